What follows belongs to an exercise in optimizing a design on an open flow for small area; a production flow would make more cautious choices.
At most, simulation tests tie the RTL to the original design; equivalence was not proved.
Order is by start time. A run may have started before the one above it ended, and the first run may already hold edits.
Some runs may be left out. An edit can pass the tests and still lose a function that they never use.
No functional check of the RTL was part of run 1.
Power is estimated from default activity; no workload was simulated.

**flow/run.sh**
```bash
#!/bin/bash
# synth_recipe.tcl (not shown) runs the flow's synth.tcl, then flattens the netlist and writes it again
# the make line also repeats each setting of config.mk as NAME=value (left out here)
make -C /OpenROAD-flow-scripts/flow DESIGN_CONFIG=/design/flow/config.mk WORK_HOME=/design/flow/orfs CLKGATE_MAP_FILE= SYNTH_SCRIPT=/design/flow/synth_recipe.tcl finish
```
**flow/config.mk**
```make
export PLATFORM = sky130hd
export DESIGN_NAME = ACTIVEPRO
export DESIGN_NICKNAME = ACTIVEPRO
export VERILOG_FILES = /design/flow/design.v
export SDC_FILE = /design/flow/constraint.sdc
export NUM_CORES = 4
export LEC_CHECK = 0
export CAP_MARGIN = 20
export CORE_MARGIN = 2
export CORE_UTILIZATION = 50
export PLACE_DENSITY = 0.6
export SLEW_MARGIN = 20
```
**flow/constraint.sdc**
```tcl
create_clock -name core_clock -period 10.0 [get_ports {SYS_CLOCK}]
set_input_delay 2.0000 -clock core_clock [delete_from_list [all_inputs] [get_ports {SYS_CLOCK}]]
set_output_delay 2.0000 -clock core_clock [all_outputs]
set_load 0.01 [all_outputs]
```
**flow/design.v**
```verilog
module ACTIVEPRO (
    input       RESET,
    input       SYS_CLOCK,                
    output reg  ACTIVE_DATA ,             
    output reg  ACTIVE_CLOCK,             
    input [511:0] ACTIVE_MESSAGE,         
    input [5:0] ACTIVE_CHANNEL,           
    input  ACTIVE_WR                      
    );
    reg [63:0][7:0] ACTIVE_MESSAGE_LATCHED; 
    reg [7:0] MESSAGE_LENGTH;
    reg [14:0] state;
    wire clockstate;
    wire [2:0] bitcount;
    wire [7:0] bytecount;
    assign clockstate = state[0];
    assign bitcount[2:0] = state[3:1];
    assign bytecount[7:0] = state[11:4];
    wire [7:0] FIRST_BYTE;
    assign FIRST_BYTE = 8'h7F;
    wire [7:0] SECOND_BYTE;
    assign SECOND_BYTE = (ACTIVE_CHANNEL & 8'h3F) | 8'h40;
    reg [7:0] clock_divider;
    reg [7:0] NEW_LENGTH;
    always @*
    begin
        NEW_LENGTH = 8'd66;
        for (int x = 63; x >= 1; x--)
            if (ACTIVE_MESSAGE[8*x +: 8] == 8'h0)
                NEW_LENGTH = x + 2;         
    end
    always @ (posedge SYS_CLOCK)
    begin
        if (RESET)
        begin
            state <= 0;
            ACTIVE_CLOCK <= 0;
            ACTIVE_DATA <= 0;
        end
        else
        begin
            if (state)
            begin
                state <= state + 1;
                if (clockstate == 1)    
                begin
                    ACTIVE_CLOCK <= 0;
                    if (bytecount == 0)
                        ACTIVE_DATA <= FIRST_BYTE[7-bitcount];
                    else if (bytecount == 1)
                        ACTIVE_DATA <= SECOND_BYTE[7-bitcount];
                    else
                        ACTIVE_DATA <= ACTIVE_MESSAGE_LATCHED[MESSAGE_LENGTH - bytecount - 1][7-bitcount];
                end
                else if (clockstate == 0)  ACTIVE_CLOCK <= 1;
                if (bytecount >= MESSAGE_LENGTH) state <= 0;
            end
            else         
            begin
                if (ACTIVE_WR) 
                begin
                    state <= 1;      
                    ACTIVE_MESSAGE_LATCHED <= ACTIVE_MESSAGE;
                    MESSAGE_LENGTH <= NEW_LENGTH;
                end
            end
        end
    end
endmodule 
```
==> results.txt, run 1 <==
switching portion of total power between 20% and 30%; simple-gate share of the synthesized area between 8 and 9%; final max-slew violation count 0; worst endpoint required time 10330 ps; Yosys top cell area share between 60 and 70%; Iter 0 DRT Violations 1511; most numerous cell in the Yosys netlist edfxtp_1; initial core utilization between 50% and 60%; Comb pwr share between 10% and 20%; Vias ~15000; mapped cell area approximately 23000 um^2; outcome timing/DRC/antenna clean; vias in the first global route around 16000; Critical Path Start ACTIVE_MESSAGE[441]; Least-Margin Pin Slew 1124 ps; Top-Level Pins roughly 520; worst vdd ir approximately 120 uV; setup TNS 0 ps; xor/xnor share of the synthesized area 0.7349%; Post-synth top cells edfxtp_1, mux4_2, nor4_1; ys flop type edfxtp_1; number of clock sinks 536; Num CTS Buffers 55; R2R Path End ACTIVE_DATA; # setup viols final 0; routed vias/inst approximately 6; Detailed Route WL 68.33 mm; Total Routing Usage GR 29.06%; top cells by area, synth edfxtp_1, mux4_2, nor4_1; largest net degree at the start of global routing 196; core area 44410 um^2; Seq pwr share about 50%; Setup crit end MESSAGE_LENGTH[2]; post-synthesis sequential area ratio 70.33%; area leader, netlist edfxtp_1; RSZ-0062 raised after global routing false; critical path launch point type input port; Mapped Nets 1833; Tcrit/Tclk final between 40% and 50%; DRC 0; Max clock buf depth 3; Fmax achieved 0.2220 GHz; Fin Clk Skew 15.27 ps; type of the worst setup path in2reg; Post-CTS Hold Fix Bufs 0; Post-Synth Adder-Cell Area less than 1%; synth unique cells 61; GR Overflow Total 0; FF-to-FF Start state[1]; fin crit period 4505 ps; Power Density 172.4 nW/um^2; Die X 216.8 um; synth-to-layout area growth 33.83%; initial antenna violation count 14; r2r setup slk 5520 ps; R2R cell count 10; # H-tree levels 2; Final Hold Fails 0; relative max-transition margin 25.05%; first-pass GRT wire length 98.63 mm; combinational family with the most area after synthesis multiplexers; crit path max fanout 4; Site Rows 77; worst skew pair latency 610 ps; CTS Root Cell clkbuf_16; dpl hpwl 51.63 mm; WL/cell 27.38 um; Clk pwr share a little under two fifths; CTS tree built; CTS clock-pin slew for the worst setup and hold paths 60 ps; Yosys Warn Count 1; layout cells sized above 1 12.57%; Vert. Die Dim 216.8 um; IO Port Bufs 522; Final Hold Slack 498.1 ps; Pint 4.079 mW; Net Sw Power about 1.1 mW; Async S/R FF share, synth 0%; setup slack at placement 4987 ps; antenna viol nets, final 0; mean post-synth cell area 17.41 um^2; type of the worst min-delay path reg2reg; die area 47010 um^2; leak pwr 9.773 nW; EDFF count, synth just over 500; mux share of post-synthesis cell area 13.02%; Critical Path AT between 4000 and 5000 ps; Placer Congestion 0.8815; Synth Register Bits 536; crit end category register; final net count around 2400; drt pass-1 iters 6; hold-critical path depth 2; Post-CTS Setup Bufs 0; post-CTS resize count 0; synthesized instance count 1301; Final WS setup 5495 ps; Max-Cap Viols 0; Synth Area in Compound Gates 5.382%
## metal layers
metal | GRT usage, % | part of all wire [%] | vias up
li1 | - | - | 6629
met4 | 7.420 | 2.1 | 8
met5 | 0 | 0.085 | -
met3 | 7.897 | 9.8 | 105
met2 | 49.10 | 50 | 747
met1 | 37.54 | 38 | 7534
## cells in the final DEF, fill, tap and decap left out, drive strengths merged, types with 3 or more instances in the layout
master and instances:
a211oi 3, a21o 6, a21oi 24, a221oi 13, a22o 22, a22oi 30
a31oi 10, and2 5, buf 16, bufinv 5, clkbuf 63, clkdlybuf4s50 522
clkinv 32, dfxtp 17, diode 11, edfxtp 519, ha 10, inv 20
mux4 130, nand2 99, nand3 25, nand4 12, nor2 51, nor2b 5
nor3 18, nor4 113, o2111ai 5, o211ai 5, o21ai 26, o31ai 4
or4 23, xnor2 12, xor2 7
## layout make-up
| class | instances | area, um^2 |
|---|---|---|
| Clock buffer | 63 | 1428 |
| Multi-Input combinational cell | 697 | 6409 |
| Inverter | 19 | 71.32 |
| Timing Repair Buffer | 538 | 5370 |
| Tap cell | 592 | 740.7 |
| Fill cell | 3055 | 14110 |
| Sequential cell | 536 | 15930 |
| Antenna cell | 11 | 27.53 |
| Clock inverter | 40 | 325.3 |
## power groups by stage
stage	Sequential [mW]	Combinational, mW	Clock [mW]
final	2.66	0.570	1.99
after global routing	2.67	0.607	2.11
after CTS	2.66	0.570	2.02
after detailed placement	2.71	0.567	0
after global placement	2.70	0.562	0
after floorplan	2.75	0.236	0
## registers in the layout, indices dropped and copies added, names as in the netlist
signal                  count
ACTIVE_MESSAGE_LATCHED    512
ACTIVE_CLOCK                1
state                      15
MESSAGE_LENGTH              7
ACTIVE_DATA                 1
## through the flow
stage	std cells	total power, mW	utilization [%]	instance area [um^2]
2_1_floorplan	1301	2.989	-	22660
3_3_place_gp	2382	3.261	64.22	28520
3_5_place_dp	2382	3.274	64.22	28520
4_1_cts	2485	5.250	68.17	30280
5_1_grt	2494	5.384	68.22	30300
6_report	2496	5.223	68.23	30300
## cells by family after synthesis
kind of cell               Yosys count
muxes                              132
adders and majority gates           11
xor gates and xnor gates            19
DFF                                536
and+or+nand+nor                    364
AOI/OAI and AO/OA                  171
buffers and inverters               68
## worst min path at each step
stage,startpoint,to,slack [ps]
global route,state[9],state[11],530
detailed placement,state[9],state[11],480
floorplan,state[12],state[12],450
CTS,state[9],state[11],490
global placement,state[8],state[8],470
finish,state[9],state[11],500
## critical path, stage by stage
cell and delay, ps:
clkdlybuf4s50_1 440, nor4_1 910, nand2_1 250, and4_1 240, a21oi_1 150, o2111ai_1 120, a211oi_1 320, o31ai_1 100
a211oi_1 180, o21ai_0 110
==> inputs of run 2 (changes only) <==
==> flow/design.v (replaced) <==
module ACTIVEPRO (
    input       RESET,
    input       SYS_CLOCK,                
    output reg  ACTIVE_DATA ,             
    output reg  ACTIVE_CLOCK,             
    input [511:0] ACTIVE_MESSAGE,         
    input [5:0] ACTIVE_CHANNEL,           
    input  ACTIVE_WR                      
    );
    localparam L = 513;
    reg          busy;                    
    reg          idle;                    
    reg [10:0]   cnt;                     
    reg [5:0]    X;                       
    reg [L-1:0]  ring;
    wire [L-1:0] mp;
    genvar g;
    generate
        for (g = 0; g < 512; g = g + 1) begin : perm
            assign mp[(2*g) % L] = ACTIVE_MESSAGE[g];
        end
    endgenerate
    assign mp[511] = 1'b0;
    always @ (posedge SYS_CLOCK)
        ring <= ~(({ring[L-2:0], ring[L-1]} | {L{idle}}) & (mp | {L{busy}}));
    wire [63:0] tap;
    generate
        for (g = 0; g < 64; g = g + 1) begin : taps
            assign tap[g] = ring[(16*g + 46) % L];
        end
    endgenerate
    reg [5:0] NEW_X;
    always @*
    begin
        NEW_X = 6'd63;
        for (int x = 63; x >= 1; x--)
            if (ACTIVE_MESSAGE[8*x +: 8] == 8'h0)
                NEW_X = x - 1;
    end
    wire [6:0] B = cnt[10:4];             
    wire [2:0] bitn = cnt[3:1];
    wire       last = (B == {1'b0, X});
    wire [7:0] SECOND_BYTE = {2'b01, ACTIVE_CHANNEL};
    reg        dbit;
    always @*
    begin
        if (B[6] && B[1:0] == 2'b01)       dbit = (bitn != 3'd0);
        else if (B[6] && B[1:0] == 2'b10)  dbit = SECOND_BYTE[7-bitn];
        else                               dbit = ~tap[X];
    end
    always @ (posedge SYS_CLOCK)
    begin
        cnt <= busy ? cnt + 11'd1 : {7'd125, 4'd1};
        if (!busy) X <= NEW_X;
    end
    always @ (posedge SYS_CLOCK)
    begin
        if (RESET)
        begin
            busy <= 1'b0;
            idle <= 1'b1;
            ACTIVE_CLOCK <= 1'b0;
            ACTIVE_DATA <= 1'b0;
        end
        else
        begin
            busy <= busy ? !last : ACTIVE_WR;
            idle <= idle ? !ACTIVE_WR : last;
            if (busy)
            begin
                ACTIVE_CLOCK <= !cnt[0];
                if (cnt[0]) ACTIVE_DATA <= dbit;
            end
        end
    end
endmodule
==> results.txt, run 2 <==
Post-Synth Adder-Cell Area 0.07266% (-0.57 points); Post-synth top cells dfxtp_1, o22ai_1, clkbuf_1; die area 35940 um^2 (-24%); antenna viol nets, final 0 (unchanged); Yosys top cell area share 61.39% (-7.4 points); Detailed Route WL 59.23 mm (-13%); combinational family with the most area after synthesis compound AO/OA/AOI/OAI gates; # setup viols final 0 (unchanged); xor/xnor share of the synthesized area 0.7630% (+0.028 points); most frequent cells in the layout dfxtp_1, clkdlybuf4s50_1, o22ai_1, nor4_1, nand2_1; post-synthesis sequential area ratio 62.43% (-7.9 points); Async S/R FF share, synth 0% (unchanged); Fmax achieved 0.2464 GHz (+11%); Die X 189.6 um (-13%); Max clock buf depth 3 (unchanged); Top-Level Pins 523 (unchanged); most common cell after layout, fill and taps aside dfxtp_1; drt pass-1 iters 5 (-1); R2R Path End ACTIVE_DATA; worst skew pair latency 560 ps (-50 ps); Critical Path AT 4450 ps (-380 ps); relative max-transition margin 24.72% (-0.33 points); worst endpoint required time 10400 ps (+70 ps); Synth Register Bits 534 (-0.37%); critical hold path startpoint ring[15]; crit end category register; core area 33700 um^2 (-24%); number of clock sinks 534 (-0.37%); type of the worst setup path in2reg; R2R cell count 8 (-2); post-CTS resize count 0 (unchanged); GR Overflow Total 0 (unchanged); final max-slew violation count 0 (unchanged); synth-to-layout area growth 41.86%; Total Routing Usage GR 31.17% (+2.1 points); # H-tree levels 2 (unchanged); mux share of post-synthesis cell area 2.442% (-11 points); Vert. Die Dim 189.6 um (-13%); largest net degree at the start of global routing 265 (+35%); IO Port Bufs 522 (unchanged); critical path launch point type input port; Non-Filler Instances 2564 (+2.7%); Tcrit/Tclk final 40.58% (-4.5 points); synth unique cells 52 (-15%); DRC 0 (unchanged); Synth Area in Compound Gates 21.66% (+16 points); CTS Root Cell clkbuf_16; Worst Hold End ring[16]; most numerous cell in the Yosys netlist dfxtp_1; fillers 2558 (-16%); RSZ-0062 raised after global routing false; Site Rows 67 (-13%); DP Cell Count 2463 (+3.4%); first-pass GRT wire length 86.51 mm (-12%); WL/cell 23.10 um (-16%); Iter 0 DRT Violations 1115 (-26%); Yosys Warn Count 1 (unchanged); critical path's largest stage delay 570 ps (-340 ps); most flop-heavy register ring; slowest cell on the critical path or4_1; layout cells sized above 1 5.026% (-7.5 points); outcome timing/DRC/antenna clean; type of the worst min-delay path reg2reg; Mapped Nets 2131 (+16%); fin crit period 4058 ps (-447.1 ps); crit path max fanout 2 (-2); FF-to-FF Start X[1]; CTS clock-pin slew for the worst setup and hold paths 60 ps (about the same); Fin Clk Skew 14.65 ps (-0.6286 ps); simple-gate share of the synthesized area 9.635% (+1.3 points); worst vdd ir 138.4 uV (+14%); initial antenna violation count 8 (-6); final net count 2592 (+9.0%); hold-critical path depth 1 (-1); Power Density 206.3 nW/um^2 (+20%); Final Hold Fails 0 (unchanged); final design utilization 72.48% (+4.3 points); dpl hpwl 44.11 mm (-15%); Post-CTS Setup Bufs 0 (unchanged); setup TNS 0 ps (unchanged); routed vias/inst 6.035 (+0.28%); Least-Margin Pin Slew 1129 ps (+4.914 ps); Pwr Total 5.039 mW (-3.5%); WP depth 8 (-2); r2r setup slk 6620 ps (+1100 ps); Regs by FF count ring: 513 flops, cnt: 11 flops, X: 6 flops; ys flop type dfxtp_1; Num CTS Buffers 52 (-5.5%); Post-CTS Hold Fix Bufs 0 (unchanged); EDFF count, synth 6 (-99%); synthesized instance count 1609 (+24%); Max-Cap Viols 0 (unchanged); Vias 15475 (+3.0%); vias in the first global route 15325 (-1.5%); mapped cell area 17220 um^2 (-24%); mean post-synth cell area 10.70 um^2 (-39%); max reg flops 513 (+0.20%); worst-path cell chain clkdlybuf4s50_1 -> or4_1 -> o211a_1 -> o21ai_0 -> a21boi_0 -> o2111ai_1 -> o2111ai_1 -> a211oi_1; top cells by area, synth dfxtp_1, o22ai_1, nor4_1; Placer Congestion 0.9370 (+6.3%); CP top delay family compound AO/OA/AOI/OAI gates; CTS tree built; most frequent CP cell o2111ai_1; area leader, netlist dfxtp_1; initial core utilization 51.10% (+0.11 points); leak pwr 9.230 nW (-5.6%); Buffers & Inverters on Critical Path 1 (unchanged)
[run 2: where the power goes]
group | leakage, nW | internal (mW) | switching, mW
combinational | 3.85 | 0.321 | 0.242
clock | 0.881 | 1.20 | 0.806
sequential | 4.50 | 2.37 | 0.105
[run 2: routing by layer]
layer | share of wire (%) | vias up | track usage (%)
li1 | - | 7263 | -
met1 | 40 | 7411 | 38.29
met2 | 49 | 696 | 54.09
met3 | 8.7 | 103 | 7.452
met4 | 2.8 | 2 | 9.988
met5 | 0.022 | - | 0
[run 2: kinds of logic after synthesis]
| kind of cell | count (synthesis) |
|---|---|
| compound gates | 591 |
| xor+xnor | 15 |
| fa+ha+maj | 1 |
| buf+inv | 132 |
| flops | 534 |
| mux | 23 |
| simple gates | 313 |
[run 2: worst max-delay path by stage]
stage                     endpoint  slack (ps)                 from
after floorplan               X[0]        6360  ACTIVE_MESSAGE[499]
after global routing          X[2]        5850  ACTIVE_MESSAGE[431]
after global placement        X[2]        5380  ACTIVE_MESSAGE[431]
final                         X[0]        5940  ACTIVE_MESSAGE[503]
after CTS                     X[0]        5940  ACTIVE_MESSAGE[503]
after detailed placement      X[0]        5370  ACTIVE_MESSAGE[503]
[run 2: metrics by stage]
stage	hold WS (ps)	area [um^2]	setup slack, ps
after floorplan	388.1	17220	6363
after global placement	392.4	22610	5378
after detailed placement	399.4	22610	5373
after CTS	408.1	24380	5942
after global routing	412.4	24420	5846
final	409.3	24430	5942
[run 2: cell type report]
type                       instances  area [um^2]  area share, %
clock buffer                      76         1584          6.485
timing repair buffer             530         5330          21.82
clock inverter                    17        190.2         0.7786
antenna                            7        17.52        0.07171
sequential                       534        10760          44.04
inverter                           9        33.78         0.1383
multi-input combinational        943         5953          24.37
tap                              448        560.5          2.295
==> inputs of run 3 (changes only) <==
--- a/flow/config.mk
+++ b/flow/config.mk
@@ -10,2 +10,4 @@
 export CORE_UTILIZATION = 50
+export CTS_BUF_LIST = sky130_fd_sc_hd__clkbuf_4 sky130_fd_sc_hd__clkbuf_8
+export CTS_CLUSTER_SIZE = 30
 export PLACE_DENSITY = 0.6
==> results.txt, run 3 <==
Yosys Warn Count 1 (unchanged); ys flop type dfxtp_1; Setup crit end X[2]; Max-Cap Viols 0 (unchanged); fillers 2581 (+0.90%); most numerous cell in the Yosys netlist dfxtp_1; vias in the first global route 15574 (+1.6%); Site Rows 67 (unchanged); CTS tree built; outcome timing/DRC/antenna clean; worst vdd ir 110.6 uV (-20%); worst skew pair latency 620 ps (+60 ps); post-synthesis sequential area ratio 62.43% (unchanged); largest net degree at the start of global routing 265 (unchanged); final design utilization 72.48% (about the same); Detailed Route WL 59.42 mm (+0.31%); Post-CTS Setup Bufs 0 (unchanged); fin crit period 3997 ps (-61.19 ps); RSZ-0062 raised after global routing false; antenna viol nets, final 0 (unchanged); post-CTS resize count 0 (unchanged); critical hold path startpoint ring[380]; Vert. Die Dim 189.6 um (unchanged); CTS Root Cell clkbuf_8; Total Routing Usage GR 31.50% (+0.33 points); DRC 0 (unchanged); top cells by area, synth dfxtp_1, o22ai_1, nor4_1; CTS clock-pin slew for the worst setup and hold paths 70 ps (about the same); synth unique cells 52 (unchanged); slowest cell on the critical path nor4_1; FF-to-FF Start X[1]; initial core utilization 51.10% (unchanged); EDFF count, synth 6 (unchanged); Placer Congestion 0.9370 (unchanged); Yosys top cell area share 61.39% (unchanged); Reg area 10760 um^2 (unchanged); Num CTS Buffers 81 (+56%); routed vias/inst 5.938 (-1.6%); Regs by FF count ring: 513 flops, cnt: 11 flops, X: 6 flops; multi-input combinational cell area 5953 um^2 (unchanged); Fin Clk Skew 27.31 ps (+12.66 ps); crit end category register; relative max-transition margin 19.24% (-5.5 points); Top-Level Pins 523 (unchanged); Least-Margin Pin Slew 1211 ps (+82.23 ps); crit path max fanout 4 (+2); most flop-heavy register ring; IO Port Bufs 522 (unchanged); layout cells sized above 1 7.678% (+2.7 points); type of the worst setup path in2reg; GR Overflow Total 0 (unchanged); leak pwr 9.300 nW (+0.75%); mapped cell area 17220 um^2 (unchanged); most common cell after layout, fill and taps aside dfxtp_1; first-pass GRT wire length 87.19 mm (+0.79%); type of the worst min-delay path reg2reg; die area 35940 um^2 (unchanged); final max-slew violation count 0 (unchanged); critical path's largest stage delay 890 ps (+320 ps); dpl hpwl 44.11 mm (unchanged); Power Density 203.6 nW/um^2 (-1.3%); initial antenna violation count 13 (+5); mean post-synth cell area 10.70 um^2 (unchanged); R2R Path End ACTIVE_DATA; Post-synth top cells dfxtp_1, o22ai_1, clkbuf_1; Mapped Nets 2131 (unchanged); area leader, netlist dfxtp_1; Iter 0 DRT Violations 1143 (+2.5%); core area 33700 um^2 (unchanged); Tcrit/Tclk final 39.97% (-0.61 points); Critical Path Start ACTIVE_MESSAGE[431]; most frequent cells in the layout dfxtp_1, clkdlybuf4s50_1, o22ai_1, nor4_1, clkbuf_8; # setup viols final 0 (unchanged); Critical Path AT 4500 ps (+50 ps); r2r setup slk 6630 ps (about the same); synthesized instance count 1609 (unchanged); worst-path cell chain clkdlybuf4s50_1 -> nor4_1 -> nand2_1 -> and4_1 -> a211oi_1 -> o31ai_1 -> a21oi_1 -> a221o_1; synth-to-layout area growth 41.85% (about the same); max reg flops 513 (unchanged); # H-tree levels 3 (+1); final net count 2620 (+1.1%); WL/cell 22.68 um (-1.8%); R2R cell count 8 (unchanged); Synth Register Bits 534 (unchanged); Async S/R FF share, synth 0% (unchanged); Max clock buf depth 3 (unchanged); Final Hold Fails 0 (unchanged); critical path launch point type input port; Vias 15557 (+0.53%); Die X 189.6 um (unchanged); Fmax achieved 0.2502 GHz (+1.5%); Post-CTS Hold Fix Bufs 0 (unchanged); setup TNS 0 ps (unchanged); number of clock sinks 534 (unchanged); worst endpoint required time 10500 ps (+100 ps); drt pass-1 iters 5 (unchanged)
run 3: cell counts after synthesis:
Identical to the previous run, type by type.
run 3: through the flow:
stage          hold slack, ps  total power, mW  worst slack [ps]  instances  cell area [um^2]
2_1_floorplan           388.1            2.726              6363       1609             17220
3_3_place_gp            392.4            3.048              5378       2463             22610
3_5_place_dp            399.4            3.064              5373       2463             22610
4_1_cts                 406.2            4.982              6017       2610             24400
5_1_grt                 409.6            5.152              5919       2619             24420
6_report                397.6            4.972              6003       2620             24430
run 3: where the power goes:
group	leakage, nW	internal, mW	switching [mW]
sequential	4.50	2.37	0.105
clock	0.963	1.10	0.839
combinational	3.84	0.320	0.240
run 3: worst max-delay path: cells and delay by family:
kind	cells	cell delay (ps)
compound gates	4	610
buf+inv	1	430
simple gates	3	1430
run 3: area by class of cell:
cell class | count | share of cell area, %
clock inverters | 22 | 0.7684
clock buffers | 125 | 6.557
repair buffers | 529 | 21.72
flip-flops and latches | 534 | 44.04
inverters | 9 | 0.1383
multi-input cells | 943 | 24.37
diodes | 10 | 0.1024
well taps | 448 | 2.295
run 3: how the worst min path moves through the flow:
| stage | to | slack [ps] | depth (start not counted) |
|---|---|---|---|
| 2_1_floorplan | ring[16] | 390 | 1 |
| 3_3_place_gp | ring[20] | 390 | 1 |
| 3_5_place_dp | ring[24] | 400 | 1 |
| 4_1_cts | ring[24] | 410 | 1 |
| 5_1_grt | ring[24] | 410 | 1 |
| 6_report | ring[381] | 400 | 1 |
run 3: metal layers:
metal  routed length (um)  vias to the layer above  global-route usage (%)
met3                 5047                      103                   8.578
li1                     -                     7344                       -
met4                 1614                        4                   12.61
met1                24050                     7446                   38.24
met5                   27                        -                       0
met2                28680                      660                   53.20
run 3: logic make-up (layout without fill, tap and decap cells):
kind of cell | Yosys count | after routing | synth area share [%]
DFF | 534 | 534 | 62.43
and+or+nand+nor | 313 | 313 | 9.635
adders and majority gates | 1 | 1 | 0.07265
buffers and inverters | 132 | 685 | 2.994
xor gates and xnor gates | 15 | 15 | 0.7629
AOI/OAI and AO/OA | 591 | 591 | 21.66
muxes | 23 | 23 | 2.442
other | 0 | 10 | 0
==> inputs of run 4 (changes only) <==
--- a/flow/config.mk
+++ b/flow/config.mk
@@ -9,6 +9,6 @@
 export CORE_MARGIN = 2
-export CORE_UTILIZATION = 50
-export CTS_BUF_LIST = sky130_fd_sc_hd__clkbuf_4 sky130_fd_sc_hd__clkbuf_8
-export CTS_CLUSTER_SIZE = 30
-export PLACE_DENSITY = 0.6
+export CORE_UTILIZATION = 75
+export CTS_BUF_LIST = sky130_fd_sc_hd__clkbuf_4
+export CTS_CLUSTER_SIZE = 20
+export PLACE_DENSITY = 0.85
 export SLEW_MARGIN = 20
==> results.txt, run 4 <==
area leader, netlist dfxtp_1; EDFF count, synth 6 (unchanged); post-synthesis sequential area ratio 62.43% (unchanged); outcome did not finish; Post-synth top cells dfxtp_1, o22ai_1, clkbuf_1; Mapped Nets 2131 (unchanged); top cells by area, synth dfxtp_1, o22ai_1, nor4_1; Site Rows 55 (-18%); Vert. Die Dim 155.5 um (-18%); Die X 155.5 um (-18%); Err [ERROR GPL-0301] Utilization 104.841 % exceeds 100%.; synthesized instance count 1609 (unchanged); Top-Level Pins 523 (unchanged); ys flop type dfxtp_1; initial core utilization 76.29% (+25 points); Async S/R FF share, synth 0% (unchanged); IO Port Bufs 522 (unchanged); mean post-synth cell area 10.70 um^2 (unchanged); mapped cell area 17220 um^2 (unchanged); synth unique cells 52 (unchanged); Synth Register Bits 534 (unchanged); Yosys top cell area share 61.39% (unchanged); Fail Step global placement (3_3_place_gp); Yosys Warn Count 1 (unchanged); most numerous cell in the Yosys netlist dfxtp_1
==> run 4: logic make-up after synthesis <==
kind of cell	after synthesis	share of synthesized area, %
and+or+nand+nor	313	9.635
muxes	23	2.442
adders and majority gates	1	0.07265
xor gates and xnor gates	15	0.7629
AOI/OAI and AO/OA	591	21.66
buffers and inverters	132	2.994
DFF	534	62.43
==> inputs of run 5 (changes only) <==
==> flow/flow/run.sh (new file) <==
#!/bin/bash
# Standard layout, with the port buffers made from the smallest buffer cell.
set -euo pipefail
export BUFFER_PORTS_ARGS="-buffer_cell sky130_fd_sc_hd__buf_1"
bash standard.sh finish > standard_flow.log 2>&1
==> flow/standard.sh (new file) <==
#!/bin/bash
# synth_recipe.tcl (not shown) runs the flow's synth.tcl, then flattens the netlist and writes it again
# the make line also repeats each setting of config.mk as NAME=value (left out here)
make -C /OpenROAD-flow-scripts/flow DESIGN_CONFIG=/design/flow/config.mk WORK_HOME=/design/flow/orfs CLKGATE_MAP_FILE= SYNTH_SCRIPT=/design/flow/synth_recipe.tcl "${@:-finish}"
--- a/flow/config.mk
+++ b/flow/config.mk
@@ -9,6 +9,4 @@
 export CORE_MARGIN = 2
-export CORE_UTILIZATION = 75
-export CTS_BUF_LIST = sky130_fd_sc_hd__clkbuf_4
-export CTS_CLUSTER_SIZE = 20
-export PLACE_DENSITY = 0.85
+export CORE_UTILIZATION = 50
+export PLACE_DENSITY = 0.6
 export SLEW_MARGIN = 20
removed: flow/run.sh
==> results.txt, run 5 <==
IO Port Bufs 522 (unchanged); Final WS setup just over 6000 ps; Tcrit/Tclk final 38.30%; largest net degree at the start of global routing ~250; die area 35940 um^2; most flop-heavy register ring; Async S/R FF share, synth 0% (unchanged); final net count 2590; first-pass GRT wire length between 80 and 90 mm; initial antenna violation count 7; synth unique cells 52 (unchanged); # setup viols final 0; drt pass-1 iters 5; Power Density 231.3 nW/um^2; worst endpoint required time between 10000 and 15000 ps; area leader, netlist dfxtp_1; max reg flops approximately 500; Fin Clk Skew 15.07 ps; ys flop type dfxtp_1; final design utilization 62.62%; Final Hold Slack about 400 ps; top cells by area, synth dfxtp_1, o22ai_1, nor4_1; routed vias/inst 5.956; fillers 2923; core area between 30000 and 40000 um^2; CTS Root Cell clkbuf_16; leak pwr between 7 and 8 nW; Critical Path AT 4270 ps; Post-synth top cells dfxtp_1, o22ai_1, clkbuf_1; worst vdd ir 150.9 uV; Fmax achieved about 0.26 GHz; Yosys top cell area share 61.39% (unchanged); setup TNS 0 ps; synth-to-layout area growth 22.55%; Yosys Warn Count 1 (unchanged); synthesized instance count 1609 (unchanged); initial core utilization 51.10% (-25 points); Detailed Route WL 56.76 mm; Die X 189.6 um (+22%); most frequent cells in the layout dfxtp_1, buf_1, o22ai_1, nor4_1, nand2_1; worst skew pair latency around 580 ps; outcome timing/DRC/antenna clean; mapped cell area 17220 um^2 (unchanged); Vert. Die Dim 189.6 um (+22%); DRC 0; Post-CTS Hold Fix Bufs 0; Least-Margin Pin Slew 1216 ps; crit end category register; antenna viol nets, final 0; post-CTS resize count 0; crit path max fanout 4; Pwr Total 4.880 mW; Regs by FF count ring: 513 flops, cnt: 11 flops, X: 6 flops; mean post-synth cell area 10.70 um^2 (unchanged); relative max-transition margin 18.96%; RSZ-0062 raised after global routing false; # H-tree levels 2; layout cells sized above 1 4.836%; type of the worst setup path in2reg; Max-Cap Viols 0; Placer Congestion 0.9209; Max clock buf depth 3; Post-CTS Setup Bufs 0; Total Routing Usage GR between 30% and 40%; dpl hpwl 42.03 mm; Vias 15260; Site Rows 67 (+22%); most numerous cell in the Yosys netlist dfxtp_1; CTS tree built; CTS clock-pin slew for the worst setup and hold paths around 60 ps; post-synthesis sequential area ratio 62.43% (unchanged); Mapped Nets 2131 (unchanged); GR Overflow Total 0; critical path launch point type input port; setup slack at placement 5683 ps; Num CTS Buffers between 50 and 60; Iter 0 DRT Violations 1092; type of the worst min-delay path reg2reg; fin crit period 3830 ps; vias in the first global route 14756; EDFF count, synth 6 (unchanged); Synth Register Bits 534 (unchanged); Final Hold Fails 0; final max-slew violation count 0; number of clock sinks roughly 530; Top-Level Pins 523 (unchanged); WL/cell 22.15 um; most common cell after layout, fill and taps aside dfxtp_1
run 5: cell counts after synthesis:
No cell type changed its count.
run 5: path summary, 6_finish.rpt:
check / endpoint / cells past startpoint / slack (ps) / from
max: X[2] / 8 / 6170 / ACTIVE_MESSAGE[431]
min: ring[173] / 1 / 400 / ring[172]
max reg2reg: ACTIVE_DATA / 8 / 6750 / X[1]
min reg2reg: ring[173] / 1 / 400 / ring[172]
run 5: worst max-delay path, cell delays in order:
cell and delay, ps:
buf_1 100, nor4_1 990, nand2_1 260, and4_1 290, a211oi_1 230, o31ai_1 110
a21oi_1 150, a221o_1 150
run 5: final cells by class:
| type | count | area, um^2 | share of cell area, % |
|---|---|---|---|
| sequential | 534 | 10760 | 50.98 |
| clock inverter | 18 | 196.4 | 0.9309 |
| antenna | 5 | 12.51 | 0.05929 |
| tap | 448 | 560.5 | 2.656 |
| timing repair buffer | 528 | 2042 | 9.676 |
| clock buffer | 77 | 1546 | 7.328 |
| inverter | 9 | 33.78 | 0.1601 |
| multi-input combinational | 943 | 5953 | 28.21 |
run 5: report_power, final:
part           switching [mW]  internal [mW]  total, mW
sequential              0.104           2.37       2.47
combinational           0.239          0.186      0.424
clock                   0.814           1.17       1.98
total                    1.16           3.72       4.88
run 5: cells by family after synthesis:
logic type,count (synthesis),synth area share [%]
xor gates and xnor gates,15,0.7629
muxes,23,2.442
and+or+nand+nor,313,9.635
buffers and inverters,132,2.994
adders and majority gates,1,0.07265
DFF,534,62.43
AOI/OAI and AO/OA,591,21.66
run 5: metrics by stage:
stage | area, um^2 | instances
after floorplan | 17220 | 1609
after global placement | 19350 | 2462
after detailed placement | 19350 | 2462
after CTS | 21090 | 2557
after global routing | 21100 | 2561
final | 21100 | 2562
run 5: metal layers:
metal	up-vias	routed length [um]	track usage [%]
met2	656	27190	50.52
met4	4	1448	9.481
met1	7254	23530	38.66
met5	-	23	0
li1	7250	-	-
met3	96	4564	6.788
==> inputs of run 6 (changes only) <==
--- a/flow/design.v
+++ b/flow/design.v
@@ -31,12 +31,22 @@
     endgenerate
-    reg [5:0] NEW_X;
-    always @*
-    begin
-        NEW_X = 6'd63;
-        for (int x = 63; x >= 1; x--)
-            if (ACTIVE_MESSAGE[8*x +: 8] == 8'h0)
-                NEW_X = x - 1;
-    end
     wire [6:0] B = cnt[10:4];             
     wire [2:0] bitn = cnt[3:1];
+    wire [31:0] det;
+    generate
+        for (g = 0; g < 32; g = g + 1) begin : dets
+            localparam integer Q = (16*(2*g+2) + 2*(g % 8)) % L;
+            assign det[g] = &{ring[(Q+14) % L], ring[(Q+12) % L], ring[(Q+10) % L], ring[(Q+8) % L],
+                              ring[(Q+6) % L],  ring[(Q+4) % L],  ring[(Q+2) % L],  ring[Q]};
+        end
+    endgenerate
+    wire       search = B[6] & (B[1] ^ B[0]) & cnt[0];    
+    wire [3:0] hit;
+    generate
+        for (g = 0; g < 4; g = g + 1) begin : hits
+            assign hit[g] = det[8*g + bitn];
+        end
+    endgenerate
+    wire [1:0] a = hit[0] ? 2'd0 : hit[1] ? 2'd1 : hit[2] ? 2'd2 : 2'd3;
+    wire [5:0] cand = {a, bitn, ~B[1]};
+    wire       take = search & (|hit) & (cand < X);
     wire       last = (B == {1'b0, X});
@@ -53,3 +63,4 @@
         cnt <= busy ? cnt + 11'd1 : {7'd125, 4'd1};
-        if (!busy) X <= NEW_X;
+        if (!busy)     X <= 6'd63;
+        else if (take) X <= cand;
     end
==> results.txt, run 6 <==
RSZ-0062 raised after global routing false; xor/xnor share of the synthesized area 0.6979% (-0.065 points); final instance area 20210 um^2 (-4.2%); FF-to-FF Start cnt[3]; worst-path cell chain clkinv_2 -> nor4_1 -> nor4_1 -> o311ai_1 -> nor2_1 -> ha_1 -> nor3_1 -> o211ai_1 -> a21oi_1 -> a31oi_1; most frequent CP cell nor4_1; final net count 2417 (-6.7%); Yosys top cell area share 65.53% (+4.1 points); CTS Root Cell clkbuf_16; synth unique cells 46 (-12%); post-synthesis sequential area ratio 65.53% (+3.1 points); Mapped Nets 1960 (-8.0%); synthesized instance count 1430 (-11%); area leader, netlist dfxtp_1; final max-slew violation count 0 (unchanged); outcome timing/DRC/antenna clean; most frequent cells in the layout dfxtp_1, buf_1, o22ai_1, nand4_1, clkbuf_16; number of clock sinks 534 (unchanged); simple-gate share of the synthesized area 5.530% (-4.1 points); type of the worst setup path reg2reg; critical path launch point type register; Post-CTS Hold Fix Bufs 0 (unchanged); critical path's largest stage delay 840 ps (-150 ps); leak pwr 7.288 nW (-6.3%); Post-synth top cells dfxtp_1, o22ai_1, clkbuf_1; vias in the first global route 13075 (-11%); Regs by FF count ring: 513 flops, cnt: 11 flops, X: 6 flops; slowest cell on the critical path dfxtp_1; CP top delay family simple AND/OR/NAND/NOR gates; mux share of post-synthesis cell area 2.684% (+0.24 points); Top-Level Pins 523 (unchanged); Max-Cap Viols 0 (unchanged); mean post-synth cell area 11.41 um^2 (+6.6%); routed vias/inst 5.671 (-4.8%); CTS clock-pin slew for the worst setup and hold paths 60 ps (about the same); Final Hold Fails 0 (unchanged); Die X 184.6 um (-2.6%); crit end category register; Post-DP Area 18410 um^2 (-4.9%); top cells by area, synth dfxtp_1, o22ai_1, mux4_2; Iter 0 DRT Violations 903 (-17%); core area 32370 um^2 (-3.9%); initial antenna violation count 9 (+2); Power Density 242.7 nW/um^2 (+5.0%); first-pass GRT wire length 73.66 mm (-12%); ys flop type dfxtp_1; Tcrit/Tclk final 34.95% (-3.3 points); worst skew pair latency 570 ps (about the same); setup TNS 0 ps (unchanged); die area 34090 um^2 (-5.1%); Yosys Warn Count 1 (unchanged); Async S/R FF share, synth 0% (unchanged); IO Port Bufs 522 (unchanged); Fmax achieved 0.2861 GHz (+9.6%); Site Rows 66 (-1.5%); synth-to-layout area growth 23.86%; EDFF count, synth 0 (-6); Pwr Total 4.905 mW (+0.50%); drt pass-1 iters 5 (unchanged); Post-CTS Setup Bufs 0 (unchanged); fin crit period 3495 ps (-334.6 ps); dpl hpwl 35.32 mm (-16%); WL/cell 21.21 um (-4.3%); combinational family with the most area after synthesis compound AO/OA/AOI/OAI gates; layout cells sized above 1 6.376% (+1.5 points); DRC 0 (unchanged); most common cell after layout, fill and taps aside dfxtp_1; Fin Clk Skew 18.21 ps (+3.142 ps); GR Overflow Total 0 (unchanged); Synth Area in Compound Gates 21.44% (-0.22 points); antenna viol nets, final 0 (unchanged); max reg flops 513 (unchanged); Detailed Route WL 50.54 mm (-11%); Buffers & Inverters on Critical Path 1 (unchanged); # setup viols final 0 (unchanged); Vias 13513 (-11%); Critical Path Start cnt[3]; Placer Congestion 0.8287 (-10%); Num CTS Buffers 52 (unchanged); Vert. Die Dim 184.6 um (-2.6%); initial core utilization 50.40% (-0.70 points); # H-tree levels 2 (unchanged); worst vdd ir 183.8 uV (+22%); worst endpoint required time 10380 ps (-60 ps); most numerous cell in the Yosys netlist dfxtp_1; CTS tree built; Post-Synth Adder-Cell Area 0.6902% (+0.62 points); Max clock buf depth 3 (unchanged); relative max-transition margin 21.20% (+2.2 points); post-CTS resize count 0 (unchanged); Critical Path AT 3880 ps (-390 ps); most flop-heavy register ring; crit path max fanout 17 (+13); Total Routing Usage GR 28.02% (-2.1 points); type of the worst min-delay path reg2reg; Least-Margin Pin Slew 1182 ps (-33.64 ps); largest net degree at the start of global routing 242 (-1.6%); critical hold path startpoint ring[118]; mapped cell area 16310 um^2 (-5.3%); Synth Register Bits 534 (unchanged)
[run 6: metrics by stage]
step	std cells	hold WS [ps]	utilization [%]	setup slack [ps]
after global routing	2378	414.3	62.38	6245
after global placement	2275	399.2	56.86	6033
after floorplan	1430	398.9	-	6791
after CTS	2371	410.5	62.33	6178
final	2383	408.4	62.42	6505
after detailed placement	2275	405.0	56.86	6036
[run 6: cell type report]
class / instances / area [um^2]
fillers: 2850 / 12160
inverters: 12 / 46.29
flip-flops and latches: 534 / 10700
clock buffers: 73 / 1491
multi-input cells: 757 / 5065
well taps: 442 / 553.0
diodes: 12 / 30.03
repair buffers: 530 / 2044
clock inverters: 23 / 276.5
[run 6: worst paths after layout]
| kind | cells after the start | end | slack [ps] |
|---|---|---|---|
| min reg2reg | 1 | ring[119] | 410 |
| min | 1 | ring[119] | 410 |
| max | 10 | X[0] | 6510 |
| max reg2reg | 10 | X[0] | 6510 |
[run 6: logic make-up (layout without fill, tap and decap cells)]
| group | after synthesis | in the layout |
|---|---|---|
| compound gates | 553 | 553 |
| flops | 534 | 534 |
| simple gates | 162 | 162 |
| buf+inv | 139 | 638 |
| mux | 20 | 20 |
| xor+xnor | 13 | 13 |
| fa+ha+maj | 9 | 9 |
| other cells | 0 | 12 |
[run 6: metal layers]
metal | track usage, % | vias up | wire, um | share of wire, %
met2 | 47.94 | 500 | 24920 | 49
met4 | 11.17 | 0 | 1500 | 3.0
met3 | 7.370 | 99 | 3808 | 7.5
li1 | - | 6545 | - | -
met1 | 33.61 | 6369 | 20310 | 40
met5 | 0 | - | 0 | 0
[run 6: power by group]
group / internal, mW / total [mW] / switching (mW)
Clock: 1.20 / 2.01 / 0.811
Sequential: 2.37 / 2.50 / 0.138
Combinational: 0.189 / 0.396 / 0.207
Total: 3.75 / 4.90 / 1.15
==> inputs of run 7 (changes only) <==
--- a/flow/config.mk
+++ b/flow/config.mk
@@ -10,2 +10,5 @@
 export CORE_UTILIZATION = 50
+export CTS_BUF_LIST = sky130_fd_sc_hd__clkbuf_16
+export CTS_CLUSTER_DIAMETER = 80
+export CTS_CLUSTER_SIZE = 30
 export PLACE_DENSITY = 0.6
==> results.txt, run 7 <==
outcome timing/DRC/antenna clean; CTS tree built; Power Density 207.7 nW/um^2 (-14%); Max clock buf depth 3 (unchanged); R2R cell count 10 (unchanged); FF-to-FF Start cnt[3]; Async S/R FF share, synth 0% (unchanged); most frequent cells in the layout dfxtp_1, buf_1, o22ai_1, nand4_1, nor3_1; top cells by area, synth dfxtp_1, o22ai_1, mux4_2; mapped cell area 16310 um^2 (unchanged); Total Routing Usage GR 27.06% (-0.96 points); max reg flops 513 (unchanged); Tcrit/Tclk final 34.90% (-0.045 points); RSZ-0062 raised after global routing false; Yosys Warn Count 1 (unchanged); Least-Margin Pin Slew 1127 ps (-54.57 ps); setup slack at placement 6036 ps (unchanged); most common cell after layout, fill and taps aside dfxtp_1; synth unique cells 46 (unchanged); Placer Congestion 0.8287 (unchanged); relative max-transition margin 24.84% (+3.6 points); Yosys top cell area share 65.53% (unchanged); Synth Register Bits 534 (unchanged); R2R Path End X[0]; Critical Path AT 3870 ps (about the same); DP Cell Count 2275 (unchanged); Non-Filler Instances 2315 (-2.9%); most frequent CP cell nor4_1; critical path launch point type register; first-pass GRT wire length 71.10 mm (-3.5%); routed vias/inst 5.701 (+0.54%); mean post-synth cell area 11.41 um^2 (unchanged); setup TNS 0 ps (unchanged); crit path max fanout 17 (unchanged); post-synthesis sequential area ratio 65.53% (unchanged); # H-tree levels 1 (-1); Final Hold Fails 0 (unchanged); Site Rows 66 (unchanged); r2r setup slk 6510 ps (about the same); Fin Clk Skew 19.77 ps (+1.567 ps); area leader, netlist dfxtp_1; most numerous cell in the Yosys netlist dfxtp_1; Post-CTS Setup Bufs 0 (unchanged); type of the worst min-delay path reg2reg; Regs by FF count ring: 513 flops, cnt: 11 flops, X: 6 flops; Mapped Nets 1960 (unchanged); WL/cell 21.29 um (+0.40%); Post-CTS Hold Fix Bufs 0 (unchanged); Vert. Die Dim 184.6 um (unchanged); EDFF count, synth 0 (unchanged); number of clock sinks 534 (unchanged); worst vdd ir 163.6 uV (-11%); Iter 0 DRT Violations 842 (-6.8%); largest net degree at the start of global routing 242 (unchanged); post-CTS resize count 0 (unchanged); worst endpoint required time 10380 ps (about the same); hold-critical path depth 1 (unchanged); Post-synth top cells dfxtp_1, o22ai_1, clkbuf_1; Worst Hold End ring[307]; Top-Level Pins 523 (unchanged); type of the worst setup path reg2reg; crit end category register; most flop-heavy register ring; DRC 0 (unchanged); # setup viols final 0 (unchanged); final design utilization 58.97% (-3.5 points); Num CTS Buffers 22 (-58%); slowest cell on the critical path dfxtp_1; worst-path cell chain clkinv_2 -> nor4_1 -> nor4_1 -> o311ai_1 -> nor2_1 -> ha_1 -> nor3_1 -> o211ai_1 -> a21oi_1 -> a31oi_1; final max-slew violation count 0 (unchanged); worst skew pair latency 550 ps (-20 ps); IO Port Bufs 522 (unchanged); antenna viol nets, final 0 (unchanged); synthesized instance count 1430 (unchanged); drt pass-1 iters 6 (+1); core area 32370 um^2 (unchanged); Vias 13198 (-2.3%); initial antenna violation count 9 (unchanged); GR Overflow Total 0 (unchanged); Final WS setup 6510 ps (+4.510 ps); fin crit period 3490 ps (-4.510 ps); Detailed Route WL 49.29 mm (-2.5%); dpl hpwl 35.32 mm (unchanged); final net count 2388 (-1.2%); Fmax achieved 0.2865 GHz (+0.13%); critical path's largest stage delay 850 ps (about the same); critical hold path startpoint ring[306]; CTS Root Cell clkbuf_16; layout cells sized above 1 3.545% (-2.8 points); synth-to-layout area growth 17.01%; Max-Cap Viols 0 (unchanged); CTS clock-pin slew for the worst setup and hold paths 110 ps (+50 ps); leak pwr 6.724 nW (-7.7%); ys flop type dfxtp_1; vias in the first global route 12525 (-4.2%); die area 34090 um^2 (unchanged); initial core utilization 50.40% (unchanged); Die X 184.6 um (unchanged)
## run 7: cell counts after synthesis
Identical to the previous run, type by type.
## run 7: how the worst max path moves through the flow
stage                                  from          end  slack (ps)  cells past startpoint
after floorplan           ACTIVE_CHANNEL[0]  ACTIVE_DATA        6790                      5
after global placement    ACTIVE_CHANNEL[1]  ACTIVE_DATA        6030                      6
after detailed placement  ACTIVE_CHANNEL[1]  ACTIVE_DATA        6040                      6
after CTS                            cnt[1]         X[0]        6210                     10
after global routing                 cnt[3]         X[0]        6250                     10
final                                cnt[3]         X[0]        6510                     10
## run 7: layer usage
layer,vias to the layer above,part of all wire [%],global-route usage [%]
met5,-,0,0
met4,0,3.2,10.10
met3,73,7.6,7.014
met2,421,49,46.11
met1,6257,40,32.97
li1,6447,-,-
## run 7: through the flow
| step | power (mW) | hold WS (ps) | instance area [um^2] |
|---|---|---|---|
| detailed placement | 2.935 | 405.0 | 18410 |
| floorplan | 2.756 | 398.9 | 16310 |
| CTS | 3.981 | 421.9 | 19030 |
| global placement | 2.921 | 399.2 | 18410 |
| finish | 3.965 | 417.9 | 19090 |
| global route | 4.126 | 427.0 | 19080 |
## run 7: layout make-up
class | instances | area, um^2
Antenna cell | 11 | 27.53
Clock buffer | 23 | 575.6
Clock inverter | 5 | 50.05
Fill cell | 2962 | 13280
Inverter | 12 | 46.29
Multi-Input combinational cell | 757 | 5065
Sequential cell | 534 | 10700
Tap cell | 442 | 553.0
Timing Repair Buffer | 531 | 2072
## run 7: logic make-up after synthesis
logic type,synth area share (%)
AOI/OAI and AO/OA,21.44
xor gates and xnor gates,0.6979
adders and majority gates,0.6902
buffers and inverters,3.428
DFF,65.53
muxes,2.684
and+or+nand+nor,5.530
## run 7: report_power, final
| group | internal (mW) | total, mW | switching [mW] |
|---|---|---|---|
| registers | 2.36 | 2.50 | 0.137 |
| logic | 0.190 | 0.396 | 0.206 |
| clock network | 0.425 | 1.07 | 0.644 |
| total | 2.98 | 3.96 | 0.986 |
## run 7: critical path: cells and delay by family, from the launching register on
kind / cells / cell delay [ps]
DFF: 1 / 850
and+or+nand+nor: 4 / 940
adders and majority gates: 1 / 220
AOI/OAI and AO/OA: 4 / 940
buffers and inverters: 1 / 380
==> inputs of run 8 (changes only) <==
--- a/flow/config.mk
+++ b/flow/config.mk
@@ -11,4 +11,4 @@
 export CTS_BUF_LIST = sky130_fd_sc_hd__clkbuf_16
-export CTS_CLUSTER_DIAMETER = 80
-export CTS_CLUSTER_SIZE = 30
+export CTS_CLUSTER_DIAMETER = 60
+export CTS_CLUSTER_SIZE = 36
 export PLACE_DENSITY = 0.6
==> results.txt, run 8 <==
antenna viol nets, final 0 (unchanged); Vert. Die Dim 184.6 um (unchanged); Site Rows 66 (unchanged); EDFF count, synth 0 (unchanged); fillers 2898 (-2.2%); setup slack at placement 6036 ps (unchanged); final design utilization 60.81% (+1.8 points); Fmax achieved 0.2892 GHz (+0.93%); Reg area 10700 um^2 (unchanged); CTS Root Cell clkbuf_16; Critical Path AT 3800 ps (-70 ps); Tcrit/Tclk final 34.58% (-0.32 points); Detailed Route WL 49.64 mm (+0.70%); type of the worst min-delay path reg2reg; Comb pwr share 8.9% (-1.1 points); Placer Congestion 0.8287 (unchanged); Critical Path Start cnt[3]; Die X 184.6 um (unchanged); Post-CTS Setup Bufs 0 (unchanged); initial core utilization 50.40% (unchanged); Max clock buf depth 3 (unchanged); worst skew pair latency 540 ps (about the same); drt pass-1 iters 7 (+1); Least-Margin Pin Slew 1191 ps (+63.55 ps); Net Sw Power 1.142 mW (+16%); Final Hold Slack 410.3 ps (-7.645 ps); Post-Synth Adder-Cell Area 0.6902% (unchanged); synth unique cells 46 (unchanged); Final WS setup 6542 ps (+32.23 ps); final max-slew violation count 0 (unchanged); Pint 3.301 mW (+11%); initial antenna violation count 9 (unchanged); crit end category register; Yosys top cell area share 65.53% (unchanged); xor/xnor share of the synthesized area 0.6979% (unchanged); critical path launch point type register; final net count 2400 (+0.50%); most frequent cells in the layout dfxtp_1, buf_1, o22ai_1, nand4_1, clkbuf_16; Total Routing Usage GR 27.47% (+0.41 points); core area 32370 um^2 (unchanged); ys flop type dfxtp_1; Post-CTS Hold Fix Bufs 0 (unchanged); combinational family with the most area after synthesis compound AO/OA/AOI/OAI gates; vias in the first global route 12786 (+2.1%); switching portion of total power 25.71% (+0.83 points); mux share of post-synthesis cell area 2.684% (unchanged); FF-to-FF Start cnt[3]; mapped cell area 16310 um^2 (unchanged); CTS clock-pin slew for the worst setup and hold paths 90 ps (-20 ps); relative max-transition margin 20.61% (-4.2 points); mean post-synth cell area 11.41 um^2 (unchanged); largest net degree at the start of global routing 242 (unchanged); post-CTS resize count 0 (unchanged); top cells by area, synth dfxtp_1, o22ai_1, mux4_2; worst vdd ir 146.9 uV (-10%); Post-synth top cells dfxtp_1, o22ai_1, clkbuf_1; first-pass GRT wire length 71.96 mm (+1.2%); worst endpoint required time 10340 ps (-40 ps); # setup viols final 0 (unchanged); GRT met2 Usage 46.39% (+0.29 points); most common cell after layout, fill and taps aside dfxtp_1; routed vias/inst 5.705 (about the same); setup TNS 0 ps (unchanged); RSZ-0062 raised after global routing false; layout cells sized above 1 5.119% (+1.6 points); GRT Max-Usage Layer met2; most flop-heavy register ring; max reg flops 513 (unchanged); IO Port Bufs 522 (unchanged); met3 Usage GRT 7.390% (+0.38 points); critical hold path startpoint ring[386]; # H-tree levels 2 (+1); Final Hold Fails 0 (unchanged); CTS tree built; area leader, netlist dfxtp_1; Seq pwr share 56.3% (-6.7 points); Yosys Warn Count 1 (unchanged); GR Overflow Total 0 (unchanged); Iter 0 DRT Violations 888 (+5.5%); crit path max fanout 17 (unchanged); Clk pwr share 34.8% (+7.8 points); synth-to-layout area growth 20.66%; leak pwr 7.013 nW (+4.3%); Synth Area in Compound Gates 21.44% (unchanged); met1 Use GR 33.03% (+0.068 points); Num CTS Buffers 34 (+55%); dpl hpwl 35.32 mm (unchanged); simple-gate share of the synthesized area 5.530% (unchanged); number of clock sinks 534 (unchanged); outcome timing/DRC/antenna clean; post-synthesis sequential area ratio 65.53% (unchanged); Power Density 225.7 nW/um^2 (+8.7%); WL/cell 21.12 um (-0.80%); synthesized instance count 1430 (unchanged); Top-Level Pins 523 (unchanged); type of the worst setup path reg2reg; fin crit period 3458 ps (-32.23 ps); Max-Cap Viols 0 (unchanged); Async S/R FF share, synth 0% (unchanged); Synth Register Bits 534 (unchanged); Regs by FF count ring: 513 flops, cnt: 11 flops, X: 6 flops; multi-input combinational cell area 5065 um^2 (unchanged); most numerous cell in the Yosys netlist dfxtp_1; Fin Clk Skew 27.48 ps (+7.705 ps); die area 34090 um^2 (unchanged); Mapped Nets 1960 (unchanged); Vias 13407 (+1.6%); DRC 0 (unchanged)
-- run 8: changes by cell type in the layout (fill, tap and decap cells not counted), sizes merged --
cell / delta
bufinv: +1
clkbuf: +14
diode: +2
clkinv: +6
inv: +12
-- run 8: power by group through the flow --
| stage | Clock [mW] | Combinational, mW | Sequential (mW) |
|---|---|---|---|
| 3_5_place_dp | 0 | 0.391 | 2.54 |
| 6_report | 1.55 | 0.397 | 2.50 |
| 3_3_place_gp | 0 | 0.381 | 2.54 |
| 4_1_cts | 1.58 | 0.393 | 2.50 |
| 2_1_floorplan | 0 | 0.275 | 2.48 |
| 5_1_grt | 1.66 | 0.437 | 2.52 |
-- run 8: cell families after synthesis --
logic type,count (synthesis)
AND/OR/NAND/NOR,162
flip-flops,534
adder cells (fa/ha/maj),9
buffers and inverters,139
AO/OA/AOI/OAI,553
XOR/XNOR,13
multiplexers,20
-- run 8: final cells by class --
class,count,share of cell area (%)
Antenna cell,13,0.1653
Clock buffer,37,4.703
Clock inverter,24,1.475
Inverter,12,0.2352
Multi-Input combinational cell,757,25.73
Sequential cell,534,54.36
Tap cell,442,2.809
Timing Repair Buffer,531,10.53
-- run 8: path summary, 6_finish.rpt --
kind,endpoint,slack [ps],cells after the start
max,X[0],6540,10
max reg2reg,X[0],6540,10
min reg2reg,ring[387],410,1
min,ring[387],410,1
-- run 8: critical path: stages (launching register included) --
cell      delay (ps)
dfxtp_1          850
clkinv_2         380
nor4_1           440
nor4_1            90
o311ai_1         170
nor2_1           150
ha_1             210
nor3_1           240
o211ai_1         180
a21oi_1          390
a31oi_1          170
-- run 8: stage by stage --
step | power, mW | std cells | cell area (um^2)
detailed placement | 2.935 | 2275 | 18410
global placement | 2.921 | 2275 | 18410
global route | 4.622 | 2343 | 19670
finish | 4.443 | 2350 | 19690
CTS | 4.468 | 2336 | 19620
floorplan | 2.756 | 1430 | 16310
-- run 8: routing by layer --
layer | share of wire (%) | wire length [um]
met5 | 0 | 0
met2 | 49 | 24160
met1 | 40 | 19760
met4 | 3.4 | 1669
met3 | 8.1 | 4043
==> inputs of run 9 (changes only) <==
--- a/flow/config.mk
+++ b/flow/config.mk
@@ -7,3 +7,3 @@
 export LEC_CHECK = 0
-export CAP_MARGIN = 20
+export CAP_MARGIN = 0
 export CORE_MARGIN = 2
@@ -11,5 +11,5 @@
 export CTS_BUF_LIST = sky130_fd_sc_hd__clkbuf_16
-export CTS_CLUSTER_DIAMETER = 60
-export CTS_CLUSTER_SIZE = 36
+export CTS_CLUSTER_DIAMETER = 80
+export CTS_CLUSTER_SIZE = 30
 export PLACE_DENSITY = 0.6
-export SLEW_MARGIN = 20
+export SLEW_MARGIN = 0
==> results.txt, run 9 <==
outcome timing/DRC/antenna clean; Clk pwr share 27.0% (-7.8 points); vias in the first global route 12525 (-2.0%); Post-CTS Hold Fix Bufs 0 (unchanged); worst skew pair latency 550 ps (about the same); Detailed Route WL 49.22 mm (-0.84%); Fin Clk Skew 20.65 ps (-6.829 ps); Final Hold Fails 0 (unchanged); most frequent cells in the layout dfxtp_1, buf_1, o22ai_1, nand4_1, nor3_1; Fmax achieved 0.2615 GHz (-9.6%); Least-Margin Pin Slew 1201 ps (+10.50 ps); die area 34090 um^2 (unchanged); switching portion of total power 24.85% (-0.86 points); leak pwr 6.710 nW (-4.3%); final instance area 19060 um^2 (-3.2%); final design utilization 58.88% (-1.9 points); core area 32370 um^2 (unchanged); Num CTS Buffers 22 (-35%); Vert. Die Dim 184.6 um (unchanged); Total Routing Usage GR 27.06% (-0.41 points); area leader, netlist dfxtp_1; final max-slew violation count 0 (unchanged); DRC 0 (unchanged); first-pass GRT wire length 71.10 mm (-1.2%); Site Rows 66 (unchanged); final net count 2387 (-0.54%); antenna viol nets, final 0 (unchanged); FF-to-FF Start cnt[1]; Top-Level Pins 523 (unchanged); Synth Register Bits 534 (unchanged); # setup viols final 0 (unchanged); CTS clock-pin slew for the worst setup and hold paths 110 ps (+20 ps); # H-tree levels 1 (-1); Yosys top cell area share 65.53% (unchanged); mean post-synth cell area 11.41 um^2 (unchanged); CTS tree built; Iter 0 DRT Violations 857 (-3.5%); Power Density 207.8 nW/um^2 (-7.9%); top cells by area, synth dfxtp_1, o22ai_1, mux4_2; Post-synth top cells dfxtp_1, o22ai_1, clkbuf_1; Async S/R FF share, synth 0% (unchanged); fillers 2965 (+2.3%); Non-Filler Instances 2314 (-1.5%); Post-DP Area 18410 um^2 (unchanged); RSZ-0062 raised after global routing false; worst vdd ir 163.9 uV (+12%); Final Hold Slack 419.6 ps (+9.304 ps); most flop-heavy register ring; Regs by FF count ring: 513 flops, cnt: 11 flops, X: 6 flops; WL/cell 21.27 um (+0.70%); mapped cell area 16310 um^2 (unchanged); initial core utilization 50.40% (unchanged); ys flop type dfxtp_1; Yosys Warn Count 1 (unchanged); Final WS setup 6176 ps (-366.1 ps); Seq pwr share 63.1% (+6.8 points); EDFF count, synth 0 (unchanged); most common cell after layout, fill and taps aside dfxtp_1; relative max-transition margin 19.91% (-0.70 points); fin crit period 3824 ps (+366.1 ps); Max clock buf depth 3 (unchanged); worst endpoint required time 10370 ps (+30 ps); post-synthesis sequential area ratio 65.53% (unchanged); dpl hpwl 35.32 mm (unchanged); Critical Path Start cnt[1]; largest net degree at the start of global routing 242 (unchanged); initial antenna violation count 9 (unchanged); synthesized instance count 1430 (unchanged); type of the worst min-delay path reg2reg; setup slack at placement 6036 ps (unchanged); Vias 13217 (-1.4%); crit path max fanout 21 (+4); CTS Root Cell clkbuf_16; Critical Path AT 4190 ps (+390 ps); Tcrit/Tclk final 38.24% (+3.7 points); Placer Congestion 0.8287 (unchanged); max reg flops 513 (unchanged); Mapped Nets 1960 (unchanged); most numerous cell in the Yosys netlist dfxtp_1; Die X 184.6 um (unchanged); drt pass-1 iters 5 (-2); Reg area 10700 um^2 (about the same); DP Cell Count 2275 (unchanged); Pwr Total 3.961 mW (-11%); Comb pwr share 9.9% (+1.0 points); IO Port Bufs 522 (unchanged); critical hold path startpoint ring[452]; multi-input combinational cell area 5065 um^2 (unchanged); critical path launch point type register; synth-to-layout area growth 16.83%; number of clock sinks 534 (unchanged); synth unique cells 46 (unchanged); Net Sw Power 984.2 uW (-14%); setup TNS 0 ps (unchanged); GR Overflow Total 0 (unchanged); Pint 2.977 mW (-9.8%); layout cells sized above 1 3.439% (-1.7 points); type of the worst setup path reg2reg; Max-Cap Viols 0 (unchanged); routed vias/inst 5.712 (+0.12%); Post-CTS Setup Bufs 0 (unchanged); crit end category register; post-CTS resize count 0 (unchanged)
-- run 9: cell counts after synthesis --
No cell type changed its count.
-- run 9: cell type report --
cell class | count | share of cell area, %
sequential | 534 | 56.13
tap | 442 | 2.901
inverter | 12 | 0.2429
multi-input combinational | 757 | 26.57
clock buffer | 23 | 3.020
clock inverter | 5 | 0.2626
timing repair buffer | 530 | 10.73
antenna | 11 | 0.1444
-- run 9: worst max-delay path, stage by stage (launching register included) --
cell and delay [ps]:
dfxtp_1 1090, inv_1 410, nor3_1 270, nor2_1 70, o311ai_1 460, nor2_1 150, ha_1 210, nor3_1 240
o211ai_1 180, a21oi_1 400, a31oi_1 170
-- run 9: final timing paths --
path                                   to  slack (ps)  cells after the start
worst min-delay path            ring[453]         420                      1
worst min register to register  ring[453]         420                      1
worst max-delay path                 X[0]        6180                     10
worst max register to register       X[0]        6180                     10
-- run 9: routing by layer --
metal,vias to the layer above,track usage (%),routed length [um]
met3,73,7.014,3739
met4,0,10.10,1597
met2,450,46.11,24130
met5,-,0,0
li1,6450,-,-
met1,6244,32.97,19750
-- run 9: kinds of logic after synthesis --
family | synth area share [%]
and+or+nand+nor | 5.530
buffers and inverters | 3.428
adders and majority gates | 0.6902
DFF | 65.53
AOI/OAI and AO/OA | 21.44
xor gates and xnor gates | 0.6979
muxes | 2.684
-- run 9: power groups by stage --
stage	Clock (mW)	Sequential, mW	Combinational (mW)
after detailed placement	0	2.54	0.391
final	1.07	2.50	0.394
after global routing	1.17	2.52	0.435
after global placement	0	2.54	0.381
after floorplan	0	2.48	0.275
after CTS	1.09	2.50	0.393
==> inputs of run 10 (changes only) <==
--- a/flow/config.mk
+++ b/flow/config.mk
@@ -12,3 +12,3 @@
 export CTS_CLUSTER_DIAMETER = 80
-export CTS_CLUSTER_SIZE = 30
+export CTS_CLUSTER_SIZE = 32
 export PLACE_DENSITY = 0.6
==> results.txt, run 10 <==
crit path max fanout 21 (unchanged); R2R cell count 10 (unchanged); hold-critical path depth 1 (unchanged); Die X 184.6 um (unchanged); RSZ-0062 raised after global routing false; worst skew pair latency 550 ps (about the same); GRT Max-Usage Layer met2; DRC 0 (unchanged); initial core utilization 50.40% (unchanged); dpl hpwl 35.32 mm (unchanged); Post-CTS Hold Fix Bufs 0 (unchanged); Top-Level Pins 523 (unchanged); GR Overflow Total 0 (unchanged); crit end category register; relative max-transition margin 21.87% (+2.0 points); Post-CTS Setup Bufs 0 (unchanged); Mapped Nets 1960 (unchanged); type of the worst min-delay path reg2reg; Vert. Die Dim 184.6 um (unchanged); Critical Path AT 4310 ps (+120 ps); FF-to-FF Start cnt[1]; Yosys Warn Count 1 (unchanged); Max clock buf depth 3 (unchanged); max reg flops 513 (unchanged); Least-Margin Pin Slew 1170 ps (-30.99 ps); post-CTS resize count 0 (unchanged); top cells by area, synth dfxtp_1, o22ai_1, mux4_2; IO Port Bufs 522 (unchanged); CTS tree built; antenna viol nets, final 0 (unchanged); type of the worst setup path reg2reg; # H-tree levels 1 (unchanged); layout cells sized above 1 3.281% (-0.16 points); Fin Clk Skew 25.26 ps (+4.613 ps); ys flop type dfxtp_1; Synth Register Bits 534 (unchanged); final net count 2386 (-0.042%); Power Density 207.0 nW/um^2 (-0.38%); WL/cell 21.36 um (+0.43%); area leader, netlist dfxtp_1; most common cell after layout, fill and taps aside dfxtp_1; Tcrit/Tclk final 39.22% (+0.98 points); leak pwr 6.691 nW (-0.28%); Regs by FF count ring: 513 flops, cnt: 11 flops, X: 6 flops; worst endpoint required time 10390 ps (+20 ps); # setup viols final 0 (unchanged); Num CTS Buffers 21 (-4.5%); post-synthesis sequential area ratio 65.53% (unchanged); fin crit period 3922 ps (+98.01 ps); Vias 13218 (+0.0076%); Final Hold Fails 0 (unchanged); first-pass GRT wire length 71.26 mm (+0.22%); mapped cell area 16310 um^2 (unchanged); Yosys top cell area share 65.53% (unchanged); setup TNS 0 ps (unchanged); met3 Usage GRT 6.837% (-0.18 points); largest net degree at the start of global routing 242 (unchanged); Iter 0 DRT Violations 956 (+12%); drt pass-1 iters 5 (unchanged); Worst Hold End ring[5]; critical path launch point type register; final max-slew violation count 0 (unchanged); Placer Congestion 0.8287 (unchanged); Async S/R FF share, synth 0% (unchanged); CTS Root Cell clkbuf_16; Max-Cap Viols 0 (unchanged); number of clock sinks 534 (unchanged); initial antenna violation count 9 (unchanged); met1 Use GR 33.15% (+0.19 points); Site Rows 66 (unchanged); Final Hold Slack 415.9 ps (-3.721 ps); most frequent cells in the layout dfxtp_1, buf_1, o22ai_1, nand4_1, nor3_1; Total Routing Usage GR 27.11% (+0.054 points); most flop-heavy register ring; Detailed Route WL 49.37 mm (+0.30%); Fmax achieved 0.2550 GHz (-2.5%); outcome timing/DRC/antenna clean; mean post-synth cell area 11.41 um^2 (unchanged); core area 32370 um^2 (unchanged); final design utilization 58.74% (-0.15 points); worst vdd ir 147.5 uV (-10%); most numerous cell in the Yosys netlist dfxtp_1; synth unique cells 46 (unchanged); die area 34090 um^2 (unchanged); Post-synth top cells dfxtp_1, o22ai_1, clkbuf_1; GRT met2 Usage 46.69% (+0.59 points); EDFF count, synth 0 (unchanged); CTS clock-pin slew for the worst setup and hold paths 120 ps (about the same); vias in the first global route 12481 (-0.35%); synthesized instance count 1430 (unchanged); r2r setup slk 6080 ps (-100 ps); routed vias/inst 5.720 (+0.14%); synth-to-layout area growth 16.54%; R2R Path End X[0]; critical hold path startpoint ring[4]
==> run 10: area by class of cell <==
class	instances	area [um^2]
clock buffer	21	525.5
tap	442	553.0
multi-input combinational	757	5065
timing repair buffer	530	2044
inverter	12	46.29
sequential	534	10700
clock inverter	5	55.05
antenna	10	25.02
fill	2973	13360
==> run 10: metrics by stage <==
stage | std cells | power (mW) | area [um^2] | setup WS (ps)
4_1_cts | 2301 | 3.953 | 18990 | 6186
3_3_place_gp | 2275 | 2.921 | 18410 | 6033
2_1_floorplan | 1430 | 2.756 | 16310 | 6791
3_5_place_dp | 2275 | 2.935 | 18410 | 6036
6_report | 2311 | 3.936 | 19010 | 6078
5_1_grt | 2307 | 4.099 | 19000 | 5859
==> run 10: how the worst max path moves through the flow <==
stage / from / to / depth (start not counted)
2_1_floorplan: ACTIVE_CHANNEL[0] / ACTIVE_DATA / 5
3_3_place_gp: ACTIVE_CHANNEL[1] / ACTIVE_DATA / 6
3_5_place_dp: ACTIVE_CHANNEL[1] / ACTIVE_DATA / 6
4_1_cts: cnt[1] / X[0] / 10
5_1_grt: cnt[1] / X[0] / 10
6_report: cnt[1] / X[0] / 10
==> run 10: power by group <==
part           internal [mW]  switching, mW
clock                  0.395          0.647
sequential              2.36          0.137
combinational          0.189          0.205
==> run 10: critical path: stages (launching register included) <==
cell and delay (ps):
dfxtp_1 1110, inv_1 440, nor3_1 280, nor2_1 80, o311ai_1 470, nor2_1 150, ha_1 220, nor3_1 240
o211ai_1 180, a21oi_1 410, a31oi_1 170
==> run 10: cells by family (layout without fill, tap and decap cells) <==
logic type	Yosys count	after routing	synth area share, %
AOI/OAI and AO/OA	553	553	21.44
xor gates and xnor gates	13	13	0.6979
adders and majority gates	9	9	0.6902
buffers and inverters	139	568	3.428
DFF	534	534	65.53
muxes	20	20	2.684
other	0	10	0
and+or+nand+nor	162	162	5.530
==> run 10: routing by layer <==
| layer | routed length (um) | vias up |
|---|---|---|
| met2 | 24340 | 451 |
| met5 | 0 | - |
| li1 | - | 6434 |
| met4 | 1275 | 0 |
| met1 | 19780 | 6271 |
| met3 | 3970 | 62 |
==> inputs of run 11 (changes only) <==
--- a/flow/config.mk
+++ b/flow/config.mk
@@ -9,7 +9,7 @@
 export CORE_MARGIN = 2
-export CORE_UTILIZATION = 50
+export CORE_UTILIZATION = 60
 export CTS_BUF_LIST = sky130_fd_sc_hd__clkbuf_16
-export CTS_CLUSTER_DIAMETER = 80
+export CTS_CLUSTER_DIAMETER = 70
 export CTS_CLUSTER_SIZE = 32
-export PLACE_DENSITY = 0.6
+export PLACE_DENSITY = 0.75
 export SLEW_MARGIN = 0
==> results.txt, run 11 <==
IO Port Bufs 522 (unchanged); worst vdd ir 204.7 uV (+39%); Least-Margin Pin Slew 1104 ps (-66.74 ps); Num CTS Buffers 26 (+24%); max reg flops 513 (unchanged); type of the worst min-delay path reg2reg; Fmax achieved 0.2761 GHz (+8.3%); Fin Clk Skew 34.69 ps (+9.428 ps); setup TNS 0 ps (unchanged); Seq pwr share 59.5% (-4.0 points); Detailed Route WL 48.81 mm (-1.1%); Max-Cap Viols 0 (unchanged); Critical Path AT 4020 ps (-290 ps); Max clock buf depth 3 (unchanged); Final Hold Slack 412.1 ps (-3.753 ps); Total Routing Usage GR 32.35% (+5.2 points); most flop-heavy register ring; Comb pwr share 9.3% (-0.7 points); Non-Filler Instances 2228 (-3.6%); core area 26800 um^2 (-17%); largest net degree at the start of global routing 245 (+1.2%); leak pwr 6.842 nW (+2.2%); RSZ-0062 raised after global routing false; Die X 168.9 um (-8.5%); DRC 0 (unchanged); Vias 13555 (+2.5%); drt pass-1 iters 5 (unchanged); area leader, netlist dfxtp_1; post-CTS resize count 0 (unchanged); relative max-transition margin 26.42% (+4.6 points); CTS clock-pin slew for the worst setup and hold paths 110 ps (about the same); critical path launch point type register; Net Sw Power 1.112 mW (+12%); Site Rows 60 (-9.1%); # H-tree levels 1 (unchanged); CTS tree built; first-pass GRT wire length 71.82 mm (+0.77%); ys flop type dfxtp_1; Async S/R FF share, synth 0% (unchanged); Post-CTS Hold Fix Bufs 0 (unchanged); antenna viol nets, final 0 (unchanged); # setup viols final 0 (unchanged); synth-to-layout area growth 17.85%; worst skew pair latency 590 ps (+40 ps); Post-synth top cells dfxtp_1, o22ai_1, clkbuf_1; Final Hold Fails 0 (unchanged); top cells by area, synth dfxtp_1, o22ai_1, mux4_2; final net count 2390 (+0.17%); most numerous cell in the Yosys netlist dfxtp_1; Clk pwr share 31.1% (+4.6 points); Regs by FF count ring: 513 flops, cnt: 11 flops, X: 6 flops; Vert. Die Dim 168.9 um (-8.5%); final max-slew violation count 0 (unchanged); die area 28530 um^2 (-16%); Tcrit/Tclk final 36.22% (-3.0 points); Mapped Nets 1960 (unchanged); synthesized instance count 1430 (unchanged); Iter 0 DRT Violations 1069 (+12%); CTS Root Cell clkbuf_16; Placer Congestion 0.8897 (+7.4%); worst endpoint required time 10400 ps (about the same); number of clock sinks 534 (unchanged); Synth Register Bits 534 (unchanged); switching portion of total power 26.42% (+1.3 points); Pint 3.097 mW (+5.1%); most common cell after layout, fill and taps aside dfxtp_1; layout cells sized above 1 4.213% (+0.93 points); routed vias/inst 6.084 (+6.4%); fin crit period 3622 ps (-300.6 ps); DP Cell Count 2173 (-4.5%); initial core utilization 60.87% (+10 points); synth unique cells 46 (unchanged); dpl hpwl 35.12 mm (-0.58%); GR Overflow Total 0 (unchanged); r2r setup slk 6380 ps (+300 ps); crit end category register; Top-Level Pins 523 (unchanged); vias in the first global route 13174 (+5.6%); Yosys Warn Count 1 (unchanged); post-synthesis sequential area ratio 65.53% (unchanged); WL/cell 21.91 um (+2.5%); most frequent cells in the layout dfxtp_1, buf_1, o22ai_1, nand4_1, nor3_1; mean post-synth cell area 11.41 um^2 (unchanged); mapped cell area 16310 um^2 (unchanged); type of the worst setup path reg2reg; outcome timing/DRC/antenna clean; crit path max fanout 23 (+9.5%); Pwr Total 4.208 mW (+6.9%); initial antenna violation count 3 (-6); Post-CTS Setup Bufs 0 (unchanged); EDFF count, synth 0 (unchanged); Yosys top cell area share 65.53% (unchanged); Power Density 218.9 nW/um^2 (+5.7%)
run 11: cell counts after synthesis:
No cell type changed its count.
run 11: routing by layer:
metal / part of all wire, % / GRT usage [%] / wire [um]
met3: 7.9 / 7.646 / 3865
met1: 39 / 39.08 / 18890
met5: 0 / 0 / 0
met4: 4.6 / 16.15 / 2264
met2: 49 / 54.37 / 23780
run 11: metrics by stage:
stage	util [%]	cell area, um^2	setup slack (ps)
final	71.74	19230	6378
after global placement	68.18	18270	6625
after detailed placement	68.18	18270	6518
after CTS	71.63	19200	6463
after global routing	71.66	19200	6111
after floorplan	-	16310	6791
run 11: final cells by class:
cell class                 instances  area [um^2]
sequential                       534        10700
timing repair buffer             529         2037
multi-input combinational        757         5065
fill                            2041         7574
inverter                          12        46.29
antenna                           12        30.03
clock inverter                    16        247.7
tap                              341        426.7
clock buffer                      27        675.6
run 11: final timing paths:
kind / startpoint / end / cells past startpoint
worst max register to register: cnt[2] / X[0] / 10
worst max-delay path: cnt[2] / X[0] / 10
worst min-delay path: ring[87] / ring[88] / 1
worst min register to register: ring[87] / ring[88] / 1
run 11: critical path, cell delays in order (launching register included):
cell	delay, ps
dfxtp_1	970
inv_2	270
nor3_1	250
nor4_1	80
nor4_1	580
a21oi_1	220
ha_1	320
nand2_1	90
o211ai_1	140
a21oi_1	360
a31oi_1	150
run 11: logic make-up after synthesis:
logic type	count (synthesis)	share of synthesized area [%]
AO/OA/AOI/OAI	553	21.44
flip-flops	534	65.53
AND/OR/NAND/NOR	162	5.530
buffers and inverters	139	3.428
multiplexers	20	2.684
XOR/XNOR	13	0.6979
adder cells (fa/ha/maj)	9	0.6902
run 11: power groups by stage:
| stage | sequential, mW | clock, mW | combinational, mW |
|---|---|---|---|
| detailed placement | 2.55 | 0 | 0.386 |
| CTS | 2.50 | 1.31 | 0.389 |
| finish | 2.51 | 1.31 | 0.393 |
| floorplan | 2.48 | 0 | 0.275 |
| global route | 2.53 | 1.39 | 0.431 |
| global placement | 2.54 | 0 | 0.371 |
==> inputs of run 12 (changes only) <==
--- a/flow/config.mk
+++ b/flow/config.mk
@@ -9,7 +9,7 @@
 export CORE_MARGIN = 2
-export CORE_UTILIZATION = 60
-export CTS_BUF_LIST = sky130_fd_sc_hd__clkbuf_16
-export CTS_CLUSTER_DIAMETER = 70
-export CTS_CLUSTER_SIZE = 32
-export PLACE_DENSITY = 0.75
+export CORE_UTILIZATION = 50
+export CTS_BUF_LIST = sky130_fd_sc_hd__clkbuf_8 sky130_fd_sc_hd__clkbuf_16
+export CTS_CLUSTER_DIAMETER = 80
+export CTS_CLUSTER_SIZE = 20
+export PLACE_DENSITY = 0.6
 export SLEW_MARGIN = 0
==> results.txt, run 12 <==
# setup viols final 0 (unchanged); CTS Root Cell clkbuf_16; # H-tree levels 1 (unchanged); Post-CTS Setup Bufs 0 (unchanged); R2R cell count 10 (unchanged); antenna viol nets, final 0 (unchanged); Total Routing Usage GR 27.25% (-5.1 points); Yosys Warn Count 1 (unchanged); Final Hold Slack 411.7 ps (-0.4130 ps); setup slack at placement 6036 ps (-481.3 ps); GR Overflow Total 0 (unchanged); worst-path cell chain inv_1 -> nor3_1 -> nor2_1 -> o311ai_1 -> nor2_1 -> ha_1 -> nor3_1 -> o211ai_1 -> a21oi_1 -> a31oi_1; Buffers & Inverters on Critical Path 1 (unchanged); Tcrit/Tclk final 38.87% (+2.7 points); relative max-transition margin 22.93% (-3.5 points); Final Hold Fails 0 (unchanged); Fmax achieved 0.2573 GHz (-6.8%); crit path max fanout 21 (-8.7%); CTS tree built; most frequent cells in the layout dfxtp_1, buf_1, o22ai_1, nand4_1; Setup crit end X[0]; Max-Cap Viols 0 (unchanged); EDFF count, synth 0 (unchanged); leak pwr 6.812 nW (-0.44%); Die X 184.6 um (+9.3%); synthesized instance count 1430 (unchanged); fin crit period 3887 ps (+265.1 ps); Vert. Die Dim 184.6 um (+9.3%); Yosys top cell area share 65.53% (unchanged); layout cells sized above 1 3.749% (-0.46 points); critical path's largest stage delay 1090 ps (+120 ps); Max clock buf depth 3 (unchanged); Mapped Nets 1960 (unchanged); core area 32370 um^2 (+21%); mapped cell area 16310 um^2 (unchanged); post-synthesis sequential area ratio 65.53% (unchanged); Critical Path AT 4290 ps (+270 ps); IO Port Bufs 522 (unchanged); setup TNS 0 ps (unchanged); R2R Path End X[0]; area leader, netlist dfxtp_1; routed vias/inst 5.709 (-6.2%); Post-synth top cells dfxtp_1, o22ai_1, clkbuf_1; Vias 13257 (-2.2%); WL/cell 21.40 um (-2.3%); FF-to-FF Start cnt[1]; type of the worst min-delay path reg2reg; number of clock sinks 534 (unchanged); Top-Level Pins 523 (unchanged); Least-Margin Pin Slew 1155 ps (+50.85 ps); Iter 0 DRT Violations 973 (-9.0%); final net count 2395 (+0.21%); Post-CTS Hold Fix Bufs 0 (unchanged); mean post-synth cell area 11.41 um^2 (unchanged); Placer Congestion 0.8287 (-6.9%); synth unique cells 46 (unchanged); most common cell after layout, fill and taps aside dfxtp_1; ys flop type dfxtp_1; initial core utilization 50.40% (-10 points); most numerous cell in the Yosys netlist dfxtp_1; dpl hpwl 35.32 mm (+0.58%); RSZ-0062 raised after global routing false; crit end category register; WP depth 10 (unchanged); initial antenna violation count 10 (+7); drt pass-1 iters 5 (unchanged); worst vdd ir 155.8 uV (-24%); Async S/R FF share, synth 0% (unchanged); post-CTS resize count 0 (unchanged); hold-critical path depth 1 (unchanged); Power Density 214.6 nW/um^2 (-2.0%); critical path launch point type register; top cells by area, synth dfxtp_1, o22ai_1, mux4_2; worst skew pair latency 580 ps (about the same); CTS clock-pin slew for the worst setup and hold paths 90 ps (-20 ps); final max-slew violation count 0 (unchanged); max reg flops 513 (unchanged); type of the worst setup path reg2reg; Fin Clk Skew 13.47 ps (-21.22 ps); DRC 0 (unchanged); first-pass GRT wire length 71.55 mm (-0.37%); slowest cell on the critical path dfxtp_1; Site Rows 66 (+10%); synth-to-layout area growth 18.08%; worst endpoint required time 10400 ps (about the same); Detailed Route WL 49.69 mm (+1.8%); Regs by FF count ring: 513 flops, cnt: 11 flops, X: 6 flops; Critical Path Start cnt[1]; CP top delay family compound AO/OA/AOI/OAI gates; r2r setup slk 6110 ps (-270 ps); most flop-heavy register ring; Final WS setup 6113 ps (-265.1 ps); Synth Register Bits 534 (unchanged); outcome timing/DRC/antenna clean; largest net degree at the start of global routing 242 (-1.2%); vias in the first global route 12646 (-4.0%); Num CTS Buffers 30 (+15%); die area 34090 um^2 (+20%)
==> run 12: worst min-delay path by stage <==
stage	endpoint	slack, ps	startpoint
2_1_floorplan	ring[0]	400	ring[512]
3_3_place_gp	ring[312]	400	ring[311]
3_5_place_dp	ring[82]	400	ring[81]
4_1_cts	ring[150]	410	ring[149]
5_1_grt	ring[263]	420	ring[262]
6_report	ring[64]	410	ring[63]
==> run 12: metal layers <==
metal / vias to the layer above / track usage (%) / share of wire, %
met1: 6244 / 33.10 / 40
met4: 0 / 11.08 / 3.6
met2: 463 / 46.30 / 49
met5: - / 0 / 0
met3: 86 / 6.817 / 7.9
li1: 6464 / - / -
==> run 12: worst register-to-register path, cell delays in order (launching register included) <==
cell	delay [ps]
dfxtp_1	1090
inv_1	430
nor3_1	270
nor2_1	70
o311ai_1	460
nor2_1	160
ha_1	220
nor3_1	240
o211ai_1	190
a21oi_1	410
a31oi_1	170
==> run 12: area by class of cell <==
cell class | instances | area [um^2]
fill | 2941 | 13110
sequential | 534 | 10700
multi-input combinational | 757 | 5065
timing repair buffer | 530 | 2044
clock buffer | 32 | 789.5
tap | 442 | 553.0
inverter | 12 | 46.29
clock inverter | 2 | 33.78
antenna | 13 | 32.53
==> run 12: cell families after synthesis <==
group,count (synthesis),share of synthesized area (%)
AO/OA/AOI/OAI,553,21.44
XOR/XNOR,13,0.6979
adder cells (fa/ha/maj),9,0.6902
buffers and inverters,139,3.428
flip-flops,534,65.53
multiplexers,20,2.684
AND/OR/NAND/NOR,162,5.530
==> run 12: metrics by stage <==
step	power, mW	util, %	instance area (um^2)	cells
6_report	4.133	59.51	19260	2322
5_1_grt	4.300	59.46	19250	2316
4_1_cts	4.152	59.41	19230	2309
3_5_place_dp	2.935	56.86	18410	2275
3_3_place_gp	2.921	56.86	18410	2275
2_1_floorplan	2.756	-	16310	1430
==> run 12: power by group <==
part	leakage (nW)	internal [mW]	switching (mW)
registers	4.50	2.36	0.137
clock network	0.409	0.582	0.657
logic	1.91	0.189	0.206
==> inputs of run 13 (changes only) <==
--- a/flow/config.mk
+++ b/flow/config.mk
@@ -10,5 +10,5 @@
 export CORE_UTILIZATION = 50
-export CTS_BUF_LIST = sky130_fd_sc_hd__clkbuf_8 sky130_fd_sc_hd__clkbuf_16
-export CTS_CLUSTER_DIAMETER = 80
-export CTS_CLUSTER_SIZE = 20
+export CTS_BUF_LIST = sky130_fd_sc_hd__clkbuf_8
+export CTS_CLUSTER_DIAMETER = 70
+export CTS_CLUSTER_SIZE = 18
 export PLACE_DENSITY = 0.6
==> results.txt, run 13 <==
Async S/R FF share, synth 0% (unchanged); DRC 0 (unchanged); max reg flops 513 (unchanged); ys flop type dfxtp_1; Post-synth top cells dfxtp_1, o22ai_1, clkbuf_1; mapped cell area 16310 um^2 (unchanged); synthesized instance count 1430 (unchanged); GR Overflow Total 0 (unchanged); relative max-transition margin 23.08% (+0.15 points); core area 32370 um^2 (unchanged); Max-Cap Viols 0 (unchanged); Critical Path AT 4290 ps (about the same); crit path max fanout 21 (unchanged); CTS clock-pin slew for the worst setup and hold paths 110 ps (+20 ps); RSZ-0062 raised after global routing false; crit end category register; Critical Path Start cnt[1]; final net count 2400 (+0.21%); Final WS setup 6116 ps (+2.430 ps); most flop-heavy register ring; Tcrit/Tclk final 38.84% (about the same); FF-to-FF Start cnt[1]; Post-CTS Hold Fix Bufs 0 (unchanged); CTS Root Cell clkbuf_8; Max clock buf depth 3 (unchanged); post-synthesis sequential area ratio 65.53% (unchanged); met3 Usage GRT 7.192% (+0.38 points); Final Hold Fails 0 (unchanged); final instance area 18980 um^2 (-1.5%); Post-CTS Setup Bufs 0 (unchanged); antenna viol nets, final 0 (unchanged); die area 34090 um^2 (unchanged); final design utilization 58.63% (-0.88 points); Regs by FF count ring: 513 flops, cnt: 11 flops, X: 6 flops; GRT Max-Usage Layer met2; final max-slew violation count 0 (unchanged); Fmax achieved 0.2574 GHz (about the same); Synth Register Bits 534 (unchanged); synth-to-layout area growth 16.34%; WL/cell 21.27 um (-0.60%); leak pwr 6.694 nW (-1.7%); Site Rows 66 (unchanged); Top-Level Pins 523 (unchanged); outcome timing/DRC/antenna clean; met1 Use GR 33.16% (+0.068 points); Yosys Warn Count 1 (unchanged); post-CTS resize count 0 (unchanged); Placer Congestion 0.8287 (unchanged); Least-Margin Pin Slew 1152 ps (-2.279 ps); Power Density 204.5 nW/um^2 (-4.7%); critical hold path startpoint ring[123]; top cells by area, synth dfxtp_1, o22ai_1, mux4_2; most frequent cells in the layout dfxtp_1, buf_1, o22ai_1, nand4_1, clkbuf_8; worst vdd ir 126.9 uV (-19%); area leader, netlist dfxtp_1; Die X 184.6 um (unchanged); Pwr Total 3.881 mW (-6.1%); IO Port Bufs 522 (unchanged); initial antenna violation count 9 (-1); EDFF count, synth 0 (unchanged); setup slack at placement 6036 ps (unchanged); type of the worst setup path reg2reg; layout cells sized above 1 4.055% (+0.31 points); critical path launch point type register; Vias 13280 (+0.17%); routed vias/inst 5.707 (about the same); Num CTS Buffers 35 (+17%); synth unique cells 46 (unchanged); dpl hpwl 35.32 mm (unchanged); # setup viols final 0 (unchanged); Post-DP Area 18410 um^2 (unchanged); fin crit period 3884 ps (-2.430 ps); first-pass GRT wire length 71.50 mm (about the same); fillers 2984 (+1.5%); worst endpoint required time 10400 ps (about the same); Iter 0 DRT Violations 893 (-8.2%); largest net degree at the start of global routing 242 (unchanged); setup TNS 0 ps (unchanged); Total Routing Usage GR 27.36% (+0.11 points); number of clock sinks 534 (unchanged); drt pass-1 iters 5 (unchanged); CTS tree built; type of the worst min-delay path reg2reg; initial core utilization 50.40% (unchanged); GRT met2 Usage 45.98% (-0.32 points); most common cell after layout, fill and taps aside dfxtp_1; Detailed Route WL 49.49 mm (-0.39%); # H-tree levels 2 (+1); Fin Clk Skew 11.28 ps (-2.196 ps); mean post-synth cell area 11.41 um^2 (unchanged); vias in the first global route 12660 (+0.11%); worst skew pair latency 570 ps (about the same); Mapped Nets 1960 (unchanged); most numerous cell in the Yosys netlist dfxtp_1; Yosys top cell area share 65.53% (unchanged); Vert. Die Dim 184.6 um (unchanged)
-- run 13: cell types whose count changed in the layout (fill, tap and decap cells not counted), sizes merged --
cell / previous run / this run
bufinv: 1 / 0
diode: 13 / 11
inv: 12 / 13
clkbuf: 32 / 39
-- run 13: final timing paths --
kind	end	slack [ps]	depth (start not counted)
max	X[0]	6120	10
min	ring[124]	410	1
max reg2reg	X[0]	6120	10
min reg2reg	ring[124]	410	1
-- run 13: layout make-up --
cell class	count	area (um^2)	area share, %
repair buffers	530	2044	10.77
flip-flops and latches	534	10700	56.37
inverters	12	46.29	0.2439
clock buffers	39	536.8	2.828
well taps	442	553.0	2.914
diodes	11	27.53	0.1450
clock inverters	2	7.507	0.03955
multi-input cells	757	5065	26.69
-- run 13: metal layers --
metal / part of all wire, % / vias up
met3: 7.7 / 93
li1: - / 6456
met2: 49 / 450
met5: 0 / -
met4: 3.6 / 0
met1: 40 / 6281
-- run 13: kinds of logic after synthesis --
group / synth area share (%)
muxes: 2.684
AOI/OAI and AO/OA: 21.44
and+or+nand+nor: 5.530
buffers and inverters: 3.428
xor gates and xnor gates: 0.6979
adders and majority gates: 0.6902
DFF: 65.53
-- run 13: through the flow --
| step | std cells | hold WS, ps |
|---|---|---|
| final | 2327 | 411.8 |
| after global routing | 2322 | 421.3 |
| after CTS | 2316 | 415.4 |
| after detailed placement | 2275 | 405.0 |
| after global placement | 2275 | 399.2 |
| after floorplan | 1430 | 398.9 |
-- run 13: worst max-delay path, cell delays in order, from the launching register on --
cell and delay (ps):
dfxtp_1 1100, inv_1 440, nor3_1 270, nor2_1 70
o311ai_1 460, nor2_1 160, ha_1 220, nor3_1 240
o211ai_1 180, a21oi_1 410, a31oi_1 170
-- run 13: report_power, final --
| group | switching (mW) | leakage [nW] | internal (mW) |
|---|---|---|---|
| clock network | 0.635 | 0.291 | 0.352 |
| registers | 0.137 | 4.50 | 2.36 |
| logic | 0.205 | 1.91 | 0.189 |
==> inputs of run 14 (changes only) <==
--- a/flow/config.mk
+++ b/flow/config.mk
@@ -11,3 +11,3 @@
 export CTS_BUF_LIST = sky130_fd_sc_hd__clkbuf_8
-export CTS_CLUSTER_DIAMETER = 70
+export CTS_CLUSTER_DIAMETER = 100
 export CTS_CLUSTER_SIZE = 18
==> results.txt, run 14 <==
Final Hold Fails 0 (unchanged); multi-input combinational cell area 5065 um^2 (unchanged); initial core utilization 50.40% (unchanged); most numerous cell in the Yosys netlist dfxtp_1; synth unique cells 46 (unchanged); setup TNS 0 ps (unchanged); most frequent cells in the layout dfxtp_1, buf_1, o22ai_1, nand4_1, clkbuf_8; type of the worst setup path reg2reg; dpl hpwl 35.32 mm (unchanged); Top-Level Pins 523 (unchanged); layout cells sized above 1 4.006% (-0.049 points); most common cell after layout, fill and taps aside dfxtp_1; Post-DP Area 18410 um^2 (unchanged); Fmax achieved 0.2543 GHz (-1.2%); worst skew pair latency 570 ps (about the same); # setup viols final 0 (unchanged); CTS clock-pin slew for the worst setup and hold paths 110 ps (about the same); max reg flops 513 (unchanged); R2R cell count 10 (unchanged); routed vias/inst 5.715 (+0.14%); first-pass GRT wire length 71.58 mm (+0.12%); Max clock buf depth 3 (unchanged); Post-synth top cells dfxtp_1, o22ai_1, clkbuf_1; Max-Cap Viols 0 (unchanged); ys flop type dfxtp_1; final instance area 18960 um^2 (about the same); Fin Clk Skew 11.37 ps (+0.09350 ps); Placer Congestion 0.8287 (unchanged); R2R Path End X[0]; Detailed Route WL 49.63 mm (+0.27%); Site Rows 66 (unchanged); DRC 0 (unchanged); fillers 2970 (-0.47%); Regs by FF count ring: 513 flops, cnt: 11 flops, X: 6 flops; # H-tree levels 2 (unchanged); leak pwr 6.678 nW (-0.23%); final max-slew violation count 0 (unchanged); outcome timing/DRC/antenna clean; Critical Path AT 4340 ps (+50 ps); Post-CTS Hold Fix Bufs 0 (unchanged); Die X 184.6 um (unchanged); synth-to-layout area growth 16.23% (about the same); critical path launch point type register; core area 32370 um^2 (unchanged); Least-Margin Pin Slew 1186 ps (+33.52 ps); synthesized instance count 1430 (unchanged); Total Routing Usage GR 27.36% (unchanged); GR Overflow Total 0 (unchanged); relative max-transition margin 20.84% (-2.2 points); Vert. Die Dim 184.6 um (unchanged); FF-to-FF Start cnt[1]; Worst Hold End ring[93]; type of the worst min-delay path reg2reg; WL/cell 21.33 um (+0.27%); Mapped Nets 1960 (unchanged); area leader, netlist dfxtp_1; Async S/R FF share, synth 0% (unchanged); worst vdd ir 139.8 uV (+10%); hold-critical path depth 1 (unchanged); number of clock sinks 534 (unchanged); Tcrit/Tclk final 39.32% (+0.47 points); Reg area 10700 um^2 (unchanged); worst endpoint required time 10400 ps (about the same); EDFF count, synth 0 (unchanged); crit path max fanout 21 (unchanged); vias in the first global route 12685 (+0.20%); RSZ-0062 raised after global routing false; Iter 0 DRT Violations 956 (+7.1%); antenna viol nets, final 0 (unchanged); top cells by area, synth dfxtp_1, o22ai_1, mux4_2; mapped cell area 16310 um^2 (unchanged); CTS tree built; most flop-heavy register ring; largest net degree at the start of global routing 242 (unchanged); Critical Path Start cnt[1]; Final Hold Slack 416.8 ps (+5.054 ps); die area 34090 um^2 (unchanged); Yosys Warn Count 1 (unchanged); crit end category register; Num CTS Buffers 35 (unchanged); post-synthesis sequential area ratio 65.53% (unchanged); Pwr Total 3.865 mW (-0.39%); IO Port Bufs 522 (unchanged); initial antenna violation count 9 (unchanged); mean post-synth cell area 11.41 um^2 (unchanged); Yosys top cell area share 65.53% (unchanged); drt pass-1 iters 5 (unchanged); final net count 2400 (unchanged); post-CTS resize count 0 (unchanged); critical hold path startpoint ring[92]; fin crit period 3932 ps (+47.38 ps); Synth Register Bits 534 (unchanged); Power Density 203.8 nW/um^2 (-0.30%); Vias 13298 (+0.14%); Post-CTS Setup Bufs 0 (unchanged); CTS Root Cell clkbuf_8; r2r setup slk 6070 ps (-50 ps)
-- run 14: cell counts after synthesis --
Identical to the previous run, type by type.
-- run 14: area by class of cell --
type | instances | area share [%]
Multi-Input combinational cell | 757 | 26.71
Inverter | 12 | 0.2441
Timing Repair Buffer | 530 | 10.78
Clock inverter | 2 | 0.06598
Tap cell | 442 | 2.917
Antenna cell | 13 | 0.1716
Clock buffer | 37 | 2.686
Sequential cell | 534 | 56.42
-- run 14: how the worst max path moves through the flow --
stage	to	slack, ps	cells after the start
global placement	ACTIVE_DATA	6030	6
detailed placement	ACTIVE_DATA	6040	6
CTS	X[0]	6190	10
global route	X[0]	5870	10
finish	X[0]	6070	10
floorplan	ACTIVE_DATA	6790	5
-- run 14: cell families (layout without fill, tap and decap cells) --
logic type,count (synthesis),in the layout,synth area share (%)
mux,20,20,2.684
xor+xnor,13,13,0.6979
simple gates,162,162,5.530
compound gates,553,553,21.44
buf+inv,139,581,3.428
flops,534,534,65.53
fa+ha+maj,9,9,0.6902
other cells,0,13,0
-- run 14: metrics by stage --
stage / instances / setup WS [ps] / utilization (%)
floorplan: 1430 / 6791 / -
detailed placement: 2275 / 6036 / 56.86
global placement: 2275 / 6033 / 56.86
global route: 2320 / 5867 / 58.52
finish: 2327 / 6068 / 58.58
CTS: 2314 / 6187 / 58.48
-- run 14: per-layer routing --
| metal | vias to the layer above | share of wire, % | global-route usage, % | wire [um] |
|---|---|---|---|---|
| li1 | 6457 | - | - | - |
| met1 | 6282 | 40 | 32.94 | 19760 |
| met2 | 461 | 49 | 46.36 | 24270 |
| met3 | 98 | 7.7 | 7.113 | 3812 |
| met4 | 0 | 3.6 | 11.68 | 1779 |
| met5 | - | 0 | 0 | 0 |
-- run 14: power by group --
part	internal (mW)	leakage (nW)	switching (mW)	total [mW]
sequential	2.36	4.50	0.137	2.50
clock	0.337	0.276	0.635	0.972
combinational	0.189	1.91	0.205	0.394
total	2.89	6.68	0.977	3.87
-- run 14: worst max-delay path, stage by stage (launching register included) --
cell,delay [ps]
dfxtp_1,1120
inv_1,430
nor3_1,280
nor2_1,80
o311ai_1,470
nor2_1,150
ha_1,220
nor3_1,240
o211ai_1,180
a21oi_1,410
a31oi_1,170
==> inputs of run 15 (changes only) <==
--- a/flow/config.mk
+++ b/flow/config.mk
@@ -13,2 +13,4 @@
 export CTS_CLUSTER_SIZE = 18
+export GPL_ROUTABILITY_DRIVEN = 0
+export GPL_TIMING_DRIVEN = 0
 export PLACE_DENSITY = 0.6
==> results.txt, run 15 <==
drt pass-1 iters 7 (+2); final net count 2519 (+5.0%); type of the worst setup path reg2reg; mapped cell area 16310 um^2 (unchanged); synthesized instance count 1430 (unchanged); most flop-heavy register ring; Vert. Die Dim 184.6 um (unchanged); initial core utilization 50.40% (unchanged); max reg flops 513 (unchanged); Synth Register Bits 534 (unchanged); IO Port Bufs 522 (unchanged); Buffers & Inverters on Critical Path 2 (+1); WL/cell 21.63 um (+1.4%); DRC 0 (unchanged); Post-CTS Hold Fix Bufs 0 (unchanged); Async S/R FF share, synth 0% (unchanged); leak pwr 6.806 nW (+1.9%); core area 32370 um^2 (unchanged); Least-Margin Pin Slew 772.2 ps (-413.6 ps); Detailed Route WL 52.81 mm (+6.4%); mux share of post-synthesis cell area 2.684% (unchanged); worst endpoint required time 10440 ps (+40 ps); Regs by FF count ring: 513 flops, cnt: 11 flops, X: 6 flops; # H-tree levels 2 (unchanged); final instance area 19370 um^2 (+2.2%); r2r setup slk 6710 ps (+650 ps); CP top delay family compound AO/OA/AOI/OAI gates; synth unique cells 46 (unchanged); CTS Root Cell clkbuf_8; first-pass GRT wire length 77.56 mm (+8.3%); Max-Cap Viols 0 (unchanged); Num CTS Buffers 35 (unchanged); worst vdd ir 146.5 uV (+4.7%); Fin Clk Skew 26.97 ps (+15.60 ps); # setup viols final 0 (unchanged); worst skew pair latency 570 ps (about the same); mean post-synth cell area 11.41 um^2 (unchanged); setup slack at placement 6502 ps (+466.0 ps); Vias 13901 (+4.5%); dpl hpwl 40.60 mm (+15%); critical path launch point type register; Fmax achieved 0.3044 GHz (+20%); most numerous cell in the Yosys netlist dfxtp_1; GR Overflow Total 0 (unchanged); Site Rows 66 (unchanged); simple-gate share of the synthesized area 5.530% (unchanged); Synth Area in Compound Gates 21.44% (unchanged); Power Density 201.8 nW/um^2 (-1.0%); slowest cell on the critical path o311ai_1; Pwr Total 3.909 mW (+1.1%); Max clock buf depth 3 (unchanged); fin crit period 3286 ps (-646.1 ps); Total Routing Usage GR 29.65% (+2.3 points); Post-synth top cells dfxtp_1, o22ai_1, clkbuf_1; fillers 2964 (-0.20%); relative max-transition margin 48.05% (+27 points); Final Hold Fails 0 (unchanged); vias in the first global route 13848 (+9.2%); setup TNS 0 ps (unchanged); most frequent cells in the layout dfxtp_1, buf_1, o22ai_1, clkbuf_1, nand4_1; type of the worst min-delay path reg2reg; post-synthesis sequential area ratio 65.53% (unchanged); final max-slew violation count 0 (unchanged); Final Hold Slack 408.5 ps (-8.282 ps); Tcrit/Tclk final 32.86% (-6.5 points); Mapped Nets 1960 (unchanged); combinational family with the most area after synthesis compound AO/OA/AOI/OAI gates; Final WS setup 6714 ps (+646.1 ps); crit path max fanout 10 (-52%); die area 34090 um^2 (unchanged); Post-CTS Setup Bufs 0 (unchanged); number of clock sinks 534 (unchanged); Post-Synth Adder-Cell Area 0.6902% (unchanged); Yosys top cell area share 65.53% (unchanged); layout cells sized above 1 3.668% (-0.34 points); top cells by area, synth dfxtp_1, o22ai_1, mux4_2; critical path's largest stage delay 570 ps (-550 ps); CTS tree built; antenna viol nets, final 0 (unchanged); Critical Path AT 3730 ps (-610 ps); largest net degree at the start of global routing 19 (-92%); synth-to-layout area growth 18.73%; Top-Level Pins 523 (unchanged); xor/xnor share of the synthesized area 0.6979% (unchanged); Post-DP Area 18830 um^2 (+2.3%); Yosys Warn Count 1 (unchanged); routed vias/inst 5.692 (-0.39%); Iter 0 DRT Violations 800 (-16%); initial antenna violation count 12 (+3); CTS clock-pin slew for the worst setup and hold paths 120 ps (about the same); post-CTS resize count 0 (unchanged); RSZ-0062 raised after global routing false; area leader, netlist dfxtp_1; EDFF count, synth 0 (unchanged); most common cell after layout, fill and taps aside dfxtp_1; ys flop type dfxtp_1; worst-path cell chain buf_6 -> inv_1 -> nor3_1 -> nor2_1 -> o311ai_1 -> nor2_1 -> ha_1 -> nor3_1 -> o211ai_1 -> a21oi_1 -> o211ai_1; Die X 184.6 um (unchanged); outcome timing/DRC/antenna clean; crit end category register
-- run 15: layer usage --
metal,global-route usage (%),part of all wire [%],vias up
li1,-,-,6713
met1,35.69,40,6595
met2,52.05,50,506
met3,7.627,8.2,81
met4,8.984,2.5,6
met5,0,0.078,-
-- run 15: report_power, final --
group / total [mW] / switching (mW) / internal (mW) / leakage, nW
sequential: 2.48 / 0.117 / 2.36 / 4.50
combinational: 0.445 / 0.246 / 0.199 / 2.04
clock: 0.984 / 0.648 / 0.337 / 0.270
-- run 15: logic make-up after synthesis --
kind of cell / count (synthesis)
xor gates and xnor gates: 13
buffers and inverters: 139
AOI/OAI and AO/OA: 553
DFF: 534
adders and majority gates: 9
and+or+nand+nor: 162
muxes: 20
-- run 15: final timing paths --
path              startpoint       end  cells after the start
setup reg to reg      cnt[1]      X[4]                     11
hold / removal      ring[11]  ring[12]                      1
setup / recovery      cnt[1]      X[4]                     11
hold reg to reg     ring[11]  ring[12]                      1
-- run 15: final cells by class --
class,instances,area [um^2],share of cell area [%]
Clock buffer,37,509.2,2.629
Sequential cell,534,10690,55.19
Clock inverter,1,8.758,0.04522
Inverter,12,46.29,0.2390
Timing Repair Buffer,522,1959,10.12
Tap cell,442,553.0,2.855
Buffer,127,513.0,2.648
Antenna cell,10,25.02,0.1292
Multi-Input combinational cell,757,5065,26.15
-- run 15: through the flow --
step           cells  utilization, %
3_5_place_dp    2394           58.16
5_1_grt         2440           59.82
2_1_floorplan   1430               -
6_report        2442           59.84
3_3_place_gp    2394           58.16
4_1_cts         2432           59.76
==> inputs of run 16 (changes only) <==
--- a/flow/config.mk
+++ b/flow/config.mk
@@ -12,5 +12,3 @@
 export CTS_CLUSTER_DIAMETER = 100
-export CTS_CLUSTER_SIZE = 18
-export GPL_ROUTABILITY_DRIVEN = 0
-export GPL_TIMING_DRIVEN = 0
+export CTS_CLUSTER_SIZE = 19
 export PLACE_DENSITY = 0.6
==> results.txt, run 16 <==
outcome timing/DRC/antenna clean; final instance area 18970 um^2 (-2.1%); worst vdd ir 169.0 uV (+15%); relative max-transition margin 3.167% (-45 points); Iter 0 DRT Violations 852 (+6.5%); Power Density 204.4 nW/um^2 (+1.3%); most numerous cell in the Yosys netlist dfxtp_1; IO Port Bufs 522 (unchanged); DRC 0 (unchanged); Fmax achieved 0.2565 GHz (-16%); RSZ-0062 raised after global routing false; final design utilization 58.60% (-1.2 points); worst endpoint required time 10410 ps (-30 ps); final max-slew violation count 0 (unchanged); max reg flops 513 (unchanged); number of clock sinks 534 (unchanged); # H-tree levels 2 (unchanged); Post-synth top cells dfxtp_1, o22ai_1, clkbuf_1; synth-to-layout area growth 16.28%; drt pass-1 iters 5 (-2); Vert. Die Dim 184.6 um (unchanged); largest net degree at the start of global routing 242 (+223); setup slack at placement 6036 ps (-466.0 ps); Critical Path Start cnt[1]; WL/cell 21.31 um (-1.5%); mean post-synth cell area 11.41 um^2 (unchanged); initial antenna violation count 9 (-3); ys flop type dfxtp_1; Mapped Nets 1960 (unchanged); Final Hold Fails 0 (unchanged); Yosys top cell area share 65.53% (unchanged); initial core utilization 50.40% (unchanged); fin crit period 3899 ps (+613.2 ps); most frequent cells in the layout dfxtp_1, buf_1, o22ai_1, nand4_1, clkbuf_8; Post-CTS Setup Bufs 0 (unchanged); leak pwr 6.684 nW (-1.8%); Max clock buf depth 3 (unchanged); critical hold path startpoint ring[92]; type of the worst setup path reg2reg; Top-Level Pins 523 (unchanged); layout cells sized above 1 4.006% (+0.34 points); post-CTS resize count 0 (unchanged); Fin Clk Skew 25.37 ps (-1.602 ps); top cells by area, synth dfxtp_1, o22ai_1, mux4_2; Yosys Warn Count 1 (unchanged); most flop-heavy register ring; Final WS setup 6101 ps (-613.2 ps); critical path launch point type register; GR Overflow Total 0 (unchanged); routed vias/inst 5.705 (+0.21%); worst skew pair latency 570 ps (about the same); most common cell after layout, fill and taps aside dfxtp_1; die area 34090 um^2 (unchanged); Tcrit/Tclk final 38.99% (+6.1 points); Detailed Route WL 49.57 mm (-6.1%); Critical Path AT 4310 ps (+580 ps); Total Routing Usage GR 27.36% (-2.3 points); CTS clock-pin slew for the worst setup and hold paths 120 ps (about the same); core area 32370 um^2 (unchanged); EDFF count, synth 0 (unchanged); Synth Register Bits 534 (unchanged); Vias 13269 (-4.5%); antenna viol nets, final 0 (unchanged); CTS tree built; DP Cell Count 2275 (-5.0%); Async S/R FF share, synth 0% (unchanged); area leader, netlist dfxtp_1; final net count 2399 (-4.8%); vias in the first global route 12661 (-8.6%); synth unique cells 46 (unchanged); Regs by FF count ring: 513 flops, cnt: 11 flops, X: 6 flops; FF-to-FF Start cnt[1]; Post-CTS Hold Fix Bufs 0 (unchanged); first-pass GRT wire length 71.49 mm (-7.8%); Num CTS Buffers 34 (-2.9%); Max-Cap Viols 0 (unchanged); # setup viols final 0 (unchanged); crit end category register; mapped cell area 16310 um^2 (unchanged); dpl hpwl 35.32 mm (-13%); Placer Congestion about 0.83; CTS Root Cell clkbuf_8; crit path max fanout 21 (+11); Least-Margin Pin Slew 1452 ps (+680.3 ps); fillers 2984 (+0.67%); setup TNS 0 ps (unchanged); Post-DP Area 18410 um^2 (-2.2%); post-synthesis sequential area ratio 65.53% (unchanged); Non-Filler Instances 2326 (-4.8%); Site Rows 66 (unchanged); Die X 184.6 um (unchanged); type of the worst min-delay path reg2reg; synthesized instance count 1430 (unchanged)
run 16: stage by stage:
stage	hold slack, ps	power [mW]
5_1_grt	411.4	4.044
2_1_floorplan	398.9	2.756
6_report	402.2	3.877
3_3_place_gp	399.2	2.921
3_5_place_dp	405.0	2.935
4_1_cts	394.8	3.898
run 16: path summary, 6_finish.rpt:
check | endpoint | slack, ps | depth (start not counted)
setup / recovery | X[0] | 6100 | 10
hold / removal | ring[93] | 400 | 1
hold reg to reg | ring[93] | 400 | 1
setup reg to reg | X[0] | 6100 | 10
run 16: worst max-delay path, cell delays in order, from the launching register on:
cell and delay, ps:
dfxtp_1 1110, inv_1 440, nor3_1 270, nor2_1 70, o311ai_1 470, nor2_1 160, ha_1 220, nor3_1 240
o211ai_1 180, a21oi_1 410, a31oi_1 170
run 16: logic make-up (layout without fill, tap and decap cells):
group	count (synthesis)	after routing	share of synthesized area [%]
compound gates	553	553	21.44
xor+xnor	13	13	0.6979
fa+ha+maj	9	9	0.6902
buf+inv	139	581	3.428
flops	534	534	65.53
mux	20	20	2.684
other cells	0	12	0
simple gates	162	162	5.530
run 16: where the power goes:
group | switching (mW) | internal, mW | leakage [nW] | total, mW
combinational | 0.205 | 0.189 | 1.91 | 0.394
clock | 0.643 | 0.341 | 0.281 | 0.984
sequential | 0.136 | 2.36 | 4.50 | 2.50
total | 0.985 | 2.89 | 6.68 | 3.88
run 16: final cells by class:
| class | count | area, um^2 | area share, % |
|---|---|---|---|
| multi-input cells | 757 | 5065 | 26.70 |
| inverters | 12 | 46.29 | 0.2440 |
| clock buffers | 37 | 509.2 | 2.684 |
| well taps | 442 | 553.0 | 2.915 |
| flip-flops and latches | 534 | 10700 | 56.40 |
| repair buffers | 530 | 2044 | 10.78 |
| diodes | 12 | 30.03 | 0.1583 |
| clock inverters | 2 | 23.77 | 0.1253 |
run 16: routing by layer:
| layer | up-vias | wire length (um) | GRT usage (%) | share of wire, % |
|---|---|---|---|---|
| met4 | 0 | 1652 | 11.59 | 3.3 |
| met5 | - | 0 | 0 | 0 |
| met3 | 85 | 3845 | 7.311 | 7.8 |
| li1 | 6458 | - | - | - |
| met2 | 435 | 24120 | 46.27 | 49 |
| met1 | 6291 | 19950 | 32.92 | 40 |
==> inputs of run 17 (changes only) <==
--- a/flow/config.mk
+++ b/flow/config.mk
@@ -9,7 +9,7 @@
 export CORE_MARGIN = 2
-export CORE_UTILIZATION = 50
+export CORE_UTILIZATION = 60
 export CTS_BUF_LIST = sky130_fd_sc_hd__clkbuf_8
 export CTS_CLUSTER_DIAMETER = 100
-export CTS_CLUSTER_SIZE = 19
-export PLACE_DENSITY = 0.6
+export CTS_CLUSTER_SIZE = 18
+export PLACE_DENSITY = 0.7
 export SLEW_MARGIN = 0
==> results.txt, run 17 <==
mapped cell area 16310 um^2 (unchanged); Power Density 204.2 nW/um^2 (about the same); R2R cell count 10 (unchanged); layout cells sized above 1 4.004% (about the same); GR Overflow Total 0 (unchanged); Placer Congestion 0.8873 (+7.1%); outcome timing/DRC/antenna clean; Tcrit/Tclk final 34.32% (-4.7 points); Reg area 10700 um^2 (unchanged); worst skew pair latency 550 ps (-20 ps); initial antenna violation count 11 (+2); Post-CTS Setup Bufs 0 (unchanged); r2r setup slk 6570 ps (+470 ps); fillers 2201 (-26%); Final Hold Slack 413.3 ps (+11.08 ps); combinational family with the most area after synthesis compound AO/OA/AOI/OAI gates; type of the worst min-delay path reg2reg; DP Cell Count 2174 (-4.4%); mux share of post-synthesis cell area 2.684% (unchanged); fin crit period 3432 ps (-466.8 ps); FF-to-FF Start cnt[3]; R2R Path End X[4]; top cells by area, synth dfxtp_1, o22ai_1, mux4_2; leak pwr 6.691 nW (+0.11%); Non-Filler Instances 2231 (-4.1%); Final Hold Fails 0 (unchanged); final max-slew violation count 0 (unchanged); worst vdd ir 153.4 uV (-9.2%); core area 26800 um^2 (-17%); CTS Root Cell clkbuf_8; Vert. Die Dim 168.9 um (-8.5%); CP top delay family simple AND/OR/NAND/NOR gates; Least-Margin Pin Slew 1179 ps (-273.3 ps); Site Rows 60 (-9.1%); Synth Area in Compound Gates 21.44% (unchanged); Max clock buf depth 3 (unchanged); synth-to-layout area growth 15.61%; first-pass GRT wire length 70.05 mm (-2.0%); vias in the first global route 12961 (+2.4%); xor/xnor share of the synthesized area 0.6979% (unchanged); max reg flops 513 (unchanged); Die X 168.9 um (-8.5%); worst-path cell chain clkinv_2 -> nor4_1 -> nor4_1 -> o311ai_1 -> nor2_1 -> ha_1 -> nor3_1 -> o211ai_1 -> a21oi_1 -> o211ai_1; Iter 0 DRT Violations 1153 (+35%); die area 28530 um^2 (-16%); worst endpoint required time 10390 ps (-20 ps); Fmax achieved 0.2914 GHz (+14%); Post-CTS Hold Fix Bufs 0 (unchanged); EDFF count, synth 0 (unchanged); Critical Path Start cnt[3]; largest net degree at the start of global routing 247 (+2.1%); Detailed Route WL 48.03 mm (-3.1%); Fin Clk Skew 12.89 ps (-12.48 ps); Setup crit end X[4]; max layer used met4; number of clock sinks 534 (unchanged); dpl hpwl 34.71 mm (-1.7%); WP depth 10 (unchanged); slowest cell on the critical path dfxtp_1; Yosys top cell area share 65.53% (unchanged); critical path's largest stage delay 870 ps (-240 ps); final net count 2400 (+0.042%); crit end category register; most numerous cell in the Yosys netlist dfxtp_1; Regs by FF count ring: 513 flops, cnt: 11 flops, X: 6 flops; DRC 0 (unchanged); multi-input combinational cell area 5065 um^2 (unchanged); CTS tree built; Yosys Warn Count 1 (unchanged); Critical Path AT 3820 ps (-490 ps); synthesized instance count 1430 (unchanged); antenna viol nets, final 0 (unchanged); CTS clock-pin slew for the worst setup and hold paths 110 ps (about the same); # H-tree levels 2 (unchanged); most frequent cells in the layout dfxtp_1, buf_1, o22ai_1, nand4_1, clkbuf_8; WL/cell 21.53 um (+1.0%); metal3 WL 4.264 mm (+11%); post-CTS resize count 0 (unchanged); drt pass-1 iters 5 (unchanged); setup TNS 0 ps (unchanged); most common cell after layout, fill and taps aside dfxtp_1; Max-Cap Viols 0 (unchanged); area leader, netlist dfxtp_1; met1 wire length 18.53 mm (-7.1%); Synth Register Bits 534 (unchanged); synth unique cells 46 (unchanged); critical path launch point type register; initial core utilization 60.87% (+10 points); simple-gate share of the synthesized area 5.530% (unchanged); RSZ-0062 raised after global routing false; # setup viols final 0 (unchanged); most flop-heavy register ring; Post-Synth Adder-Cell Area 0.6902% (unchanged); Top-Level Pins 523 (unchanged); IO Port Bufs 522 (unchanged); Async S/R FF share, synth 0% (unchanged); Num CTS Buffers 35 (+2.9%); Vias 13528 (+2.0%); post-synthesis sequential area ratio 65.53% (unchanged); Total Routing Usage GR 31.68% (+4.3 points); relative max-transition margin 21.28% (+18 points); met2 wire length 23.46 mm (-2.7%); mean post-synth cell area 11.41 um^2 (unchanged); ys flop type dfxtp_1; type of the worst setup path reg2reg; routed vias/inst 6.064 (+6.3%); Mapped Nets 1960 (unchanged); Buffers & Inverters on Critical Path 1 (unchanged); crit path max fanout 17 (-19%); Post-synth top cells dfxtp_1, o22ai_1, clkbuf_1
## run 17: cell counts after synthesis
No cell type changed its count.
## run 17: final cells by class
class	instances	area share (%)
sequential	534	56.72
multi-input combinational	757	26.85
timing repair buffer	530	10.91
clock buffer	37	2.700
tap	341	2.262
inverter	12	0.2454
antenna	17	0.2255
clock inverter	3	0.08624
## run 17: cells by family after synthesis
logic type / count (synthesis)
AOI/OAI and AO/OA: 553
DFF: 534
and+or+nand+nor: 162
buffers and inverters: 139
adders and majority gates: 9
muxes: 20
xor gates and xnor gates: 13
## run 17: power breakdown
group          total, mW  leakage, nW  internal [mW]  switching, mW
registers           2.50         4.50           2.36          0.134
logic              0.398         1.91          0.190          0.209
clock network      0.958        0.281          0.337          0.620
## run 17: routing by layer
metal  global-route usage [%]  up-vias
li1                         -     6477
met5                        0        -
met4                    15.40        0
met1                    38.06     6378
met3                    8.464      101
met2                    52.92      572
## run 17: worst min path at each step
stage | startpoint | endpoint | depth (start not counted)
finish | ring[84] | ring[85] | 1
CTS | ring[251] | ring[252] | 1
detailed placement | ring[264] | ring[265] | 1
global route | ring[122] | ring[123] | 1
global placement | ring[226] | ring[227] | 1
floorplan | ring[512] | ring[0] | 1
## run 17: worst register-to-register path, delay by kind of cell, from the launching register on
kind / cells / cell delay (ps)
and+or+nand+nor: 4 / 920
DFF: 1 / 870
AOI/OAI and AO/OA: 4 / 900
buffers and inverters: 1 / 360
adders and majority gates: 1 / 230
## run 17: through the flow
stage / setup slack [ps] / cell area (um^2) / total power [mW] / util (%)
floorplan: 6791 / 16310 / 2.756 / -
global placement: 6450 / 18290 / 2.915 / 68.26
detailed placement: 6409 / 18290 / 2.932 / 68.26
CTS: 6714 / 18820 / 3.864 / 70.22
global route: 6352 / 18840 / 4.010 / 70.31
finish: 6568 / 18860 / 3.852 / 70.38

what the ideal ports hide:
The results above use ideal ports. As a check the final layouts listed here were re-extracted and re-timed, cells and wires unchanged. Step 1 assumes that a clkbuf_16 drives the clock port and a buf_2 every other input. Step 2, shift: input delay + t, output delay - t, t = (earliest + latest rising clock arrival at the registers) / 2. This alone moves slack from input paths to output paths. Three values: no drivers, after step 1, after step 2; two values: the first two.
run	t, ns	setup WS [ns]	worst setup path after step 2	clock arrival spread, ns	worst slew at a driven data input, ns
run 1	0.661	5.495 / 5.524 / 4.869	input to register	0.015 / 0.015	0.15
run 2	0.607	5.942 / 5.963 / 5.356	input to register	0.017 / 0.018	0.11
run 3	0.659	6.003 / 6.028 / 5.370	input to register	0.028 / 0.027	0.11
run 5	0.619	6.170 / 6.199 / 5.581	input to register	0.016 / 0.017	0.11
run 6	0.615	6.505 / 6.505 / 6.094	input to register	0.019 / 0.018	0.10
run 7	0.595	6.510 / 6.510 / 6.125	input to register	0.024 / 0.023	0.10
run 8	0.585	6.542 / 6.542 / 6.041	input to register	0.030 / 0.030	0.10
run 9	0.595	6.176 / 6.176 / 6.092	input to register	0.025 / 0.025	0.10
run 10	0.599	6.078 / 6.078 / 6.078	register to register	0.028 / 0.027	0.09
run 11	0.624	6.378 / 6.378 / 6.378	register to register	0.039 / 0.040	0.09
run 12	0.625	6.113 / 6.113 / 6.061	input to register	0.018 / 0.017	0.09
run 13	0.613	6.116 / 6.116 / 6.110	input to register	0.014 / 0.014	0.09
run 14	0.615	6.068 / 6.068 / 6.068	register to register	0.014 / 0.015	0.09
run 15	0.613	6.714 / 6.714 / 6.469	input to register	0.027 / 0.027	0.09
run 16	0.610	6.101 / 6.101 / 6.101	register to register	0.026 / 0.026	0.09
run 17	0.598	6.568 / 6.568 / 6.391	input to register	0.018 / 0.018	0.10
After both steps every run listed still meets setup and hold. For run 3, which loses most, drivers alone change the setup slack by +0.025 ns; drivers and shift together by -0.633 ns.
